This is an optimization exercise on Yosys and OpenROAD, whose aim is a short achievable clock period and few clock cycles, not a production implementation. At most, simulation tests tie the RTL to the original design; equivalence was not proved. Runs are listed by start time; runs that overlapped did not see each other's results, and the first one shown may already differ from the original design. Some runs may be left out. An edit can pass the tests and still lose a function that they never use. For run 3, only the layout was checked, not whether the RTL still works. Power figures rest on the tool's default switching activity, not on a simulated workload.

<file path="config.mk">
export PLATFORM = sky130hd
export DESIGN_NAME = projectCPU2022
export DESIGN_NICKNAME = projectCPU2022
export VERILOG_FILES = /design/flow/design.v
export SDC_FILE = /design/flow/constraint.sdc
export NUM_CORES = 4
export LEC_CHECK = 0
export CAP_MARGIN = 20
export CORE_MARGIN = 2
export CORE_UTILIZATION = 40
export SLEW_MARGIN = 20
</file>
<file path="constraint.sdc">
create_clock -name core_clock -period 6.0 [get_ports {clk}]
set_input_delay 1.2000 -clock core_clock [delete_from_list [all_inputs] [get_ports {clk}]]
set_output_delay 1.2000 -clock core_clock [all_outputs]
set_load 0.01 [all_outputs]
</file>
<file path="design.v">
`timescale 1ns / 1ps
module projectCPU2022(
  clk,
  rst,
  wrEn,
  data_fromRAM,
  addr_toRAM,
  data_toRAM
);
parameter ADD = 0;
parameter NOR = 1;
parameter SRL = 2;
parameter RRL = 3;
parameter CMP = 4;
parameter BZ = 5;
parameter CP2W = 6;
parameter CPfW = 7;
parameter RI = 0;  
parameter DE = 1;  
parameter RD4 = 2;  
parameter EX = 3;  
input clk, rst;
input wire [15:0] data_fromRAM;
output reg [15:0] data_toRAM;
output reg wrEn;
output reg [12:0] addr_toRAM;
reg [12:0] PC;  
reg [15:0] W;  
reg [12:0] PCNext;
reg [15:0] WNext;
reg [2:0] state, stateNext;
reg [2:0] opcode, opcodeNext;
reg [12:0] operandA, operandANext;
reg [15:0] starA, starANext;
always @(posedge clk) begin
	state 	<= stateNext;
	PC 		<= PCNext;
	opcode 	<= opcodeNext;
	operandA <= operandANext;
	starA 	<= starANext;
	W 			<= WNext;
end
always @(*) begin
	stateNext    = state;
	PCNext 		 = PC;
	opcodeNext   = opcode;
	operandANext = operandA;
	starANext 	 = starA;
	WNext 		 = W;
	addr_toRAM   = 0;
	data_toRAM   = 0;
	wrEn         = 0;
	if(rst) begin
		stateNext 	 = 0;
		PCNext 	 	 = 0;
		opcodeNext   = 0;
		operandANext = 0;
		starANext 	 = 0;
		WNext 		 = 0;
		addr_toRAM   = 0;
		data_toRAM   = 0;
		wrEn         = 0;
	end
	else begin
		case(state)
			RI : begin
				PCNext 		 = PC;
				opcodeNext   = opcode;
				operandANext = 0;
				starANext 	 = 0;
				WNext 		 = W;
				addr_toRAM   = PC;
				data_toRAM   = 0;
				wrEn         = 0;
				stateNext 	 = DE;
			end
			DE : begin   
				PCNext = PC;
				opcodeNext = data_fromRAM[15:13];
				operandANext = data_fromRAM[12:0];
				starANext = 0;
				addr_toRAM = data_fromRAM[12:0] == 0 ? 4 : data_fromRAM[12:0];  
				WNext = W;
				wrEn = 0;
				data_toRAM = 0;
				stateNext = data_fromRAM[12:0] == 0 ? RD4 : EX;
			end
			RD4 : begin  
				PCNext = PC;
				opcodeNext = opcode;
				operandANext = data_fromRAM;
				addr_toRAM = operandANext;   
			   WNext = W;
				wrEn = 0;
				data_toRAM = 0;
				stateNext = EX;
			end
			EX : begin 
				starANext = data_fromRAM;  
				case(opcode)
					ADD : begin
						WNext = W + starANext;
						PCNext = PC+1;
						stateNext = RI;
					end
					NOR : begin
						WNext = ~(W | starANext);
						PCNext = PC+1;
						stateNext = RI;
					end
					SRL : begin
						if(starANext < 16) begin
                     WNext = W >> starANext;
                  end
                  else begin
                     WNext = W << (starANext - 16);
							if(starANext >= 32) begin
								WNext = W << (starANext % 16);
							end
						end
						PCNext = PC+1;
						stateNext = RI;
					end
					RRL : begin
						if(starANext < 16) begin
							WNext = (W >> starANext) | (W << (16 - starANext));
						end
						else begin 
							WNext = (W << (starANext - 16)) | (W >> (16 - (starANext - 16)));
							if(starANext >= 32) begin
								WNext = (W << (starANext % 16)) | (W >> (16 - (starANext % 16)));
							end
						end
						PCNext = PC+1;
						stateNext = RI;
					end
					CMP : begin
						if(WNext < starANext)
							WNext = 65535;
						else if(W == starANext)
							WNext = 0;
						else
							WNext = 1;
						PCNext = PC+1;
						stateNext = RI;
					end
					BZ : begin
						if(starANext == 0) begin
							PCNext = W;
						end
						else begin 
							PCNext = PC+1;
						end
						stateNext = RI;	
					end
					CP2W : begin
						WNext = starANext;
						PCNext = PC+1;
						stateNext = RI;
					end
					CPfW : begin
						wrEn = 1;
						addr_toRAM = operandA;
						data_toRAM = W;
						PCNext = PC+1;
						stateNext = RI;
					end
				endcase	
			end
			default: begin 
				PCNext = 0;
				stateNext = 0;
				WNext = 0;
				opcodeNext = 0;
				operandANext = 0;
				starANext = 0;
				addr_toRAM = 0;
				wrEn = 0;
				data_toRAM = 0;
			end
		endcase
	end
end
endmodule
</file>
<file path="run.sh">
#!/bin/bash
# synth_recipe.tcl (not shown) runs the flow's synth.tcl, then flattens the netlist and writes it again
# the make line also repeats each setting of config.mk as NAME=value (left out here)
make -C /OpenROAD-flow-scripts/flow DESIGN_CONFIG=/design/flow/config.mk WORK_HOME=/design/flow/orfs CLKGATE_MAP_FILE= SYNTH_SCRIPT=/design/flow/synth_recipe.tcl finish
</file>
==> impl_results.md, run 1 <==
* Register area share after synthesis at 0.114
* Post-CTS Resized at 0
* Synth Register Bits at 47
* Number of cells on the worst hold path at 2
* Arr. time, crit path at around 4.1 ns
* Number of levels in the clock H-tree at 2
* Element type at the critical path end: output pin
* Maximum number of pins on one net before global-route repair at 47
* Layout Cells excl Fill at approximately 1.4k
* Worst-path cell chain: clkdlybuf4s50_1 > buf_4 > nor4_1 > nand4_1 > nor2_1 > o21bai_1 > nand2_1 > a21oi_1 > clkdlybuf4s50_1
* Number of buffers added to fix hold violations after cts at 0
* Final setup violation count at 0
* Min-Delay Startpoint: operandA[12]
* Dominant cell by count in the synthesized netlist: sky130_fd_sc_hd__nor2_1
* Via count of the first global-routing pass at approximately 9k
* Die Y at 147 um
* Share of synthesized area spent on multiplexers at 0.136
* Global-route total usage across every layer at 0.348
* Element type at the critical path start: input port
* Number of antenna violations at the first check in global routing at 1
* Routability congestion estimate from global placement at roughly 1.0
* Dominant register cell in the synthesized netlist: sky130_fd_sc_hd__dfxtp_1
* # IOs at 48
* Power per standard cell area at roughly 230 mW/mm^2
* Proportion of power drawn by combinational gates at 0.643
* Critical path peak fanout at 12
* Slowest CP cell: sky130_fd_sc_hd__o21bai_1
* Drt total wl at around 39 mm
* EDFF count, synth at 0
* Drc violations at 0
* Post-synth net total at roughly 1.2k
* Total Nets Final at around 1.2k
* Achievable clock frequency at 189 MHz
* Proportion of netlist area held by the largest area contributor at 0.114
* Die Span X at 147 um
* Number of hold-slack violations in the final timing report at 0
* Async SR Flop Fraction at 0
* Length in cells of the worst reg-to-reg path at 11
* Total Die Area at ~0.022 sq mm
* Maximum number of buffers from clock root to sink at 2
* Startpoint of the worst register-to-register path: W[1]
* First-pass GRT wire length at 57.8 mm
* Post-CTS setup repair buffer count at 0
* Internal power at slightly above 1 mW
* Detailed-placement wirelength estimate at just under 30 mm
* Worst-case register-to-register setup slack at about 2.4 ns
* Area growth from synthesis to layout at 12.5%
* Most repeated library cell on the critical path: sky130_fd_sc_hd__clkdlybuf4s50_1
* Warning count from the yosys run at 1
* Synthesized-area fraction occupied by and/or/nand/nor cells at 0.262
* Root buffer selected by CTS: sky130_fd_sc_hd__clkbuf_16
* Worst stage delay on the critical path at slightly above 0.8 ns
* Combined area of all synthesized cells at just over 0.008 sq mm
* Total cell area at the placement stage at roughly 0.0091 sq mm
* Result of the run: no timing/DRC/antenna violations
* Remaining global-route overflow at 0
* Share of post-route cells with drive strength above 1 at 0.123
* Vias at 9,691
* Post-synthesis share of cell area spent on xor and xnor gates at 0.0211
* RSZ-0062 raised after global routing: false
* Tightest Pin Transition at about 1.1 ns
* Sw Ratio at 0.523
* Wirelength per Cell at around 27 um
* Number of sinks driven by the clock tree at between 40 and 50
* Worst-case vdd ir drop at 0.159 mV
* Synthesized instance count at roughly 1.2k
* Clk pin slew, worst setup/hold paths at about 0.080 ns
* Endpoint of the worst register-to-register path: W[9]
* Core outline area at 0.0202 sq mm
* Routed via count divided by cell count at roughly 6.7
* # Max-Cap Violations at 0
* Area fraction in compound gates after synthesis at 0.304
* Hold EP: operandA[12]
* Setup Skew at around 0.0085 ns
* Total negative slack for setup checks at 0 ns
* Max-slew violation count at 0
* Clock latency at the later pin of the worst-skew pair at ~0.30 ns
* Antenna Violating Nets Remaining at 0
* Post-synthesis share of cell area spent on full adders, half adders and majority gates at 0.0922
* Num rows at 52
* Inst Count DP at ~1.4k
* Summed area of non-filler cells in the final layout at slightly above 0.009 sq mm
* Total CTS buffers at 5
* Category of the most critical setup path: in -> out
* Post-Synthesis Mean Instance Area at roughly 7.1 sq um
* Class of the tightest hold or removal check: reg -> reg
* Final clock period utilization by the worst path at 0.882
* TritonCTS clock tree: built
* Number of filler cells placed in the layout at about 2.1k
* DRT Pass-1 Iters at 6
* Cell taking the most area after synthesis: sky130_fd_sc_hd__dfxtp_1
* Leakage component of the power at 3.45 nW
* Number of distinct standard cells referenced by the synthesized netlist at 90
* Headroom to the max-slew limit at 0.277
* Sequential share of power at 0.214
* Ranking of synthesized cells by instance count: sky130_fd_sc_hd__nor2_1 (117), sky130_fd_sc_hd__nand2_1 (104), sky130_fd_sc_hd__a21oi_1 (82)
* Dominant combinational cell family by area after synthesis: compound AO/OA/AOI/OAI gates
* Net Switching at 1.12 mW
* Starting Density at 0.407
* Port Buffers at 47
* Top cells by area, synth: sky130_fd_sc_hd__dfxtp_1 (11%), sky130_fd_sc_hd__ha_1 (9.0%), sky130_fd_sc_hd__mux2i_1 (5.5%), sky130_fd_sc_hd__nor2_1 (5.3%), sky130_fd_sc_hd__a21oi_1 (5.0%)
* Critical path data required time at ~4.8 ns
* Part of the power in the clock network at 0.142
* Post-layout min period at approximately 5.3 ns
* Number of DRC markers in iteration 0 at 1,198
==> routing by layer <==
metal  GRT usage  vias up  routed length [um]
li1            -     4348                   -
met1       0.474     4585               16300
met2       0.529      611               16500
met3      0.0676      147                3720
met4       0.167        0                2090
met5           0        -                   0
==> area by class of cell <==
| type | instances | area, sq um | share of cell area |
|---|---|---|---|
| well taps | 270 | 338 | 0.0365 |
| repair buffers | 104 | 888 | 0.0960 |
| clock inverters | 3 | 26.3 | 0.00284 |
| multi-input cells | 961 | 6740 | 0.729 |
| inverters | 50 | 188 | 0.0203 |
| clock buffers | 5 | 125 | 0.0135 |
| diodes | 1 | 2.50 | 0.000270 |
| flip-flops and latches | 47 | 941 | 0.102 |
==> flip-flops by register name, indices dropped and copies added, names as in the netlist <==
name      flops
PC           13
W            16
opcode        3
operandA     13
state         2
==> power groups by stage <==
stage	clock (mW)	combinational (mW)	sequential, mW
6_report	0.303	1.37	0.458
5_1_grt	0.316	1.46	0.464
4_1_cts	0.303	1.34	0.452
3_5_place_dp	0	1.33	0.459
3_3_place_gp	0	1.33	0.459
2_1_floorplan	0	0.888	0.417
==> worst max path at each step <==
| stage | startpoint | end | depth (start not counted) |
|---|---|---|---|
| floorplan | data_fromRAM[0] | addr_toRAM[8] | 11 |
| global placement | data_fromRAM[9] | addr_toRAM[9] | 9 |
| detailed placement | data_fromRAM[9] | addr_toRAM[9] | 9 |
| CTS | data_fromRAM[9] | addr_toRAM[9] | 9 |
| global route | data_fromRAM[9] | addr_toRAM[5] | 9 |
| finish | data_fromRAM[9] | addr_toRAM[3] | 9 |
==> per-stage QoR <==
stage | worst slack, ns | util | power, mW | hold slack, ns
2_1_floorplan | 1.38 | - | 1.30 | 0.479
3_3_place_gp | 0.805 | 0.449 | 1.79 | 0.494
3_5_place_dp | 0.733 | 0.449 | 1.79 | 0.502
4_1_cts | 0.730 | 0.457 | 2.09 | 0.522
5_1_grt | 0.504 | 0.457 | 2.24 | 0.539
6_report | 0.710 | 0.457 | 2.13 | 0.519
==> kinds of logic (layout without fill, tap and decap cells) <==
logic type,count (synthesis),after routing
other,0,1
flip-flops,47,47
adder cells (fa/ha/maj),60,60
buffers and inverters,144,162
multiplexers,87,87
AND/OR/NAND/NOR,429,429
AO/OA/AOI/OAI,366,366
XOR/XNOR,19,19
==> critical path: cells and delay by family <==
family                 cells  cell delay (ns)
and+or+nand+nor            4             0.48
AOI/OAI and AO/OA          2             1.01
buffers and inverters      3             1.39
==> layout by cell type (no fill, tap or decap), types with 7 or more instances in the layout <==
master and instances:
sky130_fd_sc_hd__buf_4 57, sky130_fd_sc_hd__o211ai_1 13, sky130_fd_sc_hd__nand4_1 8, sky130_fd_sc_hd__o221ai_1 10
sky130_fd_sc_hd__mux2i_1 45, sky130_fd_sc_hd__and3_1 16, sky130_fd_sc_hd__nand2b_1 22, sky130_fd_sc_hd__nand3_1 31
sky130_fd_sc_hd__a31oi_1 19, sky130_fd_sc_hd__nor2b_1 9, sky130_fd_sc_hd__nor2_1 117, sky130_fd_sc_hd__mux4_2 17
sky130_fd_sc_hd__and2_1 22, sky130_fd_sc_hd__a211oi_1 17, sky130_fd_sc_hd__nand2_1 104, sky130_fd_sc_hd__nor4_1 13
sky130_fd_sc_hd__o21a_1 7, sky130_fd_sc_hd__a22oi_1 31, sky130_fd_sc_hd__xnor2_1 13, sky130_fd_sc_hd__nor3_1 37
sky130_fd_sc_hd__mux2_2 25, sky130_fd_sc_hd__inv_1 47, sky130_fd_sc_hd__a311oi_1 7, sky130_fd_sc_hd__a32oi_1 12
sky130_fd_sc_hd__o21ai_0 67, sky130_fd_sc_hd__o21ai_1 8, sky130_fd_sc_hd__clkdlybuf4s50_1 45, sky130_fd_sc_hd__a21oi_1 82
sky130_fd_sc_hd__o22ai_1 9, sky130_fd_sc_hd__or3_1 12, sky130_fd_sc_hd__o31ai_1 10, sky130_fd_sc_hd__ha_1 58
sky130_fd_sc_hd__dfxtp_1 47
Testbench counts, summed over its fixed seeds: cycles 1,092,193.
==> inputs of run 2 (changes only) <==
==> design.v (replaced) <==
`timescale 1ns / 1ps
module projectCPU2022(
  clk,
  rst,
  wrEn,
  data_fromRAM,
  addr_toRAM,
  data_toRAM
);
input clk, rst;
input wire [15:0] data_fromRAM;
output wire [15:0] data_toRAM;
output wire wrEn;
output wire [12:0] addr_toRAM;
localparam LB = 6;             
localparam N  = 1 << LB;
localparam TB = 13 - LB;       
localparam K  = 32;            
localparam OP_ADD = 3'd0, OP_NOR = 3'd1, OP_SRL = 3'd2, OP_RRL = 3'd3,
           OP_CMP = 3'd4, OP_BZ = 3'd5, OP_CP2W = 3'd6, OP_CPFW = 3'd7;
reg [15:0] W;
reg        dv;         
reg [12:0] dpc;
reg [15:0] dins;
reg        dopv;       
reg [15:0] dopval;
reg        mv;         
reg [2:0]  mop;
reg [12:0] mpc;
reg [12:0] mea;
reg        mind;
reg        mmem;       
reg [15:0] mval;
reg        m_st;       
reg        m_st4;      
reg        ev;         
reg [2:0]  eop;
reg [12:0] epc;
reg [12:0] eea;
reg        eind;
reg        emem;       
reg [15:0] eval;
reg        e_st;       
reg        e_st4;      
reg        e_bz;       
reg        e_bzm;      
reg        e_bzz;      
reg        m_wmod, m_cp2w_c;    
reg        e_wmod, e_cp2w_c;    
reg        q_we;       
reg [12:0] q_a;
reg [15:0] q_d;
reg        q_fetch;
reg        a_v;        
reg        a_fetch;
reg [12:0] a_a;
reg        a_fw;       
reg [15:0] a_fwd;
reg        s0v, s1v;   
reg [12:0] s0a, s1a;
reg [15:0] s0d, s1d;
reg        lsv;        
reg [12:0] lsa;
reg [15:0] lsd;
reg        pv;         
reg [12:0] pa;
reg [15:0] pd;
reg [12:0] fpc;        
reg [12:0] fa;         
reg [12:0] fa1;        
reg        fa_miss;    
reg [N-1:0] fpc_oh;
reg [N-1:0] fa1_oh;
reg [N-1:0] mval_oh;
reg [N-1:0] eval_oh;
reg [12:0] sh4;        
reg        sh4v;
reg [N-1:0]     lv;
reg [N*TB-1:0]  ltag;
reg [N*16-1:0]  lins;
reg [N-1:0]     lopv;
reg [N*16-1:0]  lopval;
function [N-1:0] dec;
  input [LB-1:0] i;
  begin
    dec = {{(N-1){1'b0}}, 1'b1} << i;
  end
endfunction
function [N-1:0] rotl;
  input [N-1:0] x;
  begin
    rotl = {x[N-2:0], x[N-1]};
  end
endfunction
assign addr_toRAM = q_a;
assign wrEn       = q_we;
assign data_toRAM = q_d;
wire [15:0] v = emem ? data_fromRAM : eval;
wire        sleft = |v[15:4];
wire [3:0]  sa    = v[3:0];
wire [31:0] rr2   = {W, W} >> sa;
wire [31:0] rl2   = {W, W} << sa;
reg  [15:0] alu;
always @(*) begin
  case (eop)
    OP_ADD:  alu = W + v;
    OP_NOR:  alu = ~(W | v);
    OP_SRL:  alu = sleft ? (W << sa) : (W >> sa);
    OP_RRL:  alu = sleft ? rl2[31:16] : rr2[15:0];
    OP_CMP:  alu = (W < v) ? 16'hFFFF : ((W == v) ? 16'h0000 : 16'h0001);
    OP_CP2W: alu = v;
    default: alu = W;
  endcase
end
wire taken = e_bzz || (e_bzm && (data_fromRAM == 16'h0000));
wire [12:0] epc1 = epc + 13'd1;
wire [2:0]  dop  = dins[15:13];
wire [12:0] dA   = dins[12:0];
wire        dind = (dA == 13'd0);
wire [12:0] sh4_f  = e_st4 ? W[12:0] : sh4;
wire        sh4v_f = sh4v | e_st4;
wire [12:0] dea_f  = dind ? sh4_f : dA;
wire        dea_ok = !dind || sh4v_f;
wire fwdE  = e_st && (eea == dea_f);
wire fwdL  = lsv && (lsa == dea_f);
wire fwdS1 = s1v && (s1a == dea_f);
wire fwdS0 = s0v && (s0a == dea_f);
wire        dopv_e   = (!dind && dopv) || (dea_ok && (fwdE || fwdL || fwdS1 || fwdS0));
wire [15:0] dopval_e = fwdE ? W : (fwdL ? lsd : (fwdS1 ? s1d : (fwdS0 ? s0d : dopval)));
wire hazM = m_st && ((mea == dea_f) || (dind && m_st4));
wire d_want = dv && !hazM && (dop != OP_CPFW) && !dopv_e && dea_ok;
wire d_read = d_want && !s1v;
wire wr_now = s0v && (s1v || !d_want);
wire rd4_busy = (!q_we && q_a == 13'd4) || (a_v && a_a == 13'd4);
wire d_rd4  = dv && dind && !sh4v_f && !hazM && !wr_now && !rd4_busy;
wire dgo    = dv && !hazM && ((dop == OP_CPFW) ? dea_ok : (dopv_e || d_read));
wire wknown   = m_cp2w_c || (!m_wmod && (e_cp2w_c || !e_wmod));
wire [12:0] tgt = e_bz ? W[12:0] :
                  (m_cp2w_c ? mval[12:0] : (e_cp2w_c ? eval[12:0] : W[12:0]));
wire flush = e_st && ((mv && eea == mpc) || (dv && eea == dpc) || (eea == fpc) || (eea == tgt));
wire squash = taken || flush;             
wire dbz  = dv && (dop == OP_BZ) && dopv_e && wknown && !e_bz && !hazM;
wire d_tk = dbz && (dopval_e == 16'h0000) && !flush;
wire [N-1:0] w_oh   = dec(W[LB-1:0]);
wire [N-1:0] tgt_oh = e_bz ? w_oh :
                      (m_cp2w_c ? mval_oh : (e_cp2w_c ? eval_oh : w_oh));
reg [15:0] r1ins, r1opval, r2ins, r2opval;
reg [TB-1:0] r1tag, r2tag, r3tag;
reg r1v, r1opv, r2v, r2opv, r3v;
integer ri;
always @(*) begin
  r1ins = 16'd0; r1opval = 16'd0; r1tag = {TB{1'b0}}; r1v = 1'b0; r1opv = 1'b0;
  r2ins = 16'd0; r2opval = 16'd0; r2tag = {TB{1'b0}}; r2v = 1'b0; r2opv = 1'b0;
  r3tag = {TB{1'b0}}; r3v = 1'b0;
  for (ri = 0; ri < N; ri = ri + 1) begin
    r1ins   = r1ins   | (lins[ri*16 +: 16]   & {16{fpc_oh[ri]}});
    r1opval = r1opval | (lopval[ri*16 +: 16] & {16{fpc_oh[ri]}});
    r1tag   = r1tag   | (ltag[ri*TB +: TB]   & {TB{fpc_oh[ri]}});
    r1v     = r1v     | (lv[ri]   & fpc_oh[ri]);
    r1opv   = r1opv   | (lopv[ri] & fpc_oh[ri]);
    r2ins   = r2ins   | (lins[ri*16 +: 16]   & {16{tgt_oh[ri]}});
    r2opval = r2opval | (lopval[ri*16 +: 16] & {16{tgt_oh[ri]}});
    r2tag   = r2tag   | (ltag[ri*TB +: TB]   & {TB{tgt_oh[ri]}});
    r2v     = r2v     | (lv[ri]   & tgt_oh[ri]);
    r2opv   = r2opv   | (lopv[ri] & tgt_oh[ri]);
    r3tag   = r3tag   | (ltag[ri*TB +: TB]   & {TB{fa1_oh[ri]}});
    r3v     = r3v     | (lv[ri]   & fa1_oh[ri]);
  end
end
wire r1hit = r1v && (r1tag == fpc[12:LB]);
wire r2hit = r2v && (r2tag == tgt[12:LB]);
wire r3hit = r3v && (r3tag == fa1[12:LB]);
wire [15:0] rdata = (e_st && eea == a_a) ? W : (a_fw ? a_fwd : data_fromRAM);
wire        fill  = a_v && a_fetch;
wire        fb    = fill && (a_a == fpc);
wire [12:0] off = fa - fpc + 13'd1;
wire go_issue = fa_miss && !wr_now && !d_read && !d_rd4 && (off <= K);
wire can_adv  = (off < K) && (!fa_miss || go_issue);
reg [12:0] q_a_n;
always @(*) begin
  if (wr_now)      q_a_n = s0a;
  else if (d_read) q_a_n = dea_f;
  else if (d_rd4)  q_a_n = 13'd4;
  else             q_a_n = fa;
end
wire        bfwE  = e_st && (eea == q_a);
wire        bfw1  = s1v && (s1a == q_a);
wire        bfw0  = s0v && (s0a == q_a);
wire [12:0] fa_t = fa - tgt - 13'd1;
wire redirect = taken || d_tk;
wire fa_keep = r2hit && (fa_t < K - 1);
wire dfree = !dv || dgo;
wire fwant = dfree && !redirect && !flush;
wire snap  = fwant && !fb && !r1hit && !(fa == fpc && fa_miss);
always @(posedge clk) begin
  if (rst) begin
    W <= 16'd0;
    dv <= 1'b0;
    mv <= 1'b0; m_st <= 1'b0; m_st4 <= 1'b0; m_wmod <= 1'b0; m_cp2w_c <= 1'b0;
    ev <= 1'b0; e_st <= 1'b0; e_st4 <= 1'b0; e_bz <= 1'b0; e_bzm <= 1'b0; e_bzz <= 1'b0;
    e_wmod <= 1'b0; e_cp2w_c <= 1'b0;
    q_we <= 1'b0; q_a <= 13'd0; q_fetch <= 1'b1;    
    a_v <= 1'b0; a_fetch <= 1'b0;
    s0v <= 1'b0; s1v <= 1'b0;
    lsv <= 1'b0;
    pv <= 1'b0;
    fpc <= 13'd0;
    fa <= 13'd1;
    fa1 <= 13'd2;
    fpc_oh <= dec(0);
    fa1_oh <= dec(2);
    fa_miss <= 1'b1;
    sh4v <= 1'b0;
  end else begin
    if (ev) W <= alu;
    lsv <= e_st;
    lsa <= eea;
    lsd <= W;
    if (wr_now) begin
      if (s1v) begin
        s0a <= s1a; s0d <= s1d;
        if (e_st) begin s1a <= eea; s1d <= W; end
        else s1v <= 1'b0;
      end else if (e_st) begin
        s0a <= eea; s0d <= W;
      end else begin
        s0v <= 1'b0;
      end
    end else if (e_st) begin
      if (s0v) begin
        s1v <= 1'b1; s1a <= eea; s1d <= W;
      end else begin
        s0v <= 1'b1; s0a <= eea; s0d <= W;
      end
    end
    q_we    <= wr_now;
    q_a     <= q_a_n;
    q_d     <= s0d;
    q_fetch <= go_issue;
    a_v     <= !q_we;
    a_fetch <= q_fetch;
    a_a     <= q_a;
    a_fw    <= bfwE || bfw1 || bfw0;
    a_fwd   <= bfwE ? W : (bfw1 ? s1d : s0d);
    pv <= a_v;
    pa <= a_a;
    pd <= rdata;
    if (e_st4) begin
      sh4 <= W[12:0]; sh4v <= 1'b1;
    end else if (a_v && a_a == 13'd4) begin
      sh4 <= rdata[12:0]; sh4v <= 1'b1;
    end
    ev    <= mv && !squash;
    e_st  <= m_st && !squash;
    e_st4 <= m_st4 && !squash;
    e_bz  <= mv && (mop == OP_BZ) && !squash;
    e_bzm <= mv && (mop == OP_BZ) && mmem && !squash;
    e_bzz <= mv && (mop == OP_BZ) && !mmem && (mval == 16'h0000) && !squash;
    e_wmod   <= m_wmod && !squash;
    e_cp2w_c <= m_cp2w_c && !squash;
    eop   <= mop;
    epc   <= mpc;
    eea   <= mea;
    eind  <= mind;
    emem  <= mmem;
    eval  <= mval;
    eval_oh <= mval_oh;
    mv    <= dgo && !dbz && !squash;
    m_st  <= dgo && (dop == OP_CPFW) && !squash;
    m_st4 <= dgo && (dop == OP_CPFW) && (dea_f == 13'd4) && !squash;
    m_wmod   <= dgo && !dbz && (dop != OP_BZ) && (dop != OP_CPFW) && !squash;
    m_cp2w_c <= dgo && (dop == OP_CP2W) && dopv_e && !squash;
    mop   <= dop;
    mpc   <= dpc;
    mea   <= dea_f;
    mind  <= dind;
    mmem  <= !dopv_e;
    mval  <= dopval_e;
    mval_oh <= dec(dopval_e[LB-1:0]);
    if (redirect) begin
      dv     <= r2hit;
      dpc    <= tgt;
      dins   <= r2ins;
      dopv   <= r2opv;
      dopval <= r2opval;
      fpc    <= r2hit ? tgt + 13'd1 : tgt;
      fpc_oh <= r2hit ? rotl(tgt_oh) : tgt_oh;
    end else if (flush) begin
      dv  <= 1'b0;
      fpc <= epc1;
      fpc_oh <= dec(epc1[LB-1:0]);
    end else if (fwant) begin
      if (fb) begin
        dv     <= 1'b1;
        dins   <= rdata;
        dopv   <= 1'b0;
      end else begin
        dv     <= r1hit;
        dins   <= r1ins;
        dopv   <= r1opv;
        dopval <= r1opval;
      end
      dpc <= fpc;
      if (fb || r1hit) begin
        fpc <= fpc + 13'd1;
        fpc_oh <= rotl(fpc_oh);
      end
    end else begin
      dopv   <= !dind && dopv_e;
      dopval <= dopval_e;
    end
    if (redirect) begin
      if (!fa_keep) begin
        fa <= tgt; fa1 <= tgt + 13'd1; fa_miss <= !r2hit;
        fa1_oh <= rotl(tgt_oh);
      end
    end else if (flush) begin
      fa <= epc1; fa1 <= epc1 + 13'd1; fa_miss <= 1'b1;
      fa1_oh <= rotl(dec(epc1[LB-1:0]));
    end else if (snap) begin
      fa <= fpc; fa1 <= fpc + 13'd1; fa_miss <= 1'b1;
      fa1_oh <= rotl(fpc_oh);
    end else if (can_adv) begin
      fa <= fa1; fa1 <= fa1 + 13'd1; fa_miss <= !r3hit;
      fa1_oh <= rotl(fa1_oh);
    end else if (go_issue) begin
      fa_miss <= 1'b0;
    end
  end
end
genvar gi;
generate
  for (gi = 0; gi < N; gi = gi + 1) begin : line
    wire [LB-1:0] gidx = gi;
    wire [12:0] la = {ltag[gi*TB +: TB], gidx};
    wire [12:0] lA = lins[gi*16 +: 13];
    wire l_fill  = fill && (a_a[LB-1:0] == gidx);
    wire l_stins = e_st && lv[gi] && (la == eea);
    wire l_stop  = e_st && (lA == eea) && (lA != 13'd0);
    wire l_bc    = pv && (lA == pa) && (lA != 13'd0);
    always @(posedge clk) begin
      if (rst) begin
        lv[gi] <= 1'b0;
      end else if (l_fill) begin
        lv[gi] <= 1'b1;
        ltag[gi*TB +: TB] <= a_a[12:LB];
        lins[gi*16 +: 16] <= rdata;
        lopv[gi] <= 1'b0;
      end else if (l_stins) begin
        lins[gi*16 +: 16] <= W;
        lopv[gi] <= 1'b0;
      end else if (l_stop) begin
        lopv[gi] <= 1'b1;
        lopval[gi*16 +: 16] <= W;
      end else if (l_bc) begin
        lopv[gi] <= 1'b1;
        lopval[gi*16 +: 16] <= pd;
      end
    end
  end
endgenerate
endmodule
--- a/config.mk
+++ b/config.mk
@@ -6,6 +6,9 @@
 export NUM_CORES = 4
 export LEC_CHECK = 0
+export ABC_CLOCK_PERIOD_IN_PS = 3000
 export CAP_MARGIN = 20
 export CORE_MARGIN = 2
-export CORE_UTILIZATION = 40
+export CORE_UTILIZATION = 55
+export SETUP_SLACK_MARGIN = 2.5
 export SLEW_MARGIN = 20
+export TNS_END_PERCENT = 5
==> impl_results.md, run 2 <==
* Die Span X at 615 um (was 147 um)
* Async SR Flop Fraction at 0 (unchanged)
* Result of the run: aborted with a tool error (was no timing/DRC/antenna violations)
* Cell taking the most area after synthesis: sky130_fd_sc_hd__edfxtp_1 (was sky130_fd_sc_hd__dfxtp_1)
* Stage at which the run stopped: 5_1_grt
* Global-route total usage across every layer at 0.978
* Post-Synthesis Mean Instance Area at 9.66 sq um (was 7.14 sq um)
* Synthesized instance count at 21.2k (was 1,152)
* Dominant register cell in the synthesized netlist: sky130_fd_sc_hd__edfxtp_1 (was sky130_fd_sc_hd__dfxtp_1)
* Warning count from the yosys run at 1 (unchanged)
* Number of distinct standard cells referenced by the synthesized netlist at 94 (was 90)
* # IOs at 48 (unchanged)
* Tool error: [ERROR GRT-0116] Global routing finished with congestion. Check the congestion regions in the DRC Viewer.
* Remaining global-route overflow at ~14k
* Total CTS buffers at 364 (was 5)
* Num rows at 224 (was 52)
* Number of levels in the clock H-tree at 5 (was 2)
* Die Y at 615 um (was 147 um)
* Synth Register Bits at 3,285 (was 47)
* First-pass GRT wire length at 2570 mm
* Number of buffers added to fix hold violations after cts at 0 (unchanged)
* Dominant cell by count in the synthesized netlist: sky130_fd_sc_hd__edfxtp_1 (was sky130_fd_sc_hd__nor2_1)
* Ranking of synthesized cells by instance count: sky130_fd_sc_hd__edfxtp_1 (3,001), sky130_fd_sc_hd__nand2_1 (2,698), sky130_fd_sc_hd__o21ai_0 (2,393) (was sky130_fd_sc_hd__nor2_1 (117), sky130_fd_sc_hd__nand2_1 (104), sky130_fd_sc_hd__a21oi_1 (82))
* Top cells by area, synth: sky130_fd_sc_hd__edfxtp_1 (44%), sky130_fd_sc_hd__o21ai_0 (5.8%), sky130_fd_sc_hd__xor2_1 (5.8%), sky130_fd_sc_hd__nand2_1 (4.9%), sky130_fd_sc_hd__xnor2_1 (4.3%) (was sky130_fd_sc_hd__dfxtp_1 (11%), sky130_fd_sc_hd__ha_1 (9.0%), sky130_fd_sc_hd__mux2i_1 (5.5%), sky130_fd_sc_hd__nor2_1 (5.3%), sky130_fd_sc_hd__a21oi_1 (5.0%))
* Maximum number of pins on one net before global-route repair at 147
* Combined area of all synthesized cells at 0.205 sq mm (was 0.00823 sq mm)
* Maximum number of buffers from clock root to sink at 4 (was 2)
* EDFF count, synth at 3,001 (was 0)
* Routability congestion estimate from global placement at 1.56 (was 1.04)
* Post-synth net total at 21.3k (was 1,230)
* Via count of the first global-routing pass at about 250k
* Root buffer selected by CTS: sky130_fd_sc_hd__clkbuf_16 (unchanged)
* Detailed-placement wirelength estimate at 1170 mm (was 29.0 mm)
* Starting Density at 0.552 (was 0.407)
* Number of sinks driven by the clock tree at 3,285 (was 47)
* Proportion of netlist area held by the largest area contributor at 0.439 (was 0.114)
* Register area share after synthesis at 0.467 (was 0.114)
* Port Buffers at 47 (unchanged)
run 2: power by group through the flow:
stage | combinational, mW | clock [mW] | sequential, mW
2_1_floorplan | 3.12 | 0 | 25.8
3_3_place_gp | 5.19 | 0 | 26.0
3_5_place_dp | 5.29 | 0 | 26.0
4_1_cts | 5.57 | 23.2 | 25.5
run 2: how the worst max path moves through the flow:
stage | startpoint | end | slack [ns] | cells after the start
after CTS | e_st4 | fa1_oh[46] | 0.81 | 23
after global placement | m_cp2w_c | fa1_oh[7] | -0.32 | 18
after floorplan | e_st4 | dins[0] | 0.86 | 20
after detailed placement | dins[2] | fa1_oh[49] | 0.03 | 18
run 2: cell families after synthesis:
| logic type | after synthesis | synth area share |
|---|---|---|
| flops | 3285 | 0.467 |
| mux | 273 | 0.0138 |
| fa+ha+maj | 95 | 0.00591 |
| xor+xnor | 2344 | 0.100 |
| compound gates | 6436 | 0.217 |
| simple gates | 6326 | 0.150 |
| buf+inv | 2474 | 0.0460 |
run 2: stage by stage:
step | worst slack [ns] | cells | instance area (sq um) | utilization | TNS (ns)
after floorplan | 0.858 | 21200 | 205000 | - | 0
after global placement | -0.318 | 25400 | 218000 | 0.587 | -37.09
after detailed placement | 0.0315 | 25400 | 218000 | 0.588 | 0
after CTS | 0.814 | 26300 | 234000 | 0.630 | 0
run 2: repair_timing:
item                                     CTS
pin swaps                                 98
resized for setup                        282
setup buffers                            173
endpoints found under the setup margin  4781
endpoints found under the hold margin      0
cloned                                    29
run 2: per-layer routing:
layer	global-route usage	overflow
met1	0.965	1950
met5	0.809	279
met4	0.969	3091
met2	1.06	6977
met3	0.926	1938
Testbench counts for the RTL of run 2, summed over its fixed seeds: cycles 421,754.
==> inputs of run 3 (changes only) <==
--- a/design.v
+++ b/design.v
@@ -23,4 +23,5 @@
 reg [12:0] dpc;
 reg [15:0] dins;
+reg        dind;       
 reg        dopv;       
 reg [15:0] dopval;
@@ -44,4 +45,5 @@
 reg        e_st4;      
 reg        e_bz;       
+reg        e_add, e_nor, e_srl, e_rrl, e_cmp, e_cp2w, e_alu;    
 reg        e_bzm;      
 reg        e_bzz;      
@@ -79,4 +81,5 @@
 reg [N*TB-1:0]  ltag;
 reg [N*16-1:0]  lins;
+reg [N-1:0]     lind;     
 reg [N-1:0]     lopv;
 reg [N*16-1:0]  lopval;
@@ -101,21 +104,38 @@
 wire [31:0] rr2   = {W, W} >> sa;
 wire [31:0] rl2   = {W, W} << sa;
-reg  [15:0] alu;
-always @(*) begin
-  case (eop)
-    OP_ADD:  alu = W + v;
-    OP_NOR:  alu = ~(W | v);
-    OP_SRL:  alu = sleft ? (W << sa) : (W >> sa);
-    OP_RRL:  alu = sleft ? rl2[31:16] : rr2[15:0];
-    OP_CMP:  alu = (W < v) ? 16'hFFFF : ((W == v) ? 16'h0000 : 16'h0001);
-    OP_CP2W: alu = v;
-    default: alu = W;
-  endcase
-end
+wire [15:0] shl   = W << sa;
+wire [15:0] shr   = W >> sa;
+wire [15:0] ag0 = W & v;
+wire [15:0] ap0 = W ^ v;
+wire [15:0] ag1 = ag0 | (ap0 & {ag0[14:0], 1'b0});
+wire [15:0] ap1 = ap0 & {ap0[14:0], 1'b0};
+wire [15:0] ag2 = ag1 | (ap1 & {ag1[13:0], 2'b0});
+wire [15:0] ap2 = ap1 & {ap1[13:0], 2'b0};
+wire [15:0] ag3 = ag2 | (ap2 & {ag2[11:0], 4'b0});
+wire [15:0] ap3 = ap2 & {ap2[11:0], 4'b0};
+wire [15:0] ag4 = ag3 | (ap3 & {ag3[7:0], 8'b0});
+wire [15:0] sum = ap0 ^ {ag4[14:0], 1'b0};
+wire [15:0] cg0 = W & ~v;
+wire [15:0] cp0 = ~ap0;
+wire [15:0] cg1 = cg0 | (cp0 & {cg0[14:0], 1'b0});
+wire [15:0] cp1 = cp0 & {cp0[14:0], 1'b0};
+wire [15:0] cg2 = cg1 | (cp1 & {cg1[13:0], 2'b0});
+wire [15:0] cp2 = cp1 & {cp1[13:0], 2'b0};
+wire [15:0] cg3 = cg2 | (cp2 & {cg2[11:0], 4'b0});
+wire [15:0] cp3 = cp2 & {cp2[11:0], 4'b0};
+wire        wgt = cg3[15] | (cp3[15] & cg3[7]);
+wire        weq = (ap0 == 16'h0000);
+wire [15:0] cmpres = weq ? 16'h0000 : (wgt ? 16'h0001 : 16'hFFFF);
+wire [15:0] alu = ({16{e_add}}  & sum) |
+                  ({16{e_nor}}  & ~(W | v)) |
+                  ({16{e_srl}}  & (sleft ? shl : shr)) |
+                  ({16{e_rrl}}  & (sleft ? rl2[31:16] : rr2[15:0])) |
+                  ({16{e_cmp}}  & cmpres) |
+                  ({16{e_cp2w}} & v) |
+                  ({16{!e_alu}} & W);
 wire taken = e_bzz || (e_bzm && (data_fromRAM == 16'h0000));
 wire [12:0] epc1 = epc + 13'd1;
 wire [2:0]  dop  = dins[15:13];
 wire [12:0] dA   = dins[12:0];
-wire        dind = (dA == 13'd0);
 wire [12:0] sh4_f  = e_st4 ? W[12:0] : sh4;
 wire        sh4v_f = sh4v | e_st4;
@@ -147,10 +167,10 @@
 reg [15:0] r1ins, r1opval, r2ins, r2opval;
 reg [TB-1:0] r1tag, r2tag, r3tag;
-reg r1v, r1opv, r2v, r2opv, r3v;
+reg r1v, r1opv, r2v, r2opv, r3v, r1ind, r2ind;
 integer ri;
 always @(*) begin
   r1ins = 16'd0; r1opval = 16'd0; r1tag = {TB{1'b0}}; r1v = 1'b0; r1opv = 1'b0;
   r2ins = 16'd0; r2opval = 16'd0; r2tag = {TB{1'b0}}; r2v = 1'b0; r2opv = 1'b0;
-  r3tag = {TB{1'b0}}; r3v = 1'b0;
+  r3tag = {TB{1'b0}}; r3v = 1'b0; r1ind = 1'b0; r2ind = 1'b0;
   for (ri = 0; ri < N; ri = ri + 1) begin
     r1ins   = r1ins   | (lins[ri*16 +: 16]   & {16{fpc_oh[ri]}});
@@ -166,4 +186,6 @@
     r3tag   = r3tag   | (ltag[ri*TB +: TB]   & {TB{fa1_oh[ri]}});
     r3v     = r3v     | (lv[ri]   & fa1_oh[ri]);
+    r1ind   = r1ind   | (lind[ri] & fpc_oh[ri]);
+    r2ind   = r2ind   | (lind[ri] & tgt_oh[ri]);
   end
 end
@@ -200,4 +222,6 @@
     ev <= 1'b0; e_st <= 1'b0; e_st4 <= 1'b0; e_bz <= 1'b0; e_bzm <= 1'b0; e_bzz <= 1'b0;
     e_wmod <= 1'b0; e_cp2w_c <= 1'b0;
+    e_add <= 1'b0; e_nor <= 1'b0; e_srl <= 1'b0; e_rrl <= 1'b0; e_cmp <= 1'b0;
+    e_cp2w <= 1'b0; e_alu <= 1'b0;
     q_we <= 1'b0; q_a <= 13'd0; q_fetch <= 1'b1;    
     a_v <= 1'b0; a_fetch <= 1'b0;
@@ -213,5 +237,5 @@
     sh4v <= 1'b0;
   end else begin
-    if (ev) W <= alu;
+    W <= alu;
     lsv <= e_st;
     lsa <= eea;
@@ -258,4 +282,11 @@
     e_bzz <= mv && (mop == OP_BZ) && !mmem && (mval == 16'h0000) && !squash;
     e_wmod   <= m_wmod && !squash;
+    e_alu    <= m_wmod && !squash;
+    e_add    <= mv && (mop == OP_ADD) && !squash;
+    e_nor    <= mv && (mop == OP_NOR) && !squash;
+    e_srl    <= mv && (mop == OP_SRL) && !squash;
+    e_rrl    <= mv && (mop == OP_RRL) && !squash;
+    e_cmp    <= mv && (mop == OP_CMP) && !squash;
+    e_cp2w   <= mv && (mop == OP_CP2W) && !squash;
     e_cp2w_c <= m_cp2w_c && !squash;
     eop   <= mop;
@@ -282,4 +313,5 @@
       dpc    <= tgt;
       dins   <= r2ins;
+      dind   <= r2ind;
       dopv   <= r2opv;
       dopval <= r2opval;
@@ -294,8 +326,10 @@
         dv     <= 1'b1;
         dins   <= rdata;
+        dind   <= (rdata[12:0] == 13'd0);
         dopv   <= 1'b0;
       end else begin
         dv     <= r1hit;
         dins   <= r1ins;
+        dind   <= r1ind;
         dopv   <= r1opv;
         dopval <= r1opval;
@@ -346,7 +380,9 @@
         ltag[gi*TB +: TB] <= a_a[12:LB];
         lins[gi*16 +: 16] <= rdata;
+        lind[gi] <= (rdata[12:0] == 13'd0);
         lopv[gi] <= 1'b0;
       end else if (l_stins) begin
         lins[gi*16 +: 16] <= W;
+        lind[gi] <= (W[12:0] == 13'd0);
         lopv[gi] <= 1'b0;
       end else if (l_stop) begin
==> impl_results.md, run 3 <==
* Tool error: [ERROR GRT-0116] Global routing finished with congestion. Check the congestion regions in the DRC Viewer. (unchanged)
* Dominant register cell in the synthesized netlist: sky130_fd_sc_hd__edfxtp_1 (unchanged)
* Num rows at 225 (was 224)
* Number of sinks driven by the clock tree at 3,352 (was 3,285)
* Post-Synthesis Mean Instance Area at 9.69 sq um (was 9.66 sq um)
* Maximum number of buffers from clock root to sink at 4 (unchanged)
* Number of levels in the clock H-tree at 5 (unchanged)
* Cell taking the most area after synthesis: sky130_fd_sc_hd__edfxtp_1 (unchanged)
* Via count of the first global-routing pass at between 200k and 300k
* Combined area of all synthesized cells at 0.207 sq mm (was 0.205 sq mm)
* Routability congestion estimate from global placement at 1.45 (was 1.56)
* Warning count from the yosys run at 1 (unchanged)
* Ranking of synthesized cells by instance count: sky130_fd_sc_hd__edfxtp_1 (3,063), sky130_fd_sc_hd__nand2_1 (2,707), sky130_fd_sc_hd__o21ai_0 (2,396) (was sky130_fd_sc_hd__edfxtp_1 (3,001), sky130_fd_sc_hd__nand2_1 (2,698), sky130_fd_sc_hd__o21ai_0 (2,393))
* First-pass GRT wire length at around 2600 mm
* Die Y at 617 um (was 615 um)
* Stage at which the run stopped: 5_1_grt (unchanged)
* Result of the run: aborted with a tool error (unchanged)
* EDFF count, synth at 3,063 (was 3,001)
* Inst Count DP at 25.5k (was 25.4k)
* Register area share after synthesis at 0.473 (was 0.467)
* Top cells by area, synth: sky130_fd_sc_hd__edfxtp_1 (45%), sky130_fd_sc_hd__o21ai_0 (5.8%), sky130_fd_sc_hd__xor2_1 (5.6%), sky130_fd_sc_hd__nand2_1 (4.9%), sky130_fd_sc_hd__xnor2_1 (4.5%) (was sky130_fd_sc_hd__edfxtp_1 (44%), sky130_fd_sc_hd__o21ai_0 (5.8%), sky130_fd_sc_hd__xor2_1 (5.8%), sky130_fd_sc_hd__nand2_1 (4.9%), sky130_fd_sc_hd__xnor2_1 (4.3%))
* Global-route total usage across every layer at 0.997
* Number of distinct standard cells referenced by the synthesized netlist at 93 (was 94)
* Maximum number of pins on one net before global-route repair at 153
* Synthesized instance count at 21.3k (was 21.2k)
* # IOs at 48 (unchanged)
* Synth Register Bits at 3,352 (was 3,285)
* Starting Density at 0.551 (was 0.552)
* Proportion of netlist area held by the largest area contributor at 0.445 (was 0.439)
* Post-synth net total at 21.4k (was 21.3k)
* Number of buffers added to fix hold violations after cts at 0 (unchanged)
* Remaining global-route overflow at 15.8k
* Port Buffers at 47 (unchanged)
* Dominant cell by count in the synthesized netlist: sky130_fd_sc_hd__edfxtp_1 (unchanged)
* Root buffer selected by CTS: sky130_fd_sc_hd__clkbuf_16 (unchanged)
* Die Span X at 617 um (was 615 um)
* Async SR Flop Fraction at 0 (unchanged)
* Total CTS buffers at 368 (was 364)
* Detailed-placement wirelength estimate at 1190 mm (was 1170 mm)
[run 3: changes by cell type after synthesis, sizes merged, moves of 62 or more]
cell | previous run | this run
xnor2 | 997 | 1068
a22o | 933 | 787
nor2b | 96 | 31
a221oi | 941 | 806
a32o | 75 | 7
a22oi | 779 | 1146
edfxtp | 3001 | 3063
o21a | 79 | 9
[run 3: stage by stage]
stage	cell area, sq um	total power [mW]	setup WS, ns
after CTS	238000	59.1	1.01
after detailed placement	219000	34.3	0.114
after global placement	219000	34.1	0.0466
after floorplan	207000	31.0	1.02
[run 3: worst min path at each step]
stage	from	to	slack, ns
3_5_place_dp	mval_oh[58]	eval_oh[58]	0.44
4_1_cts	mval_oh[2]	eval_oh[2]	0.44
3_3_place_gp	mval_oh[58]	eval_oh[58]	0.43
2_1_floorplan	q_fetch	a_fetch	0.41
[run 3: kinds of logic after synthesis]
family                     after synthesis  share of synthesized area
AOI/OAI and AO/OA                     6438                      0.212
adders and majority gates               94                    0.00580
buffers and inverters                 2439                     0.0449
DFF                                   3352                      0.473
and+or+nand+nor                       6353                      0.149
muxes                                  255                     0.0131
xor gates and xnor gates              2401                      0.102
[run 3: timing repair]
action,CTS
gates resized for setup,482
gates cloned,66
setup buffers,291
endpoints found under the setup margin,5027
pin swaps,118
[run 3: per-layer routing]
layer,global-route usage,overflow
met5,0.849,235
met3,0.943,1911
met4,1.00,3752
met1,0.973,1790
met2,1.08,8123
[run 3: power by group through the flow]
stage	clock network [mW]	registers, mW	logic, mW
CTS	24.3	26.1	8.67
floorplan	0	26.3	4.71
detailed placement	0	26.6	7.63
global placement	0	26.6	7.52
==> inputs of run 4 (changes only) <==
--- a/design.v
+++ b/design.v
@@ -96,4 +96,23 @@
   end
 endfunction
+function [12:0] padd13;
+  input [12:0] a;
+  input [12:0] b;
+  reg [12:0] g, p, g2, p2;
+  integer k, d;
+  begin
+    g = a & b;
+    p = a ^ b;
+    for (d = 1; d < 13; d = d * 2) begin
+      g2 = g; p2 = p;
+      for (k = d; k < 13; k = k + 1) begin
+        g2[k] = g[k] | (p[k] & g[k-d]);
+        p2[k] = p[k] & p[k-d];
+      end
+      g = g2; p = p2;
+    end
+    padd13 = (a ^ b) ^ {g[11:0], 1'b0};
+  end
+endfunction
 assign addr_toRAM = q_a;
 assign wrEn       = q_we;
@@ -138,20 +157,18 @@
 wire [2:0]  dop  = dins[15:13];
 wire [12:0] dA   = dins[12:0];
-wire [12:0] sh4_f  = e_st4 ? W[12:0] : sh4;
-wire        sh4v_f = sh4v | e_st4;
-wire [12:0] dea_f  = dind ? sh4_f : dA;
-wire        dea_ok = !dind || sh4v_f;
-wire fwdE  = e_st && (eea == dea_f);
-wire fwdL  = lsv && (lsa == dea_f);
-wire fwdS1 = s1v && (s1a == dea_f);
-wire fwdS0 = s0v && (s0a == dea_f);
+wire [12:0] dea_f  = dind ? sh4 : dA;
+wire        dea_ok = !dind || sh4v;
+wire fwdE  = e_st && (dind ? (eea == sh4) : (eea == dA));
+wire fwdL  = lsv  && (dind ? (lsa == sh4) : (lsa == dA));
+wire fwdS1 = s1v  && (dind ? (s1a == sh4) : (s1a == dA));
+wire fwdS0 = s0v  && (dind ? (s0a == sh4) : (s0a == dA));
 wire        dopv_e   = (!dind && dopv) || (dea_ok && (fwdE || fwdL || fwdS1 || fwdS0));
 wire [15:0] dopval_e = fwdE ? W : (fwdL ? lsd : (fwdS1 ? s1d : (fwdS0 ? s0d : dopval)));
-wire hazM = m_st && ((mea == dea_f) || (dind && m_st4));
+wire hazM = (m_st && (dind ? (m_st4 || mea == sh4) : (mea == dA))) || (dind && e_st4);
 wire d_want = dv && !hazM && (dop != OP_CPFW) && !dopv_e && dea_ok;
 wire d_read = d_want && !s1v;
 wire wr_now = s0v && (s1v || !d_want);
 wire rd4_busy = (!q_we && q_a == 13'd4) || (a_v && a_a == 13'd4);
-wire d_rd4  = dv && dind && !sh4v_f && !hazM && !wr_now && !rd4_busy;
+wire d_rd4  = dv && dind && !sh4v && !hazM && !wr_now && !rd4_busy;
 wire dgo    = dv && !hazM && ((dop == OP_CPFW) ? dea_ok : (dopv_e || d_read));
 wire wknown   = m_cp2w_c || (!m_wmod && (e_cp2w_c || !e_wmod));
@@ -196,7 +213,10 @@
 wire        fill  = a_v && a_fetch;
 wire        fb    = fill && (a_a == fpc);
-wire [12:0] off = fa - fpc + 13'd1;
-wire go_issue = fa_miss && !wr_now && !d_read && !d_rd4 && (off <= K);
-wire can_adv  = (off < K) && (!fa_miss || go_issue);
+wire [12:0] fdist  = padd13(fa, ~fpc);                
+wire        fd_neg = (fdist[12:1] == 12'hFFF);        
+wire        in_win = fd_neg || (fdist <= K - 2);
+wire        in_win1 = fd_neg || (fdist <= K - 3);
+wire go_issue = fa_miss && !wr_now && !d_read && !d_rd4 && in_win;
+wire can_adv  = in_win1 && (!fa_miss || go_issue);
 reg [12:0] q_a_n;
 always @(*) begin
@@ -209,5 +229,5 @@
 wire        bfw1  = s1v && (s1a == q_a);
 wire        bfw0  = s0v && (s0a == q_a);
-wire [12:0] fa_t = fa - tgt - 13'd1;
+wire [12:0] fa_t = padd13(fa, ~tgt);                 
 wire redirect = taken || d_tk;
 wire fa_keep = r2hit && (fa_t < K - 1);
--- a/config.mk
+++ b/config.mk
@@ -9,5 +9,5 @@
 export CAP_MARGIN = 20
 export CORE_MARGIN = 2
-export CORE_UTILIZATION = 55
+export CORE_UTILIZATION = 32
 export SETUP_SLACK_MARGIN = 2.5
 export SLEW_MARGIN = 20
==> impl_results.md, run 4 <==
* Via count of the first global-routing pass at approximately 250k
* Number of buffers added to fix hold violations after cts at 0 (unchanged)
* Root buffer selected by CTS: sky130_fd_sc_hd__clkbuf_16 (unchanged)
* Maximum number of pins on one net before global-route repair at about 150
* EDFF count, synth at 3,063 (unchanged)
* Post-synthesis share of cell area spent on xor and xnor gates at 0.102 (about the same)
* Global-route total usage across every layer at 0.770
* Synthesized instance count at 21.5k (was 21.3k)
* Async SR Flop Fraction at 0 (unchanged)
* Post-synth net total at 21.6k (was 21.4k)
* First-pass GRT wire length at 3260 mm
* Die Span X at 809 um (was 617 um)
* Stage at which the run stopped: 5_1_grt (unchanged)
* Cell taking the most area after synthesis: sky130_fd_sc_hd__edfxtp_1 (unchanged)
* Result of the run: aborted with a tool error (unchanged)
* Number of sinks driven by the clock tree at 3,352 (unchanged)
* Proportion of netlist area held by the largest area contributor at 0.444 (was 0.445)
* Number of levels in the clock H-tree at 5 (unchanged)
* Remaining global-route overflow at 20
* Top cells by area, synth: sky130_fd_sc_hd__edfxtp_1 (44%), sky130_fd_sc_hd__xor2_1 (6.0%), sky130_fd_sc_hd__o21ai_0 (5.9%), sky130_fd_sc_hd__nand2_1 (5.0%), sky130_fd_sc_hd__a22oi_1 (4.5%) (was sky130_fd_sc_hd__edfxtp_1 (45%), sky130_fd_sc_hd__o21ai_0 (5.8%), sky130_fd_sc_hd__xor2_1 (5.6%), sky130_fd_sc_hd__nand2_1 (4.9%), sky130_fd_sc_hd__xnor2_1 (4.5%))
* Post-synthesis share of cell area spent on full adders, half adders and majority gates at 0.00518 (was 0.00580)
* Combined area of all synthesized cells at 0.207 sq mm (about the same)
* Register area share after synthesis at 0.471 (was 0.473)
* Share of synthesized area spent on multiplexers at 0.0104 (was 0.0131)
* Dominant cell by count in the synthesized netlist: sky130_fd_sc_hd__edfxtp_1 (unchanged)
* Number of distinct standard cells referenced by the synthesized netlist at 102 (was 93)
* Area fraction in compound gates after synthesis at 0.208 (was 0.212)
* Tool error: [ERROR GRT-0116] Global routing finished with congestion. Check the congestion regions in the DRC Viewer. (unchanged)
* Routability congestion estimate from global placement at 1.33 (was 1.45)
* Dominant combinational cell family by area after synthesis: compound AO/OA/AOI/OAI gates (unchanged)
* Starting Density at 0.321 (was 0.551)
* Synthesized-area fraction occupied by and/or/nand/nor cells at 0.159 (was 0.149)
* DP Worst Slack at -0.881 ns (was 0.114 ns)
* Port Buffers at 47 (unchanged)
* Maximum number of buffers from clock root to sink at 4 (unchanged)
* Warning count from the yosys run at 1 (unchanged)
* Num rows at 295 (was 225)
* Detailed-placement wirelength estimate at 1720 mm (was 1190 mm)
* Synth Register Bits at 3,352 (unchanged)
* # IOs at 48 (unchanged)
* Dominant register cell in the synthesized netlist: sky130_fd_sc_hd__edfxtp_1 (unchanged)
* Post-Synthesis Mean Instance Area at 9.62 sq um (was 9.69 sq um)
* Total CTS buffers at 414 (was 368)
* Ranking of synthesized cells by instance count: sky130_fd_sc_hd__edfxtp_1 (3,063), sky130_fd_sc_hd__nand2_1 (2,735), sky130_fd_sc_hd__o21ai_0 (2,431) (was sky130_fd_sc_hd__edfxtp_1 (3,063), sky130_fd_sc_hd__nand2_1 (2,707), sky130_fd_sc_hd__o21ai_0 (2,396))
* Die Y at 809 um (was 617 um)
## run 4: changes by cell type after synthesis, moves of 85 or more
cell / delta
sky130_fd_sc_hd__nor2_1: +181
sky130_fd_sc_hd__xor2_1: +98
sky130_fd_sc_hd__nand3_1: +93
sky130_fd_sc_hd__xnor2_1: -89
sky130_fd_sc_hd__a211oi_1: -86
sky130_fd_sc_hd__a22oi_1: +85
## run 4: per-layer routing
layer,track usage,GRT overflow
met4,0.731,3
met1,0.791,0
met5,0.471,0
met2,0.889,7
met3,0.646,10
## run 4: power groups by stage
stage | sequential, mW | clock [mW] | combinational, mW
after floorplan | 26.3 | 0 | 4.30
after global placement | 27.0 | 0 | 8.12
after detailed placement | 26.9 | 0 | 8.00
after CTS | 26.4 | 26.4 | 8.85
## run 4: kinds of logic after synthesis
family | Yosys count
buffers and inverters | 2389
multiplexers | 202
flip-flops | 3352
XOR/XNOR | 2410
AND/OR/NAND/NOR | 6776
adder cells (fa/ha/maj) | 84
AO/OA/AOI/OAI | 6332
## run 4: through the flow
stage               cells  hold WS, ns  cell area, sq um  power [mW]
floorplan           21500        0.414            208000        30.6
detailed placement  30300        0.436            234000        34.9
CTS                 31100        0.445            249000        61.7
global placement    30200        0.435            233000        35.1
## run 4: how the worst max path moves through the flow
stage | from | to | depth (start not counted)
detailed placement | m_cp2w_c | fa1_oh[17] | 22
floorplan | e_bz | fa1_oh[3] | 29
global placement | e_bz | dins[9] | 15
CTS | m_cp2w_c | fa[4] | 23
## run 4: repair_timing
action / 4_1_cts
setup buffers: 73
pin swaps: 64
setup endpoints to repair: 4659
hold endpoints to repair: 0
gates resized for setup: 244
cloned: 13
Testbench counts for the RTL of run 4, summed over its fixed seeds: cycles 422,570.
==> inputs of run 5 (changes only) <==
--- a/config.mk
+++ b/config.mk
@@ -9,5 +9,5 @@
 export CAP_MARGIN = 20
 export CORE_MARGIN = 2
-export CORE_UTILIZATION = 32
+export CORE_UTILIZATION = 40
 export SETUP_SLACK_MARGIN = 2.5
 export SLEW_MARGIN = 20
==> impl_results.md, run 5 <==
* Result of the run: aborted with a tool error (unchanged)
* Stage at which the run stopped: 5_1_grt (unchanged)
* Tool error: [ERROR GRT-0116] Global routing finished with congestion. Check the congestion regions in the DRC Viewer. (unchanged)
* Synthesized instance count at 21.5k (unchanged)
* Die Span X at 724 um (was 809 um)
* Remaining global-route overflow at ~2.7k
* Total cell area at the placement stage at 0.227 sq mm (was 0.234 sq mm)
* DP Worst Slack at -0.117 ns (was -0.881 ns)
* Routability congestion estimate from global placement at 1.42 (was 1.33)
* Die Y at 724 um (was 809 um)
* Post-Synthesis Mean Instance Area at 9.62 sq um (unchanged)
* Dominant register cell in the synthesized netlist: sky130_fd_sc_hd__edfxtp_1 (unchanged)
* Register area share after synthesis at 0.471 (unchanged)
* Top cells by area, synth: sky130_fd_sc_hd__edfxtp_1 (44%), sky130_fd_sc_hd__xor2_1 (6.0%), sky130_fd_sc_hd__o21ai_0 (5.9%), sky130_fd_sc_hd__nand2_1 (5.0%), sky130_fd_sc_hd__a22oi_1 (4.5%) (unchanged)
* Detailed-placement wirelength estimate at 1530 mm (was 1720 mm)
* Post-synth net total at 21.6k (unchanged)
* First-pass GRT wire length at 3150 mm
* Ranking of synthesized cells by instance count: sky130_fd_sc_hd__edfxtp_1 (3,063), sky130_fd_sc_hd__nand2_1 (2,735), sky130_fd_sc_hd__o21ai_0 (2,431) (unchanged)
* Combined area of all synthesized cells at 0.207 sq mm (unchanged)
* Number of sinks driven by the clock tree at 3,352 (unchanged)
* Async SR Flop Fraction at 0 (unchanged)
* Global-route total usage across every layer at 0.894
* Maximum number of pins on one net before global-route repair at 155
* # IOs at 48 (unchanged)
* Cell taking the most area after synthesis: sky130_fd_sc_hd__edfxtp_1 (unchanged)
* Maximum number of buffers from clock root to sink at 4 (unchanged)
* EDFF count, synth at 3,063 (unchanged)
* Synth Register Bits at 3,352 (unchanged)
* Total CTS buffers at 389 (was 414)
* Proportion of netlist area held by the largest area contributor at 0.444 (unchanged)
* Via count of the first global-routing pass at about 260k
* Number of distinct standard cells referenced by the synthesized netlist at 102 (unchanged)
* Root buffer selected by CTS: sky130_fd_sc_hd__clkbuf_16 (unchanged)
* Num rows at 264 (was 295)
* Starting Density at 0.401 (was 0.321)
* Warning count from the yosys run at 1 (unchanged)
* Dominant cell by count in the synthesized netlist: sky130_fd_sc_hd__edfxtp_1 (unchanged)
* Number of levels in the clock H-tree at 5 (unchanged)
* Port Buffers at 47 (unchanged)
## run 5: cell counts after synthesis
No cell type changed its count.
## run 5: cell families after synthesis
logic type      Yosys count  synth area share
compound gates         6332             0.208
xor+xnor               2410             0.102
simple gates           6776             0.159
buf+inv                2389            0.0442
fa+ha+maj                84           0.00518
mux                     202            0.0104
flops                  3352             0.471
## run 5: power groups by stage
stage | Combinational (mW) | Clock, mW | Sequential, mW
global placement | 7.96 | 0 | 26.6
floorplan | 4.30 | 0 | 26.3
detailed placement | 7.98 | 0 | 26.5
CTS | 8.84 | 25.7 | 26.1
## run 5: metal layers
metal,GRT overflow,track usage
met4,850,0.848
met3,456,0.843
met1,359,0.908
met5,71,0.720
met2,1013,0.954
## run 5: how the worst min path moves through the flow
stage,from,end,cells after the start
after CTS,mval_oh[1],eval_oh[1],0
after detailed placement,mval_oh[5],eval_oh[5],0
after global placement,mval_oh[36],eval_oh[36],0
after floorplan,q_fetch,a_fetch,1
## run 5: what timing repair did
item / CTS
hold buffers: 0
cloned: 24
pin swaps: 87
gates resized for setup: 286
setup buffers: 106
endpoints found under the setup margin: 4752
## run 5: stage by stage
step,cells,TNS [ns]
after CTS,28900,0
after global placement,28000,-28.93
after detailed placement,28100,-1.53
after floorplan,21500,0
==> inputs of run 6 (changes only) <==
--- a/design.v
+++ b/design.v
@@ -231,5 +231,5 @@
 wire [12:0] fa_t = padd13(fa, ~tgt);                 
 wire redirect = taken || d_tk;
-wire fa_keep = r2hit && (fa_t < K - 1);
+wire fa_keep = (fa_t < K - 1);
 wire dfree = !dv || dgo;
 wire fwant = dfree && !redirect && !flush;
@@ -366,5 +366,5 @@
     if (redirect) begin
       if (!fa_keep) begin
-        fa <= tgt; fa1 <= tgt + 13'd1; fa_miss <= !r2hit;
+        fa <= tgt; fa1 <= tgt + 13'd1; fa_miss <= 1'b1;
         fa1_oh <= rotl(tgt_oh);
       end
--- a/config.mk
+++ b/config.mk
@@ -9,5 +9,6 @@
 export CAP_MARGIN = 20
 export CORE_MARGIN = 2
-export CORE_UTILIZATION = 40
+export CORE_UTILIZATION = 28
+export PLACE_DENSITY = 0.35
 export SETUP_SLACK_MARGIN = 2.5
 export SLEW_MARGIN = 20
==> impl_results.md, run 6 <==
* Ranking of synthesized cells by instance count: sky130_fd_sc_hd__edfxtp_1 (3,063), sky130_fd_sc_hd__nand2_1 (2,704), sky130_fd_sc_hd__o21ai_0 (2,394) (was sky130_fd_sc_hd__edfxtp_1 (3,063), sky130_fd_sc_hd__nand2_1 (2,735), sky130_fd_sc_hd__o21ai_0 (2,431))
* Via count of the first global-routing pass at ~230k
* Synthesized instance count at 21.1k (was 21.5k)
* Maximum number of buffers from clock root to sink at 4 (unchanged)
* Async SR Flop Fraction at 0 (unchanged)
* Inst Count DP at 31.0k (was 28.1k)
* Starting Density at 0.281 (was 0.401)
* Root buffer selected by CTS: sky130_fd_sc_hd__clkbuf_16 (unchanged)
* Proportion of netlist area held by the largest area contributor at 0.447 (was 0.444)
* Detailed-placement wirelength estimate at 1860 mm (was 1530 mm)
* Maximum number of pins on one net before global-route repair at between 100 and 150
* Number of levels in the clock H-tree at 5 (unchanged)
* Global-route total usage across every layer at 0.708
* Post-Synthesis Mean Instance Area at 9.72 sq um (was 9.62 sq um)
* Number of distinct standard cells referenced by the synthesized netlist at 92 (was 102)
* First-pass GRT wire length at between 3000 and 4000 mm
* Die Span X at 861 um (was 724 um)
* Port Buffers at 47 (unchanged)
* Combined area of all synthesized cells at 0.206 sq mm (was 0.207 sq mm)
* Routability congestion estimate from global placement at 1.19 (was 1.42)
* Dominant register cell in the synthesized netlist: sky130_fd_sc_hd__edfxtp_1 (unchanged)
* Total CTS buffers at 427 (was 389)
* Remaining global-route overflow at 8
* Tool error: [ERROR GRT-0116] Global routing finished with congestion. Check the congestion regions in the DRC Viewer. (unchanged)
* Num rows at 314 (was 264)
* Stage at which the run stopped: 5_1_grt (unchanged)
* Die Y at 861 um (was 724 um)
* Dominant cell by count in the synthesized netlist: sky130_fd_sc_hd__edfxtp_1 (unchanged)
* Number of sinks driven by the clock tree at 3,352 (unchanged)
* Top cells by area, synth: sky130_fd_sc_hd__edfxtp_1 (45%), sky130_fd_sc_hd__o21ai_0 (5.8%), sky130_fd_sc_hd__xor2_1 (5.6%), sky130_fd_sc_hd__nand2_1 (4.9%), sky130_fd_sc_hd__xnor2_1 (4.6%) (was sky130_fd_sc_hd__edfxtp_1 (44%), sky130_fd_sc_hd__xor2_1 (6.0%), sky130_fd_sc_hd__o21ai_0 (5.9%), sky130_fd_sc_hd__nand2_1 (5.0%), sky130_fd_sc_hd__a22oi_1 (4.5%))
* Register area share after synthesis at 0.475 (was 0.471)
* Result of the run: aborted with a tool error (unchanged)
* # IOs at 48 (unchanged)
* Synth Register Bits at 3,352 (unchanged)
* Post-synth net total at 21.2k (was 21.6k)
* Cell taking the most area after synthesis: sky130_fd_sc_hd__edfxtp_1 (unchanged)
* EDFF count, synth at 3,063 (unchanged)
* Warning count from the yosys run at 1 (unchanged)
-- run 6: per-layer routing --
metal / overflow / global-route usage
met4: 6 / 0.651
met5: 0 / 0.307
met3: 2 / 0.559
met1: 0 / 0.749
met2: 0 / 0.840
-- run 6: power by group through the flow --
| stage | Combinational, mW | Clock (mW) | Sequential (mW) |
|---|---|---|---|
| after detailed placement | 5.36 | 0 | 26.3 |
| after CTS | 6.61 | 28.2 | 25.8 |
| after floorplan | 2.68 | 0 | 26.1 |
| after global placement | 5.32 | 0 | 26.3 |
-- run 6: cell families after synthesis --
group / synth area share
xor gates and xnor gates: 0.103
buffers and inverters: 0.0434
and+or+nand+nor: 0.155
DFF: 0.475
adders and majority gates: 0.00522
AOI/OAI and AO/OA: 0.208
muxes: 0.0107
-- run 6: stage by stage --
stage	setup WS, ns	instance area [sq um]
after floorplan	1.35	206000
after global placement	-0.384	233000
after detailed placement	-0.187	234000
after CTS	0.955	254000
-- run 6: what timing repair did --
item | in CTS
buffers inserted | 270
setup endpoints to repair | 4904
gates cloned | 46
hold buffers | 0
gates resized for setup | 454
pin swaps | 112
-- run 6: how the worst min path moves through the flow --
| stage | from | to | cells after the start |
|---|---|---|---|
| CTS | mval_oh[6] | eval_oh[6] | 0 |
| floorplan | q_fetch | a_fetch | 1 |
| global placement | mval_oh[14] | eval_oh[14] | 0 |
| detailed placement | mval[15] | eval[15] | 0 |
Testbench counts for the RTL of run 6, summed over its fixed seeds: cycles 423,439.
==> inputs of run 7 (changes only) <==
--- a/design.v
+++ b/design.v
@@ -13,8 +13,8 @@
 output wire wrEn;
 output wire [12:0] addr_toRAM;
-localparam LB = 6;             
+localparam LB = 5;             
 localparam N  = 1 << LB;
 localparam TB = 13 - LB;       
-localparam K  = 32;            
+localparam K  = 24;            
 localparam OP_ADD = 3'd0, OP_NOR = 3'd1, OP_SRL = 3'd2, OP_RRL = 3'd3,
            OP_CMP = 3'd4, OP_BZ = 3'd5, OP_CP2W = 3'd6, OP_CPFW = 3'd7;
--- a/config.mk
+++ b/config.mk
@@ -9,6 +9,6 @@
 export CAP_MARGIN = 20
 export CORE_MARGIN = 2
-export CORE_UTILIZATION = 28
-export PLACE_DENSITY = 0.35
+export CORE_UTILIZATION = 30
+export PLACE_DENSITY = 0.4
 export SETUP_SLACK_MARGIN = 2.5
 export SLEW_MARGIN = 20
==> impl_results.md, run 7 <==
* EDFF count, synth at 1,719 (was 3,063)
* Register area share after synthesis at 0.469 (was 0.475)
* Worst-case vdd ir drop at between 0.2 and 0.3 mV
* Number of filler cells placed in the layout at around 39k
* Maximum number of pins on one net before global-route repair at around 100
* Async SR Flop Fraction at 0 (unchanged)
* Post-layout min period at 5.10 ns
* Routability congestion estimate from global placement at 1.09 (was 1.19)
* Share of post-route cells with drive strength above 1 at 0.163
* Category of the most critical setup path: reg -> reg
* Clock latency at the later pin of the worst-skew pair at a little over 1 ns
* Maximum number of buffers from clock root to sink at 4 (unchanged)
* Number of levels in the clock H-tree at 4 (was 5)
* Starting Density at 0.301 (was 0.281)
* Result of the run: no timing/DRC/antenna violations (was aborted with a tool error)
* Worst-path cell chain: buf_4 > nor2b_1 > buf_4 > and2_1 > nand4_1 > nor2_1 > a21oi_1 > buf_4 > nor2_4 > buf_12
* Element type at the critical path end: register
* Warning count from the yosys run at 1 (unchanged)
* Top cells by area, synth: sky130_fd_sc_hd__edfxtp_1 (44%), sky130_fd_sc_hd__o21ai_0 (5.3%), sky130_fd_sc_hd__xnor2_1 (5.2%), sky130_fd_sc_hd__a22oi_1 (5.1%), sky130_fd_sc_hd__xor2_1 (5.1%) (was sky130_fd_sc_hd__edfxtp_1 (45%), sky130_fd_sc_hd__o21ai_0 (5.8%), sky130_fd_sc_hd__xor2_1 (5.6%), sky130_fd_sc_hd__nand2_1 (4.9%), sky130_fd_sc_hd__xnor2_1 (4.6%))
* RSZ-0062 raised after global routing: true
* Number of antenna violations at the first check in global routing at between 100 and 150
* Num rows at 230 (was 314)
* Vias at 128k
* Total negative slack for setup checks at 0 ns
* Most repeated library cell on the critical path: sky130_fd_sc_hd__buf_4
* Routed via count divided by cell count at slightly above 7
* Drt total wl at 1020 mm
* Remaining global-route overflow at 0
* Drc violations at 0
* Proportion of netlist area held by the largest area contributor at 0.436 (was 0.447)
* Worst stage delay on the critical path at 1.00 ns
* Synth Register Bits at 1,912 (was 3,352)
* Max-slew violation count at 0
* Die Span X at 632 um (was 861 um)
* Total Nets Final at around 13k
* Wirelength per Cell at about 57 um
* Leading cell type in the layout, fill and taps excluded: sky130_fd_sc_hd__edfxtp_1
* Slowest CP cell: sky130_fd_sc_hd__nor2b_1
* Tightest Pin Transition at about 1.4 ns
* Detailed-placement wirelength estimate at 691 mm (was 1860 mm)
* Critical path data required time at 6.67 ns
* Total Die Area at roughly 0.40 sq mm
* Area growth from synthesis to layout at 20.9%
* Combined area of all synthesized cells at 0.118 sq mm (was 0.206 sq mm)
* Element type at the critical path start: register
* Leakage component of the power at 47.5 nW
* Number of distinct standard cells referenced by the synthesized netlist at 98 (was 92)
* Total design power at about 35 mW
* Synthesized instance count at 12.2k (was 21.1k)
* Total CTS buffers at 239 (was 427)
* Number of sinks driven by the clock tree at 1,912 (was 3,352)
* Achievable clock frequency at 196 MHz
* Power per standard cell area at ~250 mW/mm^2
* Clk pin slew, worst setup/hold paths at about 0.060 ns
* Port Buffers at 47 (unchanged)
* Number of hold-slack violations in the final timing report at 0
* Via count of the first global-routing pass at 115k
* Arr. time, crit path at around 5.8 ns
* Final setup violation count at 0
* Dominant cell by count in the synthesized netlist: sky130_fd_sc_hd__edfxtp_1 (unchanged)
* Post-synth net total at 12.3k (was 21.2k)
* # Max-Cap Violations at 0
* Largest regs: lins: 512 flops, lopval: 512 flops, ltag: 256 flops
* Number of DRC markers in iteration 0 at ~26k
* Leading cell types in the layout, fill and taps excluded: sky130_fd_sc_hd__edfxtp_1 (1,719), sky130_fd_sc_hd__nand2_1 (1,532), sky130_fd_sc_hd__o21ai_0 (1,236)
* # IOs at 48 (unchanged)
* Core outline area at about 0.4 sq mm
* First-pass GRT wire length at 1280 mm
* TritonCTS clock tree: built
* DRT Pass-1 Iters at 10
* Headroom to the max-slew limit at 0.0391
* Final clock period utilization by the worst path at 0.850
* Class of the tightest hold or removal check: reg -> reg
* Critical path peak fanout at 16
* Setup Skew at approximately 0.069 ns
* Number of buffers and inverters on the critical path at 4
* Die Y at 632 um (was 861 um)
* Cell taking the most area after synthesis: sky130_fd_sc_hd__edfxtp_1 (unchanged)
* Dominant register cell in the synthesized netlist: sky130_fd_sc_hd__edfxtp_1 (unchanged)
* Antenna Violating Nets Remaining at 0
* Global-route total usage across every layer at 0.490
* Post-Synthesis Mean Instance Area at 9.67 sq um (was 9.72 sq um)
* Largest delay share family, worst path: simple AND/OR/NAND/NOR gates
* Ranking of synthesized cells by instance count: sky130_fd_sc_hd__edfxtp_1 (1,719), sky130_fd_sc_hd__nand2_1 (1,548), sky130_fd_sc_hd__o21ai_0 (1,247) (was sky130_fd_sc_hd__edfxtp_1 (3,063), sky130_fd_sc_hd__nand2_1 (2,704), sky130_fd_sc_hd__o21ai_0 (2,394))
* Root buffer selected by CTS: sky130_fd_sc_hd__clkbuf_16 (unchanged)
-- run 7: changes by cell type after synthesis, moves of 135 or more --
cell	change
sky130_fd_sc_hd__xnor2_1	-391
sky130_fd_sc_hd__o21ai_0	-1147
sky130_fd_sc_hd__buf_1	-218
sky130_fd_sc_hd__xor2_1	-633
sky130_fd_sc_hd__nand3_1	-187
sky130_fd_sc_hd__a221oi_1	-614
sky130_fd_sc_hd__and3_1	-135
sky130_fd_sc_hd__nand4_1	-289
sky130_fd_sc_hd__nor4_1	-324
sky130_fd_sc_hd__a22o_1	-594
sky130_fd_sc_hd__nor2_1	-287
sky130_fd_sc_hd__clkbuf_1	-791
sky130_fd_sc_hd__nand2_1	-1156
sky130_fd_sc_hd__edfxtp_1	-1344
-- run 7: through the flow --
stage	utilization	setup slack [ns]	cells	hold slack, ns	cell area [sq um]
2_1_floorplan	-	1.23	12200	0.414	118000
3_3_place_gp	0.329	-0.323	17100	0.433	129000
3_5_place_dp	0.330	0.205	17100	0.438	130000
4_1_cts	0.359	1.26	17800	0.443	141000
5_1_grt	0.364	0.982	17900	0.460	143000
6_report	0.364	0.902	17900	0.456	143000
-- run 7: kinds of logic (layout without fill, tap and decap cells) --
logic type      Yosys count  after routing  synth area share
mux                     198            198            0.0183
other cells               0             90                 0
compound gates         3535           3535             0.202
flops                  1912           1912             0.469
xor+xnor               1385           1385             0.103
simple gates           3812           3813             0.157
fa+ha+maj                84             84           0.00907
buf+inv                1317           1701            0.0427
-- run 7: where the power goes --
| part | total (mW) | switching (mW) | internal [mW] |
|---|---|---|---|
| clock | 15.4 | 6.82 | 8.61 |
| combinational | 4.61 | 2.98 | 1.63 |
| sequential | 15.1 | 0.434 | 14.6 |
| total | 35.1 | 10.2 | 24.9 |
-- run 7: final timing paths --
path              depth (start not counted)        from  slack [ns]    endpoint
setup / recovery                         10      eea[3]        0.90   lins[141]
hold / removal                            0  mval_oh[6]        0.46  eval_oh[6]
setup reg to reg                         10      eea[3]        0.90   lins[141]
hold reg to reg                           0  mval_oh[6]        0.46  eval_oh[6]
-- run 7: cell type report --
class                   count  area [sq um]  share of cell area
multi-input cells        9015         60600               0.423
repair buffers           1119         11600              0.0810
flip-flops and latches   1912         55700               0.389
inverters                 136           522             0.00365
clock buffers             306          6460              0.0452
diodes                     90           225             0.00157
well taps                5220          6530              0.0457
clock inverters           140          1470              0.0102
-- run 7: per-layer routing --
metal	track usage	part of all wire	vias to the layer above
met2	0.676	0.39	12600
met1	0.600	0.37	64600
met3	0.201	0.14	3748
met5	0.00121	0.00042	-
li1	-	-	47000
met4	0.383	0.096	58
-- run 7: timing repair --
item	in CTS	in global routing
endpoints found under the setup margin	2526	2554
cloned	22	11
resized for setup	288	155
hold buffers	0	0
pin swaps	85	35
buffers inserted	171	69
Testbench counts for the RTL of run 7, summed over its fixed seeds: cycles 510,979.
==> inputs of run 8 (changes only) <==
--- a/design.v
+++ b/design.v
@@ -13,8 +13,8 @@
 output wire wrEn;
 output wire [12:0] addr_toRAM;
-localparam LB = 5;             
+localparam LB = 4;             
 localparam N  = 1 << LB;
 localparam TB = 13 - LB;       
-localparam K  = 24;            
+localparam K  = 8;            
 localparam OP_ADD = 3'd0, OP_NOR = 3'd1, OP_SRL = 3'd2, OP_RRL = 3'd3,
            OP_CMP = 3'd4, OP_BZ = 3'd5, OP_CP2W = 3'd6, OP_CPFW = 3'd7;
--- a/config.mk
+++ b/config.mk
@@ -9,6 +9,6 @@
 export CAP_MARGIN = 20
 export CORE_MARGIN = 2
-export CORE_UTILIZATION = 30
-export PLACE_DENSITY = 0.4
+export CORE_UTILIZATION = 35
+export PLACE_DENSITY = 0.5
 export SETUP_SLACK_MARGIN = 2.5
 export SLEW_MARGIN = 20
==> impl_results.md, run 8 <==
* Result of the run: no timing/DRC/antenna violations (unchanged)
* Combined area of all synthesized cells at 0.0723 sq mm (was 0.118 sq mm)
* Dominant register cell in the synthesized netlist: sky130_fd_sc_hd__edfxtp_1 (unchanged)
* EDFF count, synth at 1,031 (was 1,719)
* Layout Cells excl Fill at 10.2k (was 17.9k)
* Hold EP: eval[14] (was eval_oh[6])
* Vias at 70.5k (was 128k)
* Async SR Flop Fraction at 0 (unchanged)
* Post-layout min period at 4.79 ns (was 5.10 ns)
* Root buffer selected by CTS: sky130_fd_sc_hd__clkbuf_16 (unchanged)
* Length in cells of the worst reg-to-reg path at 20 (was 10)
* First-pass GRT wire length at 580 mm (was 1280 mm)
* Drc violations at 0 (unchanged)
* Dominant combinational cell family by area after synthesis: compound AO/OA/AOI/OAI gates (unchanged)
* Number of antenna violations at the first check in global routing at 26 (was 140)
* TritonCTS clock tree: built (unchanged)
* Number of distinct standard cells referenced by the synthesized netlist at 91 (was 98)
* Total design power at 24.6 mW (was 35.1 mW)
* Setup Skew at 0.0594 ns (was 0.0686 ns)
* Global-route total usage across every layer at 0.399 (was 0.490)
* Class of the tightest hold or removal check: reg -> reg (unchanged)
* Post-synthesis share of cell area spent on full adders, half adders and majority gates at 0.0148 (was 0.00907)
* Ranking of synthesized cells by instance count: sky130_fd_sc_hd__edfxtp_1 (1,031), sky130_fd_sc_hd__nand2_1 (771), sky130_fd_sc_hd__o21ai_0 (699) (was sky130_fd_sc_hd__edfxtp_1 (1,719), sky130_fd_sc_hd__nand2_1 (1,548), sky130_fd_sc_hd__o21ai_0 (1,247))
* Cell taking the most area after synthesis: sky130_fd_sc_hd__edfxtp_1 (unchanged)
* Synth Register Bits at 1,176 (was 1,912)
* Clock latency at the later pin of the worst-skew pair at 0.86 ns (was 1.03 ns)
* Routability congestion estimate from global placement at 1.05 (was 1.09)
* Register area share after synthesis at 0.468 (was 0.469)
* Achievable clock frequency at 209 MHz (was 196 MHz)
* Wirelength per Cell at 42.7 um (was 56.7 um)
* Share of post-route cells with drive strength above 1 at 0.158 (was 0.163)
* Startpoint of the worst register-to-register path: dind (was eea[3])
* Element type at the critical path end: register (unchanged)
* Post-synth net total at 7,408 (was 12.3k)
* Drt total wl at 435 mm (was 1020 mm)
* Area fraction in compound gates after synthesis at 0.200 (was 0.202)
* Element type at the critical path start: register (unchanged)
* Total CTS buffers at 145 (was 239)
* Clk pin slew, worst setup/hold paths at 0.06 ns (about the same)
* Endpoint of the worst register-to-register path: dopval[3] (was lins[141])
* Top cells by area, synth: sky130_fd_sc_hd__edfxtp_1 (43%), sky130_fd_sc_hd__xnor2_1 (6.7%), sky130_fd_sc_hd__o21ai_0 (4.8%), sky130_fd_sc_hd__dfxtp_1 (4.0%), sky130_fd_sc_hd__nand2_1 (4.0%) (was sky130_fd_sc_hd__edfxtp_1 (44%), sky130_fd_sc_hd__o21ai_0 (5.3%), sky130_fd_sc_hd__xnor2_1 (5.2%), sky130_fd_sc_hd__a22oi_1 (5.1%), sky130_fd_sc_hd__xor2_1 (5.1%))
* Largest regs: lins: 256 flops, lopval: 256 flops, ltag: 144 flops (was lins: 512 flops, lopval: 512 flops, ltag: 256 flops)
* Maximum number of pins on one net before global-route repair at 84 (was 102)
* Final clock period utilization by the worst path at 0.798 (was 0.850)
* Number of DRC markers in iteration 0 at 12.7k (was 25.7k)
* Power per standard cell area at 287 mW/mm^2 (was 246 mW/mm^2)
* Core outline area at 0.205 sq mm (was 0.393 sq mm)
* Synthesized instance count at 7,306 (was 12.2k)
* Critical path data required time at 6.56 ns (was 6.67 ns)
* Total Die Area at 0.210 sq mm (was 0.400 sq mm)
* Max-slew violation count at 0 (unchanged)
* Inst Count DP at 9,688 (was 17.1k)
* Maximum number of buffers from clock root to sink at 3 (was 4)
* Proportion of netlist area held by the largest area contributor at 0.428 (was 0.436)
* Routed via count divided by cell count at 6.91 (was 7.14)
* Remaining global-route overflow at 0 (unchanged)
* DRT Pass-1 Iters at 7 (was 10)
* Hold Slack at 0.453 ns (was 0.456 ns)
* Number of cells on the worst hold path at 0 (unchanged)
* Via count of the first global-routing pass at 65.3k (was 115k)
* Leakage component of the power at 28.6 nW (was 47.5 nW)
* Area growth from synthesis to layout at 18.4% (was 20.9%)
* Category of the most critical setup path: reg -> reg (unchanged)
* # Max-Cap Violations at 0 (unchanged)
* Die Span X at 459 um (was 632 um)
* Final setup violation count at 0 (unchanged)
* Headroom to the max-slew limit at 0.123 (was 0.0391)
* Post-route worst setup slack at 1.21 ns (was 0.902 ns)
* Num rows at 166 (was 230)
* Min-Delay Startpoint: mval[14] (was mval_oh[6])
* # IOs at 48 (unchanged)
* Post-Synthesis Mean Instance Area at 9.90 sq um (was 9.67 sq um)
* Share of synthesized area spent on multiplexers at 0.0295 (was 0.0183)
* Antenna Violating Nets Remaining at 0 (unchanged)
* Post-synthesis share of cell area spent on xor and xnor gates at 0.105 (was 0.103)
* Worst-case vdd ir drop at 0.325 mV (was 0.259 mV)
* Number of hold-slack violations in the final timing report at 0 (unchanged)
* Arr. time, crit path at 5.35 ns (was 5.77 ns)
* Number of sinks driven by the clock tree at 1,176 (was 1,912)
* RSZ-0062 raised after global routing: true (unchanged)
* Leading cell type in the layout, fill and taps excluded: sky130_fd_sc_hd__edfxtp_1 (unchanged)
* Worst-case register-to-register setup slack at 1.21 ns (was 0.90 ns)
* Port Buffers at 47 (unchanged)
* Dominant cell by count in the synthesized netlist: sky130_fd_sc_hd__edfxtp_1 (unchanged)
* Leading cell types in the layout, fill and taps excluded: sky130_fd_sc_hd__edfxtp_1 (1,031), sky130_fd_sc_hd__nand2_1 (762), sky130_fd_sc_hd__o21ai_0 (672) (was sky130_fd_sc_hd__edfxtp_1 (1,719), sky130_fd_sc_hd__nand2_1 (1,532), sky130_fd_sc_hd__o21ai_0 (1,236))
* Starting Density at 0.353 (was 0.301)
* Total negative slack for setup checks at 0 ns (unchanged)
* DP Worst Slack at 0.493 ns (was 0.205 ns)
* Number of levels in the clock H-tree at 4 (unchanged)
* Die Y at 459 um (was 632 um)
* Synthesized-area fraction occupied by and/or/nand/nor cells at 0.139 (was 0.157)
* Critical path peak fanout at 8 (was 16)
* Total Nets Final at 7,481 (was 12.5k)
* Warning count from the yosys run at 1 (unchanged)
* Detailed-placement wirelength estimate at 279 mm (was 691 mm)
* Tightest Pin Transition at 1.31 ns (was 1.43 ns)
* Number of buffers added to fix hold violations after cts at 0 (unchanged)
## run 8: cell types whose count changed in the layout (fill, tap and decap cells not counted), moves of 121 or more
cell / change
sky130_fd_sc_hd__a21oi_1: -121
sky130_fd_sc_hd__a22oi_1: -613
sky130_fd_sc_hd__nand2_1: -770
sky130_fd_sc_hd__edfxtp_1: -688
sky130_fd_sc_hd__nand4_1: -257
sky130_fd_sc_hd__nor4_1: -137
sky130_fd_sc_hd__xor2_1: -366
sky130_fd_sc_hd__xnor2_1: -152
sky130_fd_sc_hd__o21ai_0: -564
sky130_fd_sc_hd__buf_4: -374
sky130_fd_sc_hd__nor2_1: -128
## run 8: worst max-delay path, stage by stage, from the launching register on
cell and delay [ns]:
sky130_fd_sc_hd__edfxtp_1 0.45, sky130_fd_sc_hd__buf_6 0.17, sky130_fd_sc_hd__buf_16 0.15, sky130_fd_sc_hd__mux2i_4 0.19
sky130_fd_sc_hd__buf_12 0.15, sky130_fd_sc_hd__xnor2_1 0.15, sky130_fd_sc_hd__nor4_1 0.31, sky130_fd_sc_hd__nand2_1 0.16
sky130_fd_sc_hd__buf_6 0.16, sky130_fd_sc_hd__o41a_4 0.50, sky130_fd_sc_hd__o21ai_2 0.10, sky130_fd_sc_hd__o21ai_2 0.10
sky130_fd_sc_hd__nor4_4 0.31, sky130_fd_sc_hd__and4_4 0.37, sky130_fd_sc_hd__a21oi_4 0.09, sky130_fd_sc_hd__buf_12 0.15
sky130_fd_sc_hd__buf_6 0.12, sky130_fd_sc_hd__buf_12 0.13, sky130_fd_sc_hd__buf_16 0.16, sky130_fd_sc_hd__nor3_4 0.50
sky130_fd_sc_hd__a21oi_2 0.04
## run 8: kinds of logic (layout without fill, tap and decap cells)
kind of cell / after synthesis / after routing
multiplexers: 194 / 194
AND/OR/NAND/NOR: 2088 / 2089
adder cells (fa/ha/maj): 84 / 84
flip-flops: 1176 / 1176
XOR/XNOR: 869 / 869
buffers and inverters: 804 / 982
AO/OA/AOI/OAI: 2091 / 2097
other: 0 / 12
## run 8: final cells by class
| cell class | instances | area, sq um |
|---|---|---|
| fillers | 19500 | 119000 |
| inverters | 121 | 467 |
| clock inverters | 82 | 881 |
| well taps | 2688 | 3360 |
| multi-input cells | 5333 | 37200 |
| repair buffers | 602 | 6000 |
| flip-flops and latches | 1176 | 33900 |
| diodes | 12 | 30.0 |
| clock buffers | 177 | 3830 |
## run 8: power by group
part	leakage, nW	switching (mW)	internal [mW]	total (mW)
Combinational	15.6	3.38	2.45	5.83
Clock	2.28	3.94	5.14	9.08
Sequential	10.8	0.579	9.13	9.71
Total	28.6	7.90	16.7	24.6
## run 8: timing repair
| item | CTS | global route |
|---|---|---|
| endpoints found under the setup margin | 1022 | 1170 |
| setup buffers | 160 | 35 |
| hold endpoints to repair | 0 | 0 |
| pin swaps | 93 | 35 |
| gates resized for setup | 239 | 71 |
| cloned | 26 | 8 |
## run 8: worst max path at each step
stage	slack [ns]	depth (start not counted)	start	to
after floorplan	1.76	15	dind	dind
after global placement	0.37	15	dind	dopval[3]
after detailed placement	0.49	15	dind	dins[4]
after CTS	1.41	10	eea[2]	lind[1]
after global routing	1.11	22	dind	dopval[3]
final	1.21	20	dind	dopval[3]
## run 8: stage by stage
| stage | utilization | cell area, sq um |
|---|---|---|
| floorplan | - | 72600 |
| global placement | 0.374 | 76700 |
| detailed placement | 0.374 | 76800 |
| CTS | 0.413 | 84800 |
| global route | 0.418 | 85600 |
| finish | 0.418 | 85600 |
## run 8: per-layer routing
layer / GRT usage / routed length, um
met5: 0.000459 / 163
met4: 0.280 / 38100
met3: 0.123 / 55300
met2: 0.584 / 181000
met1: 0.501 / 161000
Testbench counts for the RTL of run 8, summed over its fixed seeds: cycles 740,909.

==> afterwards: timing with drivers on the ports <==
No port has a modelled driver above. Below, the same layouts with a new extraction and two added sets of constraints.
Step 1 (the two cells are an assumption about what drives the block):
set clk [get_ports {clk}]
set_driving_cell -lib_cell sky130_fd_sc_hd__clkbuf_16 $clk
set_driving_cell -lib_cell sky130_fd_sc_hd__buf_2 [delete_from_list [all_inputs] $clk]
Step 2 also shifts input and output timing later by t, the mid clock arrival at the registers, as if the neighbouring blocks saw the same clock.
Slacks: no drivers / after step 1 / after step 2; pairs: no drivers / after step 1.
run | t, ns | setup slack, ns | cell pins on the clock port's net
run 1 | 0.344 | 0.710 / 0.687 / 0.631 | 1
run 7 | 1.120 | 0.902 / 0.902 / 0.638 | 1
run 8 | 0.924 | 1.214 / 1.214 / 0.762 | 1
After both steps every run listed still meets setup and hold. The setup slack of run 8, which loses most, moves by 0.000 ns with the drivers and by -0.452 ns with both steps.
